Source: an optimization exercise on an open RTL-to-GDS flow (aim: small area). Production flows keep margins and buffers that such runs may drop. RTL that was checked went through simulation tests only; none was proved equivalent to the original. Order is by start time. A run may have started before the one above it ended, and the first run may already hold edits. Not every run is shown, and edits may drop behaviour that the tests do not exercise. Function not checked in runs 2 and 3: the RTL went through the layout flow alone. Power figures rest on the tool's default switching activity, not on a simulated workload.

### flow/config.mk
export PLATFORM = sky130hd
export DESIGN_NAME = riscv
export DESIGN_NICKNAME = riscv
export VERILOG_FILES = /design/flow/design.v
export SDC_FILE = /design/flow/constraint.sdc
export NUM_CORES = 4
export LEC_CHECK = 0
export CAP_MARGIN = 20
export CORE_MARGIN = 2
export CORE_UTILIZATION = 40
export SETUP_SLACK_MARGIN = 0.2
export SLEW_MARGIN = 20
### flow/constraint.sdc
create_clock -name core_clock -period 10.0 [get_ports {clk}]
set_input_delay 2.0000 -clock core_clock [delete_from_list [all_inputs] [get_ports {clk}]]
set_output_delay 2.0000 -clock core_clock [all_outputs]
set_load 0.01 [all_outputs]
### flow/design.v
module mux(data1,data2,sel,dout
    );
	input [31:0]data1;
	input [31:0]data2;
	input sel;
	output [31:0]dout;
	assign dout = sel ? data1 : data2 ;
endmodule
module cla_4(
    input wire [3:0] p,
    input wire [3:0] g,
    input wire c_in,
    output [4:1] c,
    output gx,
    output px
);
    assign c[1] = p[0] & c_in | g[0];
    assign c[2] = p[1] & p[0] & c_in | p[1] & g[0] | g[1];
    assign c[3] = p[2] & p[1] & p[0] & c_in | p[2] & p[1] & g[0] | p[2] & g[1] | g[2];
    assign c[4] = gx | px & c_in;
    assign px = p[3] & p[2] & p[1] & p[0];
    assign gx = g[3] | p[3] & g[2] | p[3] & p[2] & g[1] | p[3] & p[2] & p[1] & g[0];
endmodule
module cla_adder32(
    input wire [31:0] A,
    input wire [31:0] B,
    input wire cin,
    output wire [31:0] result,
    output wire cout
);
    wire [31:0] TAG = A & B;
    wire [31:0] TAP = A | B;
    wire [32:1] TAC;
    wire [15:0] TAG_0;
    wire [15:0] TAP_0;
    wire [3:0] TAG_1;
    wire [3:0] TAP_1;
    wire [8:1] TAC_1;
    wire [4:1] TAC_2;
    assign result = A ^ B ^ {TAC[31:1], cin};  
    cla_4 cla_0_0(.p(TAP[3:0]), .g(TAG[3:0]), .c_in(cin), .c(TAC[4:1]), .gx(TAG_0[0]), .px(TAP_0[0]));
    cla_4 cla_0_1(.p(TAP[7:4]), .g(TAG[7:4]), .c_in(TAC_1[1]), .c(TAC[8:5]), .gx(TAG_0[1]), .px(TAP_0[1]));
    cla_4 cla_0_2(.p(TAP[11:8]), .g(TAG[11:8]), .c_in(TAC_1[2]), .c(TAC[12:9]), .gx(TAG_0[2]), .px(TAP_0[2]));
    cla_4 cla_0_3(.p(TAP[15:12]), .g(TAG[15:12]), .c_in(TAC_1[3]), .c(TAC[16:13]), .gx(TAG_0[3]), .px(TAP_0[3]));
    cla_4 cla_0_4(.p(TAP[19:16]), .g(TAG[19:16]), .c_in(TAC_1[4]), .c(TAC[20:17]), .gx(TAG_0[4]), .px(TAP_0[4]));
    cla_4 cla_0_5(.p(TAP[23:20]), .g(TAG[23:20]), .c_in(TAC_1[5]), .c(TAC[24:21]), .gx(TAG_0[5]), .px(TAP_0[5]));
    cla_4 cla_0_6(.p(TAP[27:24]), .g(TAG[27:24]), .c_in(TAC_1[6]), .c(TAC[28:25]), .gx(TAG_0[6]), .px(TAP_0[6]));
    cla_4 cla_0_7(.p(TAP[31:28]), .g(TAG[31:28]), .c_in(TAC_1[7]), .c(TAC[32:29]), .gx(TAG_0[7]), .px(TAP_0[7]));
    cla_4 cla_1_0(.p(TAP_0[3:0]), .g(TAG_0[3:0]), .c_in(cin), .c(TAC_1[4:1]), .gx(TAG_1[0]), .px(TAP_1[0]));
    cla_4 cla_1_1(.p(TAP_0[7:4]), .g(TAG_0[7:4]), .c_in(TAC_2[1]), .c(TAC_1[8:5]), .gx(TAG_1[1]), .px(TAP_1[1]));
    cla_4 cla_1_2(.p(TAP_0[11:8]), .g(TAG_0[11:8]), .c_in(TAC_2[2]), .c(), .gx(TAG_1[2]), .px(TAP_1[2]));
    cla_4 cla_1_3(.p(TAP_0[15:12]), .g(TAG_0[15:12]), .c_in(TAC_2[3]), .c(), .gx(TAG_1[3]), .px(TAP_1[3]));
    cla_4 cla_2_0(.p(TAP_1[3:0]), .g(TAG_1[3:0]), .c_in(cin), .c(TAC_2[4:1]), .gx(), .px());
    assign cout = TAC[32];
endmodule
module Adder(
    input wire [31:0] A,
    input wire [31:0] B,
    input wire Cin,
    input wire [3:0] ALU_CTL,
    output wire ADD_carry,
    output wire ADD_OverFlow,
    output wire ADD_zero,
    output wire [31:0] ADD_result
);
    cla_adder32 cla_adder32_inst1(
        .A(A),
        .B(B),
        .cin(Cin),
        .cout(ADD_carry),
        .result(ADD_result)
    );  
    assign ADD_zero = ~(|ADD_result);  
    assign ADD_OverFlow = 
                            ((ALU_CTL == 4'b0001) & ~A[31] & ~B[31] & ADD_result[31])   
                            | ((ALU_CTL == 4'b0001) & A[31] & B[31] & ~ADD_result[31])  
                            | ((ALU_CTL == 4'b0011) & A[31] & ~B[31] & ~ADD_result[31])  
                            | ((ALU_CTL == 4'b0011) & ~A[31] & B[31] & ADD_result[31]);  
endmodule
module logic_unit(
    input wire [31:0] ALU_DA,
    input wire [31:0] ALU_DB,
    input wire [1:0] Logicctr,
    output reg [31:0] logic_result
);
    always @(*) begin
        case(Logicctr)
            2'b00: logic_result = ALU_DA & ALU_DB;   
            2'b01: logic_result = ALU_DA | ALU_DB;   
            2'b10: logic_result = ALU_DA ^ ALU_DB;   
            2'b11: logic_result = ~(ALU_DA | ALU_DB);  
        endcase
    end
endmodule
module Shifter(
    input wire [31:0] ALU_DA,
    input wire [4:0] ALU_SHIFT,
    input wire [1:0] Shiftctr,
    output reg [31:0] shift_result
);
    wire [5:0] shift_n = 6'd32 - ALU_SHIFT;
    always @(*) begin
        case(Shiftctr)
            2'b00: shift_result = ALU_DA << ALU_SHIFT;  
            2'b01: shift_result = ALU_DA >> ALU_SHIFT;  
            2'b10: shift_result = ({32{ALU_DA[31]}} << shift_n) | (ALU_DA >> ALU_SHIFT);  
            default: shift_result = ALU_DA;
        endcase
    end
endmodule
module alu(
    input wire [31:0] ALU_DA,
    input wire [31:0] ALU_DB,
    input wire [3:0] ALU_CTL,
    output wire ALU_ZERO,
    output wire ALU_OverFlow,
    output wire [31:0] ALU_DC
);
    wire SUBctr = (~ALU_CTL[3] & ~ALU_CTL[2] & ALU_CTL[1]) | (ALU_CTL[3] & ~ALU_CTL[2]);
    wire [1:0] Opctr = ALU_CTL[3:2];
    wire Ovctr = ALU_CTL[0] & ~ALU_CTL[3] & ~ALU_CTL[2];
    wire SIGctr = ALU_CTL[0];
    wire [1:0] Logicctr = ALU_CTL[1:0];
    wire [1:0] Shiftctr = ALU_CTL[1:0];
    wire [31:0] logic_result;
    wire [31:0] shift_result;
    wire ADD_carry, ADD_OverFlow;
    wire [31:0] ADD_result;
    logic_unit logic_u (
        .ALU_DA(ALU_DA),
        .ALU_DB(ALU_DB),
        .Logicctr(Logicctr),
        .logic_result(logic_result)
    );
    Shifter shifter (
        .ALU_DA(ALU_DA),
        .ALU_SHIFT(ALU_DB[4:0]),
        .Shiftctr(Shiftctr),
        .shift_result(shift_result)
    );
    Adder adder (
        .A(ALU_DA),
        .B(SUBctr ? ~ALU_DB : ALU_DB),
        .Cin(SUBctr),
        .ALU_CTL(ALU_CTL),
        .ADD_carry(ADD_carry),
        .ADD_OverFlow(ADD_OverFlow),
        .ADD_zero(ALU_ZERO),
        .ADD_result(ADD_result)
    );
    assign ALU_OverFlow = ADD_OverFlow & Ovctr;
    wire LESS_M1 = ADD_carry ^ SUBctr;
    wire LESS_M2 = (ALU_DA[31] ^ ALU_DB[31]) ? ALU_DA[31] : ADD_result[31];
    wire LESS_S = (SIGctr == 1'b0) ? LESS_M1 : LESS_M2;
    wire [31:0] SLT_result = (LESS_S) ? 32'h00000001 : 32'h00000000;
    reg [31:0] ALU_DC_internal;
    always @(*) begin
        case(Opctr)
            2'b00: ALU_DC_internal = ADD_result;
            2'b01: ALU_DC_internal = logic_result;
            2'b10: ALU_DC_internal = SLT_result;
            2'b11: ALU_DC_internal = shift_result; 
        endcase
    end
    assign ALU_DC = ALU_DC_internal;
endmodule
module branch_judge(
  input 	wire	beq,
  input 	wire	bne,
  input 	wire	blt,
  input 	wire	bge,
  input 	wire	bltu,
  input 	wire	bgeu,
  input 	wire	jal,
  input 	wire	jalr,
  input 	wire	zero,
  input 	wire	ALU_result_sig,
  output jump_flag
);
  assign jump_flag = 	jal | jalr |
						(beq && zero)|
						(bne && (!zero))|
						(blt && ALU_result_sig)|
						(bge && (!ALU_result_sig))|
						(bltu && ALU_result_sig)|
						(bgeu && (!ALU_result_sig));
endmodule
module instr_decode(
	input [31:0]instr,
	output [6:0]opcode,
	output [2:0]func3,
	output func7,
	output [4:0]Rs1,
	output [4:0]Rs2,
	output [4:0]Rd,
	output [31:0]imme
	 );
	wire I_type;
	wire U_type;
	wire J_type;
	wire B_type;
	wire S_type;
	wire [31:0]I_imme;
	wire [31:0]U_imme;
	wire [31:0]J_imme;
	wire [31:0]B_imme;
	wire [31:0]S_imme;
	assign opcode=instr[6:0];
	assign func3=instr[14:12];
	assign func7=instr[30];
	assign Rs1=instr[19:15];
	assign Rs2=instr[24:20];
	assign Rd =instr[11:7];
	assign I_type=(instr[6:0]==7'b1100111) | (instr[6:0]==7'b0000011) | (instr[6:0]==7'b0010011);
	assign U_type=(instr[6:0]==7'b0110111) | (instr[6:0]==7'b0010111);
	assign J_type=(instr[6:0]==7'b1101111);
	assign B_type=(instr[6:0]==7'b1100011);
	assign S_type=(instr[6:0]==7'b0100011);
	assign I_imme={{20{instr[31]}},instr[31:20]}; 
	assign U_imme={instr[31:12],{12{1'b0}}};
	assign J_imme={{12{instr[31]}},instr[19:12],instr[20],instr[30:21],1'b0};   
	assign B_imme={{20{instr[31]}},instr[7],instr[30:25],instr[11:8],1'b0};
	assign S_imme={{20{instr[31]}},instr[31:25],instr[11:7]}; 
	assign imme= I_type?I_imme :
				 U_type?U_imme :
				 J_type?J_imme :
				 B_type?B_imme :
				 S_type?S_imme : 32'd0;
endmodule
module registers(
	clk,
	rst_n,
	W_en,
	Rs1,
	Rs2,
	Rd,
	Wr_data,
	Rd_data1,
	Rd_data2
    );
	input clk;
	input rst_n;
	input W_en;
	input [4:0]Rs1;
	input [4:0]Rs2;
	input [4:0]Rd;
	input [31:0]Wr_data;
	output [31:0]Rd_data1;
	output [31:0]Rd_data2;
	reg [31:0] regs [31:0];
	always@(posedge clk )
		begin
			if(!rst_n)
				begin
					regs[0]<=32'd0;
					regs[1]<=32'd0;
					regs[2]<=32'd0;
					regs[3]<=32'd0;
					regs[4]<=32'd0;
					regs[5]<=32'd0;
					regs[6]<=32'd0;
					regs[7]<=32'd0;
					regs[8]<=32'd0;
					regs[9]<=32'd0;
					regs[10]<=32'd0;
					regs[11]<=32'd0;
					regs[12]<=32'd0;
					regs[13]<=32'd0;
					regs[14]<=32'd0;
					regs[15]<=32'd0;
					regs[16]<=32'd0;
					regs[17]<=32'd0;
					regs[18]<=32'd0;
					regs[19]<=32'd0;
					regs[20]<=32'd0;
					regs[21]<=32'd0;
					regs[22]<=32'd0;
					regs[23]<=32'd0;
					regs[24]<=32'd0;
					regs[25]<=32'd0;
					regs[26]<=32'd0;
					regs[27]<=32'd0;
					regs[28]<=32'd0;
					regs[29]<=32'd0;
					regs[30]<=32'd0;
					regs[31]<=32'd0;
				end
			else if(W_en & (Rd!=0))
					regs[Rd]<=Wr_data;	
		end
	assign Rd_data1=(Rs1==5'd0)?32'd0: regs[Rs1];
	assign Rd_data2=(Rs2==5'd0)?32'd0: regs[Rs2];
endmodule
module pc_reg(
	clk,
	rst_n,
	pc_new,
	pc_out
    );
	input clk;
	input rst_n;
	input [31:0]pc_new;
	output reg [31:0]pc_out;
	always@(posedge clk or negedge rst_n)
	begin
		if(!rst_n)
			pc_out<=32'd0;
		else
			pc_out<=pc_new;
	end	
endmodule
module control(
	input 	 wire	[6:0]	opcode,
	input 	 wire	[2:0]	func3,
	input 	 wire	func7,
	output   wire	MemRead,
	output   wire	MemtoReg,
	output   wire	MemWrite,
	output   wire	ALUSrc,
	output   wire	RegWrite,
	output   wire	lui,
	output   wire	U_type,
	output   wire	jal,
	output   wire	jalr,
	output   wire	beq,
	output   wire	bne,
	output   wire	blt,
	output   wire	bge,
	output   wire	bltu,
	output   wire	bgeu,
	output   wire	[2:0]	RW_type,
	output   wire	[3:0]	ALUctl
);
	wire [1:0]ALUop;
	main_control main_control_inst(
	.opcode(opcode),
	.func3(func3),
	.MemRead(MemRead),
	.MemtoReg(MemtoReg),
	.ALUop(ALUop),
	.MemWrite(MemWrite),
	.ALUSrc(ALUSrc),
	.RegWrite(RegWrite),
	.lui(lui),
	.U_type(U_type),
	.jal(jal),
	.jalr(jalr),
	.beq(beq),
	.bne(bne),
	.blt(blt),
	.bge(bge),
	.bltu(bltu),
	.bgeu(bgeu),
	.RW_type(RW_type)
    );
	alu_control alu_control_inst(
	.ALUop(ALUop),
	.func3(func3),
	.func7(func7),
	.ALUctl(ALUctl)
    );
endmodule
module main_control(
	input 	wire	[6:0]	opcode,
	input 	wire	[2:0]	func3,
	output  wire	 		MemRead,
	output  wire 			MemtoReg,
	output  wire 	[1:0]	ALUop,
	output  wire 			MemWrite,
	output  wire 			ALUSrc,
	output  wire 			RegWrite,
	output  wire 			lui,
	output  wire 			U_type,
	output  wire			jal,
	output  wire 			jalr,
	output  wire 			beq,
	output  wire 			bne,
	output  wire 			blt,
	output  wire 			bge,
	output  wire 			bltu,
	output  wire 			bgeu,
	output  wire 	[2:0]	RW_type
);
	wire branch;
	wire R_type;
	wire I_type;
	wire load;
	wire store;
	wire auipc;
	assign branch=(opcode==7'b1100011)?1'b1:1'b0;
	assign R_type=(opcode==7'b0110011)?1'b1:1'b0;
	assign I_type=(opcode==7'b0010011)?1'b1:1'b0;
	assign U_type=(lui | auipc)? 1'b1:1'b0;
	assign load=(opcode==7'b0000011)?1'b1:1'b0;
	assign store=(opcode==7'b0100011)?1'b1:1'b0;
	assign jal=(opcode==7'b1101111)?1'b1:1'b0;
	assign jalr=(opcode==7'b1100111)?1'b1:1'b0;
	assign lui=(opcode==7'b0110111)?1'b1:1'b0;
	assign auipc=(opcode==7'b0010111)?1'b1:1'b0;
	assign beq= branch & (func3==3'b000);
	assign bne= branch & (func3==3'b001);
	assign blt= branch & (func3==3'b100);
	assign bge= branch & (func3==3'b101);
	assign bltu= branch & (func3==3'b110);
	assign bgeu= branch & (func3==3'b111);
	assign RW_type=func3;
	assign MemRead= load;
	assign MemWrite= store;
	assign RegWrite= jal| jalr | load | I_type |R_type | U_type;
	assign ALUSrc=load | store |I_type | jalr;
	assign MemtoReg= load;
	assign ALUop[1]= R_type|branch;
	assign ALUop[0]= I_type|branch;
endmodule
module alu_control(
	input 	wire	[1:0]	ALUop,
	input 	wire	[2:0]	func3,
	input 	wire			func7,
	output 	wire	[3:0]	ALUctl
    );
	wire [3:0]branchop;
	reg  [3:0]RIop;
	assign branchop=(func3[2] & func3[1])? 4'b1000 : (func3[2] ^ func3[1])? 4'b1001 : 4'b0011;
	always@(*)
	begin
		case(func3)
			3'b000: if(ALUop[1] & func7)
					RIop=4'b0011;
					else              
					RIop=4'b0001;
			3'b001: RIop=4'b1100;
			3'b010: RIop=4'b1001;
			3'b011: RIop=4'b1000;
			3'b100: RIop=4'b0110;
			3'b101: if(func7)
					RIop=4'b1110;
					else
					RIop=4'b1101;
			3'b110: RIop=4'b0101;
			3'b111: RIop=4'b0100;
			default:RIop=4'b0001;
		endcase
	end
	assign ALUctl=(ALUop[1]^ALUop[0])? RIop:(ALUop[1]&ALUop[0])?branchop:4'b0001;
endmodule
module datapath(
	input 	clk,
	input   rst_n,
	input   [31:0]instr,
	input   MemtoReg,
	input   ALUSrc,
	input   RegWrite,
	input   lui,
	input   U_type,
	input   jal,
	input   jalr,
	input   beq,
	input   bne,
	input   blt,
	input   bge,
	input   bltu,
	input   bgeu,
	input   [3:0]ALUctl,
	input [31:0]Rd_mem_data,
	output  [7:0]rom_addr,
	output [31:0]Wr_mem_data,
	output [31:0]ALU_result,
	output [6:0]opcode,
	output [2:0]func3,
	output func7
    );
	wire [4:0]Rs1;
	wire [4:0]Rs2;
	wire [4:0]Rd;
	wire [31:0]imme;
	wire [31:0] Wr_reg_data;
	wire [31:0] Rd_data1;
	wire [31:0] Rd_data2;
	wire zero;
	wire [31:0]pc_order;
	wire [31:0]pc_jump;
	wire   [31:0]pc_new;
	wire [31:0]pc_out;
	wire jump_flag;
	wire [31:0]ALU_DB;
	wire [31:0]WB_data;
	wire reg_sel;
	wire [31:0]Wr_reg_data1;
	wire [31:0]Wr_reg_data2;
	wire [31:0]pc_jump_order;
	wire [31:0]pc_jalr;
	wire ALU_result_sig;
	assign reg_sel=jal | jalr ;
	assign Wr_mem_data=Rd_data2;
	assign rom_addr=pc_out[9:2];
	assign pc_jalr={ALU_result[31:1],1'b0};
	assign ALU_result_sig=ALU_result[0];
	pc_reg pc_reg_inst (
    .clk(clk), 
    .rst_n(rst_n), 
    .pc_new(pc_new), 
    .pc_out(pc_out)
    );
	instr_decode instr_decode_inst (
    .instr(instr), 
    .opcode(opcode), 
    .func3(func3), 
    .func7(func7), 
    .Rs1(Rs1), 
    .Rs2(Rs2), 
    .Rd(Rd), 
    .imme(imme)
    );
    registers registers_inst (
    .clk(clk), 
	.rst_n(rst_n), 
    .W_en(RegWrite), 
    .Rs1(Rs1), 
    .Rs2(Rs2), 
    .Rd(Rd), 
    .Wr_data(Wr_reg_data), 
    .Rd_data1(Rd_data1), 
    .Rd_data2(Rd_data2)
    );
	alu alu_inst (
    .ALU_DA(Rd_data1), 
    .ALU_DB(ALU_DB), 
    .ALU_CTL(ALUctl), 
    .ALU_ZERO(zero), 
    .ALU_OverFlow(), 
    .ALU_DC(ALU_result)
    );
	branch_judge branch_judge_inst (
    .beq(beq), 
    .bne(bne), 
    .blt(blt), 
    .bge(bge), 
    .bltu(bltu), 
    .bgeu(bgeu), 
    .jal(jal), 
    .jalr(jalr), 
    .zero(zero), 
    .ALU_result_sig(ALU_result_sig), 
    .jump_flag(jump_flag)
    );
	cla_adder32 pc_adder_4 (
    .A(pc_out), 
    .B(32'd4), 
    .cin(1'd0), 
    .result(pc_order), 
    .cout()
    );
	cla_adder32 pc_adder_imme (
    .A(pc_out), 
    .B(imme), 
    .cin(1'd0), 
    .result(pc_jump), 
    .cout()
    );
	mux pc_mux (
    .data1(pc_jump), 
    .data2(pc_order), 
    .sel(jump_flag), 
    .dout(pc_jump_order)
    );
	mux pc_jalr_mux (
    .data1(pc_jalr), 
    .data2(pc_jump_order), 
    .sel(jalr), 
    .dout(pc_new)
    );
	mux ALU_data_mux (
    .data1(imme), 
    .data2(Rd_data2), 
    .sel(ALUSrc), 
    .dout(ALU_DB)
    );
	mux WB_data_mux (
    .data1(Rd_mem_data), 
    .data2(ALU_result), 
    .sel(MemtoReg), 
    .dout(WB_data)
    );
	mux jalr_mux (
    .data1(pc_order), 
    .data2(WB_data), 
    .sel(reg_sel), 
    .dout(Wr_reg_data2)
    );
	mux lui_mux (
    .data1(imme), 
    .data2(pc_jump), 
    .sel(lui), 
    .dout(Wr_reg_data1)
    );
	mux Wr_reg_mux (
    .data1(Wr_reg_data1), 
    .data2(Wr_reg_data2), 
    .sel(U_type), 
    .dout(Wr_reg_data)
    );
endmodule
module riscv(
	input clk,
	input rst_n,
	input [31:0]instr,
	input [31:0]Rd_mem_data,
	output [7:0]rom_addr,
	output [31:0]Wr_mem_data,
	output W_en,
	output R_en,
	output [31:0]ram_addr,
	output [2:0]RW_type
    );
	wire [6:0]opcode;
	wire [2:0]func3;
	wire func7;
	wire MemtoReg;
	wire ALUSrc;
	wire RegWrite;
	wire lui;
	wire U_type;
	wire jal;
	wire jalr;
	wire beq;
	wire bne;
	wire blt;
	wire bge;
	wire bltu;
	wire bgeu;
	wire [3:0]ALUctl;
	control control_inst (
    .opcode(opcode), 
    .func3(func3), 
    .func7(func7), 
    .MemRead(R_en), 
    .MemtoReg(MemtoReg), 
    .MemWrite(W_en), 
    .ALUSrc(ALUSrc), 
    .RegWrite(RegWrite), 
	.lui(lui),
	.U_type(U_type),
    .jal(jal), 
    .jalr(jalr), 
    .beq(beq), 
    .bne(bne), 
    .blt(blt), 
    .bge(bge), 
    .bltu(bltu), 
    .bgeu(bgeu), 
    .RW_type(RW_type), 
    .ALUctl(ALUctl)
    );
	datapath datapath_inst (
    .clk(clk), 
    .rst_n(rst_n), 
    .instr(instr), 
    .MemtoReg(MemtoReg), 
    .ALUSrc(ALUSrc), 
    .RegWrite(RegWrite), 
	.lui(lui),
	.U_type(U_type),
    .jal(jal), 
    .jalr(jalr), 
    .beq(beq), 
    .bne(bne), 
    .blt(blt), 
    .bge(bge), 
    .bltu(bltu), 
    .bgeu(bgeu), 
    .ALUctl(ALUctl), 
    .Rd_mem_data(Rd_mem_data), 
    .rom_addr(rom_addr), 
    .Wr_mem_data(Wr_mem_data),
	.ALU_result(ram_addr),
	.opcode(opcode),
	.func3(func3),
	.func7(func7)
    );
endmodule
### flow/run.sh
#!/bin/bash
# synth_recipe.tcl (not shown) runs the flow's synth.tcl, then flattens the netlist and writes it again
# the make line also repeats each setting of config.mk as NAME=value (left out here)
make -C /OpenROAD-flow-scripts/flow DESIGN_CONFIG=/design/flow/config.mk WORK_HOME=/design/flow/orfs CLKGATE_MAP_FILE= SYNTH_SCRIPT=/design/flow/synth_recipe.tcl finish
==> results of run 1 <==
-- cell usage in the layout, fill, tap and decap left out, types with 47 or more instances in the layout --
master / n
sky130_fd_sc_hd__a21oi_1: 215
sky130_fd_sc_hd__a211oi_1: 47
sky130_fd_sc_hd__clkbuf_16: 117
sky130_fd_sc_hd__inv_1: 197
sky130_fd_sc_hd__o22ai_1: 65
sky130_fd_sc_hd__nor2_1: 1086
sky130_fd_sc_hd__clkdlybuf4s50_1: 124
sky130_fd_sc_hd__nor3_1: 183
sky130_fd_sc_hd__o21ai_0: 172
sky130_fd_sc_hd__xnor2_1: 81
sky130_fd_sc_hd__buf_12: 51
sky130_fd_sc_hd__nand2_1: 288
sky130_fd_sc_hd__mux4_2: 431
sky130_fd_sc_hd__mux2_2: 97
sky130_fd_sc_hd__a221oi_1: 50
sky130_fd_sc_hd__nand2_2: 51
sky130_fd_sc_hd__mux2i_1: 278
sky130_fd_sc_hd__ha_1: 195
sky130_fd_sc_hd__buf_4: 713
sky130_fd_sc_hd__edfxtp_1: 1024
sky130_fd_sc_hd__nand3_1: 57
sky130_fd_sc_hd__o221ai_1: 52
-- repair_timing --
action / CTS / global route
endpoints found under the setup margin: 62 / 56
cloned: 2 / 5
pin swaps: 12 / 22
setup buffers: 5 / 10
gates resized for setup: 41 / 67
-- stage by stage --
| step | std cells | hold slack [ns] |
|---|---|---|
| after CTS | 8710 | 0.567 |
| after floorplan | 5954 | 0.513 |
| after global placement | 8493 | 0.541 |
| after detailed placement | 8493 | 0.552 |
| final | 8731 | 0.559 |
| after global routing | 8726 | 0.627 |
-- worst paths after layout --
path	startpoint	slack (ns)	endpoint
worst max-delay path	instr[15]	0.23	ram_addr[24]
min in group asynchronous	rst_n	2.10	datapath_inst.pc_reg_inst.pc_out[3]
worst max register to register	datapath_inst.registers_inst.regs[31][11]	1.56	datapath_inst.pc_reg_inst.pc_out[29]
max in group asynchronous	rst_n	7.45	datapath_inst.pc_reg_inst.pc_out[27]
worst min-delay path	datapath_inst.pc_reg_inst.pc_out[0]	0.56	datapath_inst.pc_reg_inst.pc_out[0]
worst min register to register	datapath_inst.pc_reg_inst.pc_out[0]	0.56	datapath_inst.pc_reg_inst.pc_out[0]
-- sequential cells by signal, indices dropped and copies added (netlist names) --
| signal | cells |
|---|---|
| datapath_inst.pc_reg_inst.pc_out | 32 |
| datapath_inst.registers_inst.regs | 1024 |
-- area by class of cell --
| type | instances | area, um^2 | area share, % |
|---|---|---|---|
| sequential | 1056 | 31600 | 39.2 |
| timing repair buffer | 919 | 8110 | 10.1 |
| clock inverter | 69 | 579 | 0.721 |
| clock buffer | 141 | 2910 | 3.62 |
| multi-input combinational | 4129 | 33700 | 41.9 |
| antenna | 6 | 15.0 | 0.0187 |
| tap | 2204 | 2760 | 3.43 |
| inverter | 207 | 779 | 0.970 |
-- layer usage --
layer  vias up  track usage [%]
met4         6             23.7
met3      1200             9.49
met1     28700             44.4
li1      23200                -
met5         -                0
met2      4566             54.9
-- logic make-up after synthesis --
kind of cell	count (synthesis)
simple gates	1968
flops	1056
compound gates	999
mux	810
buf+inv	769
fa+ha+maj	202
xor+xnor	118
other cells	1
-- power by group through the flow --
stage	sequential, mW	clock (mW)	combinational (mW)
after floorplan	5.24	0	2.54
after global placement	5.28	0	4.91
after detailed placement	5.30	0	4.92
after CTS	5.21	4.09	4.98
after global routing	5.23	4.24	5.30
final	5.21	4.08	5.15
-- worst register-to-register path, delay by kind of cell (launching register included) --
kind / cells / cell delay, ns
DFF: 1 / 0.39
xor gates and xnor gates: 1 / 0.15
adders and majority gates: 2 / 0.66
buffers and inverters: 8 / 1.16
AOI/OAI and AO/OA: 8 / 1.54
muxes: 4 / 1.45
and+or+nand+nor: 11 / 2.99
==> reports/metrics.cfg, run 1 <==
[status]
run_status = no timing/DRC/antenna violations

[min_path]
min_path_cells = 2
hold_class = flop to flop

[sta]
hold_violations = 0
setup_viol = 0
timing.final.crit_share_pct = 97.7
tightestPinTransition_ns = 1.21
achievable_frequency_ghz = 0.102
timing.slew.headroom_pct = 19.4
final.setup.worst_slack_ns = 0.228
setup_repair_after_global_routing_missed_its_margin = true
timing_max_transition_violations_final = 0
fin_worst_skew_ns = 0.0597
fin_crit_ns = 9.77
final_tns_setup_ns = 0

[yosys]
synth_enable_flop_cells = 1024
most_instantiated_cells_after_synthesis = 1,096 x sky130_fd_sc_hd__nor2_1, 1,024 x sky130_fd_sc_hd__edfxtp_1, 431 x sky130_fd_sc_hd__mux4_2, 354 x sky130_fd_sc_hd__nand2_1, 346 x sky130_fd_sc_hd__clkbuf_1
post_synth_xor_area_fraction_pct = 1.53
synth_seq_cells = 1056
post_synth_fa_ha_maj_area_fraction_pct = 3.80
synth_simple_gate_area_share_pct = 12.6
ys.flop_type = sky130_fd_sc_hd__edfxtp_1
largest_family_of_logic_cells_by_synthesized_area = multiplexers
synth_top_area_share_pct = 45.5
synth.largest_area_cell = sky130_fd_sc_hd__edfxtp_1
mappedNetlistArea_um2 = 67600
fraction_of_registers_with_async_set_reset_pct = 3.03
post_synth.cell_area_avg_um2 = 11.4
post_synth_mux_area_share_pct = 20.2
synth-seq-area-share_pct = 46.6
synthDistinctLibCells = 115
syn-instance-count = 5923
yosys_warnings = 6
yosys-top-cells-area = sky130_fd_sc_hd__edfxtp_1 45%, sky130_fd_sc_hd__mux4_2 14%, sky130_fd_sc_hd__nor2_1 6.1%
synthMostInstantiatedCell = sky130_fd_sc_hd__nor2_1
synth-compound-area-share_pct = 10.2

[cells_and_area]
finalCoreUtilization_pct = 48.0
finalNetCount = 6693
drive_gt1_share_pct = 26.1
layout.cell_area.non_filler_um2 = 80400
area_growth_pct = 18.8
nFillCells = 15100

[placed_design]
detailedPlace.worstSlack_ns = -1.30
dp_hpwl_um = 210000
place_congestion = 1.01
placed_area_um2 = 76100
io_buffers = 142

[power]
irDropWorstVdd_v = 0.000153
internal_power_mw = 9.14
comb_power_share_pct = 35.6
switching_power_mw = 5.30
p_total_mw = 14.4
p_leak_nw = 30.7
sequentialPowerShare_pct = 36.1
swShare_pct = 36.7
p_per_area_nw_per_um2 = 180
power.share.clock_pct = 28.3

[routing]
topmost_layer_with_routed_signal_wires = met5
met2WireLength_um = 140000
initialDrtViolationCount = 8776
post_drt_via_cell_ratio = 6.61
drt-met1-wl_um = 111000
final_antenna_net_count = 0
route.vias.total = 57700
drcViolationCount = 0
routed-wl-met3_um = 39700
routed_wl_um = 316000
number_of_detailed_route_iterations_in_the_first_pass = 8
drt-wirelength-per-cell_um = 36.2

[clocking]
cts_inserted_buffers = 112
htree_num_levels = 3
cts_hold_repair.buffers = 0
clk_latency_worst_skew_pair_ns = 0.79
clk_path_buf_depth = 3
cts_sinks = 1056
cts_root_buf = sky130_fd_sc_hd__clkbuf_16
clk_pin_slew_worst_paths_ns = 0.07
cts_tree = yes

[critical_path]
critPathBufInv = 6
crit_chain = buf_8 > buf_12 > buf_12 > buf_4 > mux4_2 > mux2_2 > nor4_1 > a311oi_1 > nand3_1 > nand3_1 > o21ai_2 > mux2i_1 > nor2b_1 > a2111oi_2 > buf_4 > a21oi_1 > or3_1 > clkdlybuf4s50_1
critical_path_depth = 18
max_fo_critical_path = 29
reg2reg_depth = 34
setup.worst_path.class = primary input to output pin
timing.critical_path.arrival_ns = 7.77
critical_path_required_ns = 8.00
critPathMaxStageDelay_ns = 0.70
setup.worst_path.start_class = primary input
cpLargestDelayFamily = buffers and inverters
type_of_element_capturing_the_critical_path = output pin
worst_path_max_delay_cell = sky130_fd_sc_hd__nor4_1

[grt]
largest_net_degree_at_the_start_of_global_routing = 69
gr-total-overflow = 0
grt_util_all_layers_pct = 35.8
grt_first_pass_wirelength_um = 436000
grt_pass1_vias = 56200
grt_antenna_before_repair = 8

[job]
max-cap-violations = 0

[floorplan]
core_area_um2 = 168000
i_o_pin_count = 143
chipWidth_um = 415
dieArea_um2 = 172000
initial_utilization_pct = 40.4
floorplan.rows = 150
y_dimension_of_the_die_um = 415

==> run 2: changes to the inputs <==
==> flow/design.v (replaced) <==
module riscv(
	input clk,
	input rst_n,
	input [31:0]instr,
	input [31:0]Rd_mem_data,
	output [7:0]rom_addr,
	output [31:0]Wr_mem_data,
	output W_en,
	output R_en,
	output [31:0]ram_addr,
	output [2:0]RW_type
    );
	reg [31:1] pc;
	reg [31:0] r [1:31];
	wire [31:0] s1n, s2n;
	wire [31:1] wr, hold;
	wire [31:0] wdg;
	wire [31:1] pc_next;
	wire [31:0] rs1v, rs2v;
	genvar gb, gr;
	generate for (gb = 0; gb < 32; gb = gb + 1) begin : g_rd
		wire [31:0] col;
		assign col[0] = 1'b0;
		for (gr = 1; gr < 32; gr = gr + 1) begin : g_c
			assign col[gr] = r[gr][gb];
		end
		rf_rdslice u_rd1 (.d(col), .sn(s1n), .o(rs1v[gb]));
		rf_rdslice u_rd2 (.d(col), .sn(s2n), .o(rs2v[gb]));
	end endgenerate
	riscv_core u_core (
		.rst_n(rst_n), .instr(instr), .Rd_mem_data(Rd_mem_data), .pc(pc), .rs1v(rs1v), .rs2v(rs2v),
		.s1n(s1n), .s2n(s2n), .wr(wr), .hold(hold), .wdg(wdg), .pc_next(pc_next),
		.Wr_mem_data(Wr_mem_data), .W_en(W_en), .R_en(R_en), .ram_addr(ram_addr), .RW_type(RW_type));
	assign rom_addr = pc[9:2];
	always @(posedge clk or negedge rst_n)
		if (!rst_n) pc <= 31'd0;
		else pc <= pc_next;
	generate for (gr = 1; gr < 32; gr = gr + 1) begin : g_wr
		wire [31:0] dnext;
		rf_wcell u_w (.q(r[gr]), .hold(hold[gr]), .wr(wr[gr]), .wd(wdg), .d(dnext));
		always @(posedge clk) r[gr] <= dnext;
	end endgenerate
endmodule
module riscv_core(
	input rst_n,
	input [31:0] instr,
	input [31:0] Rd_mem_data,
	input [31:1] pc,
	input [31:0] rs1v,
	input [31:0] rs2v,
	output reg [31:0] s1n,
	output reg [31:0] s2n,
	output reg [31:1] wr,
	output reg [31:1] hold,
	output [31:0] wdg,
	output [31:1] pc_next,
	output [31:0] Wr_mem_data,
	output W_en,
	output R_en,
	output [31:0] ram_addr,
	output [2:0] RW_type
    );
	wire b6 = instr[6], b5 = instr[5], b4 = instr[4], b3 = instr[3], b2 = instr[2];
	wire [2:0] f3 = instr[14:12];
	wire i30 = instr[30];
	wire i31 = instr[31];
	wire is_load  = ~b6 & ~b5 & ~b4;
	wire is_store = ~b6 &  b5 & ~b4;
	wire is_br    =  b6 & ~b2;
	wire is_jal   =  b3;
	wire is_jump  =  b6 & b2;           
	wire is_lui   = ~b6 & b5 & b2;
	wire is_auipc = ~b6 & ~b5 & b2;
	wire is_alu   = ~b6 & b4 & ~b2;     
	wire is_op    = is_alu & b5;
	wire reg_wr   = ~is_br & ~is_store;
	wire use_pc   = is_auipc | is_jal;
	wire use_rs1  = ~(b2 & (~b6 | b3));  
	wire use_imm  = ~(is_op | is_br);
	wire [4:0] rs1 = instr[19:15];
	wire [4:0] rs2 = instr[24:20];
	wire [4:0] rd  = instr[11:7];
	integer k;
	always @(*) begin
		for (k = 0; k < 32; k = k + 1) begin
			s1n[k] = ~(use_rs1 & (rs1 == k));
			s2n[k] = ~(rs2 == k);
		end
		s1n[0] = use_rs1 & (rs1 != 5'd0);   
	end
	genvar gi;
	wire isS = is_store;
	wire isU = ~b6 & b2;
	wire isJ = is_jal;
	wire [31:0] imm_a;
	assign imm_a[0]     = isU | isJ ? 1'b0 : (isS ? instr[7] : instr[20]);
	assign imm_a[4:1]   = isU ? 4'd0 : (isS ? instr[11:8] : instr[24:21]);
	assign imm_a[10:5]  = isU ? 6'd0 : instr[30:25];
	assign imm_a[11]    = isU ? 1'b0 : (isJ ? instr[20] : i31);
	assign imm_a[19:12] = (isU | isJ) ? instr[19:12] : {8{i31}};
	assign imm_a[30:20] = isU ? instr[30:20] : {11{i31}};
	assign imm_a[31]    = i31;
	wire [31:0] immB = {{19{i31}}, i31, instr[7], instr[30:25], instr[11:8], 1'b0};
	wire [31:0] A = rs1v | ({pc, 1'b0} & {32{use_pc}});
	wire [31:0] B = use_imm ? imm_a : rs2v;
	wire sub = is_br | (is_alu & ~f3[2] & f3[1]) | (is_op & ~f3[2] & ~f3[1] & ~f3[0] & i30);
	wire [31:0] Bx = B ^ {32{sub}};
	wire [31:0] p = A ^ Bx;
	wire [31:0] g = A & Bx;
	wire [32:0] s33 = {1'b0, A} + {1'b0, Bx} + {32'd0, sub};
	wire [31:0] sum = s33[31:0];
	wire cout = s33[32];
	wire signed_cmp = is_br ? ~f3[1] : ~f3[0];
	wire lt = signed_cmp ? (p[31] ^ cout) : ~cout;
	wire eq = &p;
	wire taken = is_br & ((f3[2] ? lt : eq) ^ f3[0]);
	wire [31:0] Arev;
	generate for (gi = 0; gi < 32; gi = gi + 1) begin : g_rev
		assign Arev[gi] = A[31-gi];
	end endgenerate
	wire [31:0] shin = f3[2] ? A : Arev;
	wire fill = i30 & A[31] & f3[2];
	wire [4:0] sh = B[4:0];
	wire [31:0] s1 = sh[0] ? {fill, shin[31:1]} : shin;
	wire [31:0] s2 = sh[1] ? {{2{fill}}, s1[31:2]} : s1;
	wire [31:0] s4 = sh[2] ? {{4{fill}}, s2[31:4]} : s2;
	wire [31:0] s8 = sh[3] ? {{8{fill}}, s4[31:8]} : s4;
	wire [31:0] shr = sh[4] ? {{16{fill}}, s8[31:16]} : s8;
	wire [31:0] shl;
	generate for (gi = 0; gi < 32; gi = gi + 1) begin : g_rev2
		assign shl[gi] = shr[31-gi];
	end endgenerate
	reg [31:0] res;
	always @(*) begin
		if (is_alu) begin
			case (f3)
				3'b000: res = sum;
				3'b001: res = shl;
				3'b010: res = {31'd0, lt};
				3'b011: res = {31'd0, lt};
				3'b100: res = p;
				3'b101: res = shr;
				3'b110: res = p | g;
				default: res = g;
			endcase
		end else
			res = sum;
	end
	wire [31:1] badd = taken ? immB[31:1] : 31'd2;
	wire [31:1] pcadd = pc + badd;
	assign pc_next = is_jump ? sum[31:1] : pcadd;
	wire [31:0] wd = is_load ? Rd_mem_data : (is_jump ? {pcadd, 1'b0} : res);
	assign wdg = wd & {32{rst_n}};
	wire we = reg_wr & rst_n;
	integer j;
	always @(*)
		for (j = 1; j < 32; j = j + 1) begin
			wr[j]   = ~rst_n | (we & (rd == j));
			hold[j] = ~wr[j];
		end
	assign Wr_mem_data = rs2v;
	assign W_en        = is_store;
	assign R_en        = is_load;
	assign ram_addr    = sum;
	assign RW_type     = f3;
endmodule
module rf_rdslice(input [31:0] d, input [31:0] sn, output o);
	assign o = &(d | sn);
endmodule
module rf_wcell(input [31:0] q, input hold, input wr, input [31:0] wd, output [31:0] d);
	assign d = (q & {32{hold}}) | (wd & {32{wr}});
endmodule
--- a/flow/config.mk
+++ b/flow/config.mk
@@ -10,3 +10,4 @@
 export CORE_UTILIZATION = 40
 export SETUP_SLACK_MARGIN = 0.2
 export SLEW_MARGIN = 20
+export SYNTH_HIERARCHICAL = 1
==> run 2 against run 1 <==
  * Worst setup slack better by 0.067 ns
  * Global-route usage is 3.8 points higher
  * Clock skew is 0.0021 ns lower
  * Critical path depth is 26 higher
  * Register-to-register slack better by 0.97 ns
  * Critical path type is now primary input to flop
  * Largest cell class unchanged
  * Largest power group is now combinational cells
  * Highest routed layer unchanged
==> reports/metrics.cfg, run 2 <==
[sta]
fin_worst_skew_ns = 0.0577  ; -0.00205 ns
timing.final.crit_share_pct = 97.1  ; -0.67 points
finalHoldWorstSlack_ns = 0.511  ; -0.0484 ns
tightestPinTransition_ns = 1.23  ; +0.0237 ns
hold_violations = 0  ; unchanged
timing_max_transition_violations_final = 0  ; unchanged
timing.slew.headroom_pct = 17.8  ; -1.6 points
setup_viol = 0  ; unchanged
final.setup.worst_slack_ns = 0.295  ; +0.0665 ns
setup_repair_after_global_routing_missed_its_margin = false
fin_crit_ns = 9.71  ; -0.0665 ns
achievable_frequency_ghz = 0.103  ; +0.69%

[routing]
final_antenna_net_count = 0  ; unchanged
number_of_detailed_route_iterations_in_the_first_pass = 6  ; -2
route.vias.total = 59100  ; +2.4%
drcViolationCount = 0  ; unchanged
initialDrtViolationCount = 9299  ; +6.0%
routed_wl_um = 284000  ; -10%
drt-wirelength-per-cell_um = 32.9  ; -9.0%
post_drt_via_cell_ratio = 6.85  ; +3.7%

[yosys]
synth_top_area_share_pct = 37.6  ; -7.9 points
synth_enable_flop_cells = 0  ; -100%
mappedNetlistArea_um2 = 52800  ; -22%
syn-instance-count = 5808  ; -1.9%
yosys_warnings = 10  ; +4
fraction_of_registers_with_async_set_reset_pct = 3.03  ; unchanged
post_synth.cell_area_avg_um2 = 9.10  ; -20%
synthDistinctLibCells = 104  ; -9.6%
yosys-top-cells-area = sky130_fd_sc_hd__dfxtp_1 38%, sky130_fd_sc_hd__a22o_1 15%, sky130_fd_sc_hd__o22ai_1 12%
synth.largest_area_cell = sky130_fd_sc_hd__dfxtp_1
ys.flop_type = sky130_fd_sc_hd__dfxtp_1
synthMostInstantiatedCell = sky130_fd_sc_hd__o22ai_1
synth_seq_cells = 1023  ; -3.1%
most_instantiated_cells_after_synthesis = 1,036 x sky130_fd_sc_hd__o22ai_1, 992 x sky130_fd_sc_hd__dfxtp_1, 932 x sky130_fd_sc_hd__a22o_1, 719 x sky130_fd_sc_hd__nor2_1, 256 x sky130_fd_sc_hd__nand2_1
synth-seq-area-share_pct = 39.1  ; -7.6 points

[power]
irDropWorstVdd_v = 0.000162  ; +6.3%
p_leak_nw = 29.1  ; -5.1%
p_per_area_nw_per_um2 = 295  ; +64%

[floorplan]
i_o_pin_count = 143  ; unchanged
dieArea_um2 = 135000  ; -22%
initial_utilization_pct = 40.2  ; -0.12 points
y_dimension_of_the_die_um = 367  ; -12%
floorplan.rows = 133  ; -11%
chipWidth_um = 367  ; -12%
core_area_um2 = 131000  ; -22%

[cells_and_area]
area_used_by_multi_input_combinational_logic_um2 = 30100  ; -11%
nFillCells = 12200  ; -19%
finish.cell_count_without_fillers = 8622  ; -1.2%
area_growth_pct = 29.3
top_register = r
drive_gt1_share_pct = 22.2  ; -4.0 points
layout_commonest_cell = sky130_fd_sc_hd__o22ai_1
most_used_cells_in_the_layout_excluding_fill_and_tap_cells = 1,035 x sky130_fd_sc_hd__o22ai_1, 992 x sky130_fd_sc_hd__dfxtp_1, 932 x sky130_fd_sc_hd__a22o_1, 847 x sky130_fd_sc_hd__buf_4, 693 x sky130_fd_sc_hd__nor2_1
biggest_registers_after_layout = r x992, pc x31
finalNetCount = 6911  ; +3.3%
number_of_flip_flops_in_the_largest_register = 992  ; -3.1%
area.sequential_um2 = 20600  ; -35%

[critical_path]
critical_path_depth = 44  ; +26
critical_path.reg2reg.endpoint = r[14][27]
critical_path_required_ns = 10.67  ; +2.67 ns
setup.worst_path.class = primary input to flop
critPathBufInv = 14  ; +8
regToRegSetupSlack_ns = 2.53  ; +0.97 ns
max_fo_critical_path = 11  ; -62%
reg2reg_depth = 35  ; +2.9%
timing.critical_path.arrival_ns = 10.37  ; +2.60 ns
worst_path_max_delay_cell = sky130_fd_sc_hd__clkdlybuf4s50_1
critPathMaxStageDelay_ns = 0.51  ; -0.19 ns
cpLargestDelayFamily = buffers and inverters
worst_path_most_repeated_cell = sky130_fd_sc_hd__buf_4
type_of_element_capturing_the_critical_path = flop
setup.worst_path.start_class = primary input
crit-reg2reg-launch = r[30][0]

[min_path]
min_path_cells = 1  ; -1
worstHoldStart = r[19][10]
hold_class = flop to flop
timing.hold.worst_endpoint = r[19][10]

[clocking]
clk_latency_worst_skew_pair_ns = 0.77  ; -0.02 ns
cts_sinks = 1023  ; -3.1%
cts_tree = yes
htree_num_levels = 3  ; unchanged
clk_path_buf_depth = 3  ; unchanged
cts_inserted_buffers = 106  ; -5.4%
cts_hold_repair.buffers = 0  ; unchanged
clk_pin_slew_worst_paths_ns = 0.06  ; about the same
cts_root_buf = sky130_fd_sc_hd__clkbuf_16

[status]
run_status = no timing/DRC/antenna violations

[placed_design]
dp_hpwl_um = 198000  ; -5.6%
detailedPlace.worstSlack_ns = -1.03  ; +0.275 ns
dpl.cell_count = 8377  ; -1.4%
place_congestion = 1.06  ; +4.8%
io_buffers = 140  ; -1.4%

[job]
max-cap-violations = 0  ; unchanged

[grt]
gr-total-overflow = 0  ; unchanged
grt_util_all_layers_pct = 39.6  ; +3.8 points
grt_antenna_before_repair = 8  ; unchanged
grt_first_pass_wirelength_um = 393000  ; -9.8%
largest_net_degree_at_the_start_of_global_routing = 66  ; -4.3%
grt_pass1_vias = 54300  ; -3.5%

-- run 2: Yosys stat by module (local to each module, per instance) --
module,times used,flops+latches,cells inside
riscv,1,1023,1032
rf_rdslice,64,0,27
riscv_core,1,0,1870
rf_wcell,31,0,38
-- run 2: stage by stage --
step	instance area (um^2)	setup TNS, ns	total power, mW	util (%)
final	68300	0	20.1	52.0
after global routing	68300	0	20.7	52.0
after CTS	67200	0	19.4	51.2
after detailed placement	63500	-544.30	15.2	48.3
after global placement	63500	-443.35	15.1	48.3
after floorplan	53200	0	10.9	-
-- run 2: area by class of cell --
type / count / area share [%]
Sequential cell: 1023 / 30.2
Timing Repair Buffer: 1165 / 16.4
Inverter: 126 / 0.692
Clock buffer: 149 / 4.52
Multi-Input combinational cell: 4346 / 44.1
Clock inverter: 48 / 0.865
Tap cell: 1755 / 3.21
Antenna cell: 10 / 0.0366
-- run 2: routing by layer --
layer | track usage (%) | up-vias | routed length [um]
li1 | - | 24800 | -
met1 | 51.7 | 28600 | 108000
met2 | 56.5 | 4589 | 114000
met3 | 12.8 | 1044 | 40300
met4 | 23.5 | 4 | 21700
met5 | 0 | - | 14
-- run 2: power by group --
part           leakage, nW  total [mW]  switching (mW)  internal (mW)
sequential            8.62        6.96            1.35           5.61
clock                 1.83        4.26            1.83           2.42
combinational         18.7        8.91            4.86           4.04
-- run 2: worst max-delay path by stage --
stage	slack (ns)	startpoint	end
final	0.29	instr[22]	r[14][27]
after global routing	0.17	instr[22]	r[14][27]
after CTS	0.20	instr[24]	r[5][22]
after detailed placement	-1.03	instr[22]	r[5][23]
after global placement	-0.91	instr[22]	r[16][23]
after floorplan	0.22	instr[21]	r[10][11]
-- run 2: repair_timing --
| item | 4_1_cts | 5_1_grt |
|---|---|---|
| setup endpoints to repair | 604 | 670 |
| resized for setup | 27 | 128 |
| gates cloned | 0 | 10 |
| setup buffers | 2 | 26 |
| pin swaps | 7 | 55 |
-- run 2: cell families (layout without fill, tap and decap cells) --
| logic type | Yosys count | count (layout) | synth area share, % |
|---|---|---|---|
| flip-flops | 1023 | 1023 | 39.1 |
| XOR/XNOR | 93 | 93 | 1.54 |
| other | 1 | 74 | 0.00710 |
| buffers and inverters | 502 | 1488 | 6.71 |
| AO/OA/AOI/OAI | 2658 | 2658 | 36.7 |
| adder cells (fa/ha/maj) | 77 | 77 | 1.85 |
| multiplexers | 118 | 118 | 2.86 |
| AND/OR/NAND/NOR | 1336 | 1336 | 11.2 |
==> run 3: changes to the inputs <==
==> flow/design.v (replaced) <==
module riscv(
	input clk,
	input rst_n,
	input [31:0]instr,
	input [31:0]Rd_mem_data,
	output [7:0]rom_addr,
	output [31:0]Wr_mem_data,
	output W_en,
	output R_en,
	output [31:0]ram_addr,
	output [2:0]RW_type
    );
	reg [31:1] pc;           
	reg [31:0] r [1:31];     
	wire [31:1] s1, s2;      
	wire [31:1] wr, hold;    
	wire use_imm, sub, use_pc, is_jump, is_br, is_load, is_store;
	wire [31:0] imm_a;
	wire [12:1] immB;
	wire [7:0] wsel;         
	wire signed_cmp;
	rv_dec u_dec (
		.instr(instr), .rst_n(rst_n),
		.s1(s1), .s2(s2), .wr(wr), .hold(hold),
		.use_imm(use_imm), .sub(sub), .use_pc(use_pc), .is_jump(is_jump), .is_br(is_br),
		.is_load(is_load), .is_store(is_store), .imm_a(imm_a), .immB(immB), .wsel(wsel),
		.signed_cmp(signed_cmp));
	wire [31:0] rs1v, rs2v;
	genvar gb, gr;
	generate for (gb = 0; gb < 32; gb = gb + 1) begin : g_rd
		wire [31:1] col;
		for (gr = 1; gr < 32; gr = gr + 1) begin : g_c
			assign col[gr] = r[gr][gb];
		end
		rf_rdslice u_rd1 (.d(col), .s(s1), .o(rs1v[gb]));
		rf_rdslice u_rd2 (.d(col), .s(s2), .o(rs2v[gb]));
	end endgenerate
	wire [31:0] A;
	rv_opa u_opa (.rs1v(rs1v), .pc(pc), .use_pc(use_pc), .a(A));
	wire [31:0] Bx;
	rv_opb u_opb (.rs2v(rs2v), .imm(imm_a), .use_imm(use_imm), .sub(sub), .bx(Bx));
	wire [31:0] sum, p, g;
	wire cout;
	rv_add32 u_add (.a(A), .b(Bx), .cin(sub), .s(sum), .cout(cout), .p(p), .g(g));
	wire [31:0] shr, shl;
	rv_shift u_sh (.a(A), .sh(Bx[4:0]), .right(instr[14]), .arith(instr[30]), .shr(shr), .shl(shl));
	wire lt, taken;
	rv_cmp u_cmp (.p(p), .cout(cout), .signed_cmp(signed_cmp), .is_br(is_br), .f3(instr[14:12]), .lt(lt), .taken(taken));
	wire [31:2] inc;         
	rv_inc u_inc (.pc(pc[31:2]), .s(inc));
	wire [31:1] tgt;         
	rv_tgt u_tgt (.pc(pc), .immB(immB), .s(tgt));
	wire [31:1] pc_next;
	rv_pcmux u_pcm (.inc({inc, pc[1]}), .tgt(tgt), .sum(sum[31:1]), .taken(taken), .jump(is_jump), .y(pc_next));
	always @(posedge clk or negedge rst_n)
		if (!rst_n) pc <= 31'd0;
		else pc <= pc_next;
	wire [31:0] wd;
	rv_wb u_wb (.mem(Rd_mem_data), .pc4({inc, pc[1], 1'b0}), .sum(sum), .p(p), .g(g), .shl(shl), .shr(shr), .lt(lt),
		.sel(wsel), .wd(wd));
	generate for (gr = 1; gr < 32; gr = gr + 1) begin : g_wr
		wire [31:0] dnext;
		rf_wcell u_w (.q(r[gr]), .hold(hold[gr]), .wr(wr[gr]), .wd(wd), .d(dnext));
		always @(posedge clk) r[gr] <= dnext;
	end endgenerate
	assign rom_addr    = pc[9:2];
	assign Wr_mem_data = rs2v;
	assign W_en        = is_store;
	assign R_en        = is_load;
	assign ram_addr    = sum;
	assign RW_type     = instr[14:12];
endmodule
module rv_dec(
	input [31:0] instr,
	input rst_n,
	output [31:1] s1,
	output [31:1] s2,
	output [31:1] wr,
	output [31:1] hold,
	output use_imm,
	output sub,
	output use_pc,
	output is_jump,
	output is_br,
	output is_load,
	output is_store,
	output [31:0] imm_a,
	output [12:1] immB,
	output [7:0] wsel,
	output signed_cmp
    );
	wire b6 = instr[6], b5 = instr[5], b4 = instr[4], b3 = instr[3], b2 = instr[2];
	wire [2:0] f3 = instr[14:12];
	wire i30 = instr[30];
	wire i31 = instr[31];
	assign is_load  = ~b6 & ~b5 & ~b4;
	assign is_store = ~b6 &  b5 & ~b4;
	assign is_br    =  b6 & ~b2;
	assign is_jump  =  b6 & b2;            
	wire is_jal     =  b3;
	wire is_alu     = ~b6 & b4 & ~b2;      
	wire is_op      = is_alu & b5;
	wire reg_wr     = ~is_br & ~is_store;
	wire isU        = ~b6 & b2;            
	assign use_pc   = (isU & ~b5) | is_jal;  
	wire use_rs1    = ~(b2 & (~b6 | b3));  
	assign use_imm  = ~(is_op | is_br);
	assign sub = is_br | (is_alu & ~f3[2] & f3[1]) | (is_op & ~f3[2] & ~f3[1] & ~f3[0] & i30);
	assign signed_cmp = is_br ? ~f3[1] : ~f3[0];
	rv_dec5 u_d1 (.a(instr[19:15]), .en(use_rs1), .y(s1));
	rv_dec5 u_d2 (.a(instr[24:20]), .en(1'b1), .y(s2));
	rv_dec5w u_dw (.a(instr[11:7]), .en(reg_wr), .rst_n(rst_n), .wr(wr), .hold(hold));
	wire isS = is_store;
	wire isJ = is_jal;
	assign imm_a[0]     = isU | isJ ? 1'b0 : (isS ? instr[7] : instr[20]);
	assign imm_a[4:1]   = isU ? 4'd0 : (isS ? instr[11:8] : instr[24:21]);
	assign imm_a[10:5]  = isU ? 6'd0 : instr[30:25];
	assign imm_a[11]    = isU ? 1'b0 : (isJ ? instr[20] : i31);
	assign imm_a[19:12] = (isU | isJ) ? instr[19:12] : {8{i31}};
	assign imm_a[30:20] = isU ? instr[30:20] : {11{i31}};
	assign imm_a[31]    = i31;
	assign immB = {i31, instr[7], instr[30:25], instr[11:8]};
	wire ok = rst_n;
	wire alu_add = ~is_alu | (f3 == 3'b000);
	assign wsel[0] = ok & is_load;
	assign wsel[1] = ok & is_jump;
	assign wsel[2] = ok & ~is_load & ~is_jump & alu_add;
	assign wsel[3] = ok & is_alu & f3[2] & ~f3[0];             
	assign wsel[4] = ok & is_alu & f3[2] & f3[1];              
	assign wsel[5] = ok & is_alu & (f3 == 3'b001);
	assign wsel[6] = ok & is_alu & (f3 == 3'b101);
	assign wsel[7] = ok & is_alu & ~f3[2] & f3[1];            
endmodule
module rv_dec5(input [4:0] a, input en, output [31:1] y);
	wire [3:0] hin;
	wire [7:0] lon;
	genvar i;
	generate for (i = 0; i < 4; i = i + 1) begin : g_h
		assign hin[i] = ~(en & (a[4:3] == i));
	end
	for (i = 0; i < 8; i = i + 1) begin : g_l
		assign lon[i] = ~(a[2:0] == i);
	end
	for (i = 1; i < 32; i = i + 1) begin : g_y
		g_nor2 u_n (.a(hin[i/8]), .b(lon[i%8]), .y(y[i]));
	end endgenerate
endmodule
module rv_dec5w(input [4:0] a, input en, input rst_n, output [31:1] wr, output [31:1] hold);
	wire [3:0] hin;
	wire [7:0] lon;
	genvar i;
	generate for (i = 0; i < 4; i = i + 1) begin : g_h
		assign hin[i] = ~(en & (a[4:3] == i));
	end
	for (i = 0; i < 8; i = i + 1) begin : g_l
		assign lon[i] = ~(a[2:0] == i);
	end
	for (i = 1; i < 32; i = i + 1) begin : g_y
		g_o21ai u_w (.a1(hin[i/8]), .a2(lon[i%8]), .b1(rst_n), .y(wr[i]));
		g_inv u_h (.a(wr[i]), .y(hold[i]));
	end endgenerate
endmodule
module rf_rdslice(input [31:1] d, input [31:1] s, output o);
	wire [10:0] n;
	genvar i;
	generate for (i = 0; i < 10; i = i + 1) begin : g_p
		g_a222oi u_p (.a1(d[3*i+1]), .a2(s[3*i+1]), .b1(d[3*i+2]), .b2(s[3*i+2]), .c1(d[3*i+3]), .c2(s[3*i+3]), .y(n[i]));
	end endgenerate
	g_nand2 u_l (.a(d[31]), .b(s[31]), .y(n[10]));
	wire [2:0] m;
	g_nand4 u_m0 (.a(n[0]), .b(n[1]), .c(n[2]), .d(n[3]), .y(m[0]));
	g_nand4 u_m1 (.a(n[4]), .b(n[5]), .c(n[6]), .d(n[7]), .y(m[1]));
	g_nand3 u_m2 (.a(n[8]), .b(n[9]), .c(n[10]), .y(m[2]));
	g_or3 u_o (.a(m[0]), .b(m[1]), .c(m[2]), .y(o));
endmodule
module rf_wcell(input [31:0] q, input hold, input wr, input [31:0] wd, output [31:0] d);
	assign d = (q & {32{hold}}) | (wd & {32{wr}});
endmodule
module rv_opa(input [31:0] rs1v, input [31:1] pc, input use_pc, output [31:0] a);
	assign a = rs1v | ({pc, 1'b0} & {32{use_pc}});
endmodule
module rv_opb(input [31:0] rs2v, input [31:0] imm, input use_imm, input sub, output [31:0] bx);
	assign bx = (use_imm ? imm : rs2v) ^ {32{sub}};
endmodule
module rv_add32(input [31:0] a, input [31:0] b, input cin, output [31:0] s, output cout,
	output [31:0] p, output [31:0] g);
	assign p = a ^ b;
	assign g = a & b;
	wire [32:0] c;
	rv_bk #(.N(32)) u_bk (.g(g), .p(p), .cin(cin), .c(c));
	assign s = p ^ c[31:0];
	assign cout = c[32];
endmodule
module rv_bk #(parameter N = 32) (input [N-1:0] g, input [N-1:0] p, input cin, output [N:0] c);
	localparam D0 = (1 << $clog2(N)) / 4;
	reg [N-1:0] G, P;
	integer d, i;
	always @(*) begin
		G = g;
		P = p;
		G[0] = g[0] | (p[0] & cin);
		for (d = 1; d < N; d = d * 2)
			for (i = 2 * d - 1; i < N; i = i + 2 * d) begin
				G[i] = G[i] | (P[i] & G[i - d]);
				P[i] = P[i] & P[i - d];
			end
		for (d = D0; d >= 1; d = d / 2)
			for (i = 3 * d - 1; i < N; i = i + 2 * d)
				G[i] = G[i] | (P[i] & G[i - d]);
	end
	assign c = {G, cin};
endmodule
module rv_cmp(input [31:0] p, input cout, input signed_cmp, input is_br, input [2:0] f3,
	output lt, output taken);
	assign lt = signed_cmp ? (p[31] ^ cout) : ~cout;
	wire eq = &p;
	assign taken = is_br & ((f3[2] ? lt : eq) ^ f3[0]);
endmodule
module rv_shift(input [31:0] a, input [4:0] sh, input right, input arith, output [31:0] shr, output [31:0] shl);
	wire fill = arith & a[31] & right;
	wire filln = ~fill;
	wire [31:0] x0, x1, x2, x3, x4, x5;
	genvar i;
	generate for (i = 0; i < 32; i = i + 1) begin : g_s
		g_mux2i u0 (.a0(a[31-i]), .a1(a[i]), .s(right), .y(x0[i]));
		g_mux2i u1 (.a0(x0[i]), .a1(i + 1  < 32 ? x0[(i + 1)  % 32] : filln), .s(sh[0]), .y(x1[i]));
		g_mux2i u2 (.a0(x1[i]), .a1(i + 2  < 32 ? x1[(i + 2)  % 32] : fill),  .s(sh[1]), .y(x2[i]));
		g_mux2i u3 (.a0(x2[i]), .a1(i + 4  < 32 ? x2[(i + 4)  % 32] : filln), .s(sh[2]), .y(x3[i]));
		g_mux2i u4 (.a0(x3[i]), .a1(i + 8  < 32 ? x3[(i + 8)  % 32] : fill),  .s(sh[3]), .y(x4[i]));
		g_mux2i u5 (.a0(x4[i]), .a1(i + 16 < 32 ? x4[(i + 16) % 32] : filln), .s(sh[4]), .y(x5[i]));
		assign shr[i] = x5[i];
		assign shl[i] = x5[31-i];
	end endgenerate
endmodule
module rv_inc(input [31:2] pc, output [31:2] s);
	wire [31:3] c;
	assign s[2] = ~pc[2];
	assign c[3] = pc[2];
	genvar i;
	generate for (i = 3; i < 31; i = i + 1) begin : g_i
		g_ha u_h (.a(pc[i]), .b(c[i]), .s(s[i]), .c(c[i+1]));
	end endgenerate
	assign s[31] = pc[31] ^ c[31];
endmodule
module rv_tgt(input [31:1] pc, input [12:1] immB, output [31:1] s);
	wire [13:1] c;
	assign c[1] = 1'b0;
	genvar i;
	generate for (i = 1; i < 13; i = i + 1) begin : g_lo
		g_fa u_f (.a(pc[i]), .b(immB[i]), .ci(c[i]), .s(s[i]), .co(c[i+1]));
	end endgenerate
	wire neg = immB[12];
	wire up = c[13] & ~neg;      
	wire dn = ~c[13] & neg;      
	wire [31:13] ti, td;         
	assign ti[13] = 1'b1;
	assign td[13] = 1'b1;
	generate for (i = 14; i < 32; i = i + 1) begin : g_hi
		assign ti[i] = ti[i-1] & pc[i-1];
		assign td[i] = td[i-1] & ~pc[i-1];
	end endgenerate
	assign s[31:13] = pc[31:13] ^ (({19{up}} & ti) | ({19{dn}} & td));
endmodule
module rv_pcmux(input [31:1] inc, input [31:1] tgt, input [31:1] sum, input taken, input jump, output [31:1] y);
	wire e_s = jump;
	wire e_t = taken & ~jump;
	wire e_i = ~taken & ~jump;
	assign y = (sum & {31{e_s}}) | (tgt & {31{e_t}}) | (inc & {31{e_i}});
endmodule
module rv_wb(input [31:0] mem, input [31:0] pc4, input [31:0] sum, input [31:0] p, input [31:0] g,
	input [31:0] shl, input [31:0] shr, input lt, input [7:0] sel, output [31:0] wd);
	assign wd = (mem & {32{sel[0]}}) | (pc4 & {32{sel[1]}}) | (sum & {32{sel[2]}}) |
	            (p & {32{sel[3]}}) | (g & {32{sel[4]}}) | (shl & {32{sel[5]}}) | (shr & {32{sel[6]}}) |
	            {31'd0, lt & sel[7]};
endmodule
module g_nand2(input a, input b, output y);
	assign y = ~(a & b);
endmodule
module g_o21ai(input a1, input a2, input b1, output y);
	assign y = ~((a1 | a2) & b1);
endmodule
module g_o22ai(input a1, input a2, input b1, input b2, output y);
	assign y = ~((a1 | a2) & (b1 | b2));
endmodule
module g_nor4(input a, input b, input c, input d, output y);
	assign y = ~(a | b | c | d);
endmodule
module g_and4(input a, input b, input c, input d, output y);
	assign y = a & b & c & d;
endmodule
module g_mux2i(input a0, input a1, input s, output y);
	assign y = ~(s ? a1 : a0);
endmodule
module g_nor2(input a, input b, output y);
	assign y = ~(a | b);
endmodule
module g_nand3(input a, input b, input c, output y);
	assign y = ~(a & b & c);
endmodule
module g_nand4(input a, input b, input c, input d, output y);
	assign y = ~(a & b & c & d);
endmodule
module g_or3(input a, input b, input c, output y);
	assign y = a | b | c;
endmodule
module g_inv(input a, output y);
	assign y = ~a;
endmodule
module g_a222oi(input a1, input a2, input b1, input b2, input c1, input c2, output y);
	assign y = ~((a1 & a2) | (b1 & b2) | (c1 & c2));
endmodule
module g_ha(input a, input b, output s, output c);
	assign s = a ^ b;
	assign c = a & b;
endmodule
module g_fa(input a, input b, input ci, output s, output co);
	assign s = a ^ b ^ ci;
	assign co = (a & b) | (ci & (a ^ b));
endmodule
==> run 3 against run 2 <==
  * Still clean
  * Synthesized area shrank 8.0%
  * Sequential cell count is the same
  * Global-route usage shrank 4.6 points
  * Routed wire length shrank 19%
  * First-iteration DRC count shrank 3.4%
  * Sequential power grew 8.0%
==> reports/metrics.cfg, run 3 <==
[cells_and_area]
nFillCells = 11000  ; -10%
finalNetCount = 5064  ; -27%
area.sequential_um2 = 20600  ; unchanged
number_of_flip_flops_in_the_largest_register = 992  ; unchanged
area_used_by_multi_input_combinational_logic_um2 = 25900  ; -14%
top_register = r
layout_commonest_cell = sky130_fd_sc_hd__dfxtp_1
biggest_registers_after_layout = r x992, pc x31
finish.cell_count_without_fillers = 6632  ; -23%
drive_gt1_share_pct = 20.9  ; -1.2 points
area_growth_pct = 22.2
most_used_cells_in_the_layout_excluding_fill_and_tap_cells = 992 x sky130_fd_sc_hd__dfxtp_1, 930 x sky130_fd_sc_hd__a22o_1, 671 x sky130_fd_sc_hd__a222oi_1, 622 x sky130_fd_sc_hd__buf_4, 258 x sky130_fd_sc_hd__mux2i_1

[yosys]
post_synth.cell_area_avg_um2 = 11.3  ; +24%
yosys-top-cells-area = sky130_fd_sc_hd__dfxtp_1 41%, sky130_fd_sc_hd__a22o_1 17%, sky130_fd_sc_hd__a222oi_1 14%
fraction_of_registers_with_async_set_reset_pct = 3.03  ; unchanged
synthDistinctLibCells = 74  ; -29%
mappedNetlistArea_um2 = 48600  ; -8.0%
synth_top_area_share_pct = 40.8  ; +3.3 points
synth-seq-area-share_pct = 42.4  ; +3.4 points
syn-instance-count = 4311  ; -26%
synth_enable_flop_cells = 0  ; unchanged
synth.largest_area_cell = sky130_fd_sc_hd__dfxtp_1
ys.flop_type = sky130_fd_sc_hd__dfxtp_1
synthMostInstantiatedCell = sky130_fd_sc_hd__dfxtp_1
synth_seq_cells = 1023  ; unchanged
most_instantiated_cells_after_synthesis = 992 x sky130_fd_sc_hd__dfxtp_1, 930 x sky130_fd_sc_hd__a22o_1, 671 x sky130_fd_sc_hd__a222oi_1, 259 x sky130_fd_sc_hd__mux2i_1, 198 x sky130_fd_sc_hd__buf_6
yosys_warnings = 10  ; unchanged

[sta]
timing_max_transition_violations_final = 0  ; unchanged
hold_violations = 0  ; unchanged
setup_repair_after_global_routing_missed_its_margin = true
tightestPinTransition_ns = 0.979  ; -0.251 ns
timing.final.crit_share_pct = 98.0  ; +0.96 points
timing.slew.headroom_pct = 34.5  ; +17 points
fin_crit_ns = 9.80  ; +0.0960 ns
achievable_frequency_ghz = 0.102  ; -0.98%
setup_viol = 0  ; unchanged
finalHoldWorstSlack_ns = 0.511  ; -0.000292 ns
fin_worst_skew_ns = 0.0473  ; -0.0104 ns

[critical_path]
reg2reg_depth = 20  ; -43%
type_of_element_capturing_the_critical_path = output pin
worst_path_max_delay_cell = sky130_fd_sc_hd__clkdlybuf4s50_1
crit_chain = clkdlybuf4s50_1 > nand3b_1 > buf_12 > nor2_4 > buf_4 > a222oi_1 > nand4_1 > buf_4 > or3_1 > ha_1 > a21o_4 > a31o_1 > a211o_4 > nand4_4 > a21oi_2 > a221o_1 > a31oi_4 > inv_1 > xor2_1 > buf_4 > clkdlybuf4s50_1
setup.worst_path.start_class = primary input
critPathMaxStageDelay_ns = 0.63  ; +0.12 ns
worst_path_most_repeated_cell = sky130_fd_sc_hd__buf_4
critical_path_required_ns = 8.00  ; -2.67 ns
regToRegSetupSlack_ns = 2.41  ; -0.12 ns
max_fo_critical_path = 13  ; +2
critical_path.reg2reg.endpoint = pc[22]
timing.critical_path.arrival_ns = 7.80  ; -2.57 ns
crit-reg2reg-launch = pc[1]
setup.worst_path.class = primary input to output pin

[routing]
route.vias.total = 47500  ; -20%
final_antenna_net_count = 0  ; unchanged
drcViolationCount = 0  ; unchanged
routed_wl_um = 229000  ; -19%
initialDrtViolationCount = 8981  ; -3.4%
drt-wirelength-per-cell_um = 34.6  ; +5.0%
number_of_detailed_route_iterations_in_the_first_pass = 14  ; +8
post_drt_via_cell_ratio = 7.16  ; +4.4%

[min_path]
timing.hold.worst_endpoint = r[31][31]
worstHoldStart = r[31][31]
hold_class = flop to flop
min_path_cells = 1  ; unchanged

[placed_design]
place_congestion = 1.06  ; +0.22%
io_buffers = 140  ; unchanged
dp_hpwl_um = 159000  ; -20%
dpl.cell_count = 6413  ; -23%

[power]
p_leak_nw = 24.5  ; -16%
sequentialPowerShare_pct = 40.2  ; +5.6 points
internal_power_mw = 11.6  ; -4.0%
p_per_area_nw_per_um2 = 315  ; +6.9%
swShare_pct = 38.1  ; -1.9 points
irDropWorstVdd_v = 0.000218  ; +34%
switching_power_mw = 7.13  ; -11%
power.share.clock_pct = 23.4  ; +2.3 points
comb_power_share_pct = 36.4  ; -7.9 points

[grt]
grt_util_all_layers_pct = 34.9  ; -4.6 points
gr-total-overflow = 0  ; unchanged
grt_pass1_vias = 44500  ; -18%
largest_net_degree_at_the_start_of_global_routing = 64  ; -3.0%
grt_first_pass_wirelength_um = 323000  ; -18%
grt_antenna_before_repair = 4  ; -4

[floorplan]
floorplan.rows = 127  ; -4.5%
dieArea_um2 = 124000  ; -7.9%
i_o_pin_count = 143  ; unchanged
initial_utilization_pct = 40.4  ; +0.18 points
chipWidth_um = 353  ; -4.0%
y_dimension_of_the_die_um = 353  ; -4.0%
core_area_um2 = 120000  ; -8.4%

[status]
run_status = no timing/DRC/antenna violations

[clocking]
clk_path_buf_depth = 3  ; unchanged
clk_pin_slew_worst_paths_ns = 0.06  ; about the same
cts_sinks = 1023  ; unchanged
clk_latency_worst_skew_pair_ns = 0.76  ; about the same
cts_inserted_buffers = 108  ; +1.9%
cts_root_buf = sky130_fd_sc_hd__clkbuf_16
cts_tree = yes
cts_hold_repair.buffers = 0  ; unchanged
htree_num_levels = 3  ; unchanged

[job]
max-cap-violations = 0  ; unchanged

[run 3: power by group through the flow]
stage	Clock (mW)	Sequential (mW)	Combinational, mW
3_3_place_gp	0	7.44	6.54
4_1_cts	4.40	7.45	6.64
3_5_place_dp	0	7.51	6.61
6_report	4.39	7.52	6.81
2_1_floorplan	0	7.05	3.94
5_1_grt	4.57	7.73	7.10
[run 3: timing repair]
action,4_1_cts,5_1_grt
gates cloned,0,0
pin swaps,9,10
endpoints found under the hold margin,0,0
buffers inserted,10,3
setup endpoints to repair,13,12
resized for setup,16,23
[run 3: kinds of logic after synthesis]
logic type | synth area share, %
buf+inv | 6.41
xor+xnor | 1.53
compound gates | 35.5
fa+ha+maj | 2.09
flops | 42.4
other cells | 0.0232
simple gates | 6.71
mux | 5.33
[run 3: layout make-up]
class	instances	area share [%]
flip-flops and latches	1023	34.7
repair buffers	799	11.5
inverters	43	0.272
multi-input cells	2949	43.6
well taps	1612	3.39
clock buffers	165	5.59
clock inverters	37	0.937
diodes	4	0.0168
[run 3: stage by stage]
stage          total power, mW  util (%)  area, um^2  worst slack, ns  TNS, ns
2_1_floorplan             11.0         -       48700            0.242        0
5_1_grt                   19.4      49.4       59400            0.140        0
3_5_place_dp              14.1      45.9       55200           -0.178   -0.243
3_3_place_gp              14.0      45.9       55200           -0.218   -0.358
4_1_cts                   18.5      49.3       59300            0.216        0
6_report                  18.7      49.4       59400            0.199        0
[run 3: worst max-delay path by stage]
| stage | startpoint | to | cells after the start |
|---|---|---|---|
| finish | instr[18] | ram_addr[30] | 21 |
| global route | instr[23] | ram_addr[30] | 25 |
| CTS | instr[24] | ram_addr[29] | 24 |
| detailed placement | instr[6] | ram_addr[31] | 24 |
| global placement | instr[6] | ram_addr[31] | 23 |
| floorplan | instr[23] | ram_addr[31] | 16 |
[run 3: per-layer routing]
| metal | routed length (um) | vias to the layer above | global-route usage, % |
|---|---|---|---|
| li1 | - | 19900 | - |
| met1 | 87700 | 23400 | 44.7 |
| met5 | 17 | - | 0 |
| met4 | 17300 | 2 | 22.8 |
| met3 | 26600 | 618 | 8.45 |
| met2 | 97700 | 3450 | 52.4 |
[run 3: critical path: cells and delay by family]
family / cells / cell delay, ns
AO/OA/AOI/OAI: 7 / 2.05
AND/OR/NAND/NOR: 5 / 1.19
buffers and inverters: 7 / 2.02
adder cells (fa/ha/maj): 1 / 0.37
XOR/XNOR: 1 / 0.14
[run 3: per-module statistics from Yosys (local to each module, per instance), a selection]
module	cells	area, um^2	copies in the design	flops+latches
rv_tgt	79	599	1	0
rv_opa	35	275	1	0
rv_add32	64	681	1	0
g_o21ai	1	5.00	31	0
rv_wb	150	1090	1	0
rv_dec5w	12	88.8	1	0
g_fa	1	20.0	12	0
g_nand4	1	6.26	128	0
riscv	1035	20700	1	1023
==> run 4: changes to the inputs <==
--- a/flow/design.v
+++ b/flow/design.v
@@ -51,10 +51,9 @@
 	wire [31:1] tgt;         
 	rv_tgt u_tgt (.pc(pc), .immB(immB), .s(tgt));
 	wire [31:1] pc_next;
-	rv_pcmux u_pcm (.inc({inc, pc[1]}), .tgt(tgt), .sum(sum[31:1]), .taken(taken), .jump(is_jump), .y(pc_next));
-	always @(posedge clk or negedge rst_n)
-		if (!rst_n) pc <= 31'd0;
-		else pc <= pc_next;
+	rv_pcmux u_pcm (.inc({inc, pc[1]}), .tgt(tgt), .sum(sum[31:1]), .taken(taken), .jump(is_jump), .rst_n(rst_n), .y(pc_next));
+	always @(posedge clk)
+		pc <= pc_next;
 	wire [31:0] wd;
 	rv_wb u_wb (.mem(Rd_mem_data), .pc4({inc, pc[1], 1'b0}), .sum(sum), .p(p), .g(g), .shl(shl), .shr(shr), .lt(lt),
 		.sel(wsel), .wd(wd));
@@ -174,7 +173,10 @@
 	g_or3 u_o (.a(m[0]), .b(m[1]), .c(m[2]), .y(o));
 endmodule
 module rf_wcell(input [31:0] q, input hold, input wr, input [31:0] wd, output [31:0] d);
-	assign d = (q & {32{hold}}) | (wd & {32{wr}});
+	genvar i;
+	generate for (i = 0; i < 32; i = i + 1) begin : g_b
+		g_a22o u_b (.a1(q[i]), .a2(hold), .b1(wd[i]), .b2(wr), .y(d[i]));
+	end endgenerate
 endmodule
 module rv_opa(input [31:0] rs1v, input [31:1] pc, input use_pc, output [31:0] a);
 	assign a = rs1v | ({pc, 1'b0} & {32{use_pc}});
@@ -192,7 +194,7 @@
 	assign cout = c[32];
 endmodule
 module rv_bk #(parameter N = 32) (input [N-1:0] g, input [N-1:0] p, input cin, output [N:0] c);
-	localparam D0 = (1 << $clog2(N)) / 4;
+	localparam D0 = N > 16 ? 8 : (N > 8 ? 4 : (N > 4 ? 2 : 1));   
 	reg [N-1:0] G, P;
 	integer d, i;
 	always @(*) begin
@@ -261,11 +263,17 @@
 	end endgenerate
 	assign s[31:13] = pc[31:13] ^ (({19{up}} & ti) | ({19{dn}} & td));
 endmodule
-module rv_pcmux(input [31:1] inc, input [31:1] tgt, input [31:1] sum, input taken, input jump, output [31:1] y);
-	wire e_s = jump;
-	wire e_t = taken & ~jump;
-	wire e_i = ~taken & ~jump;
-	assign y = (sum & {31{e_s}}) | (tgt & {31{e_t}}) | (inc & {31{e_i}});
+module rv_pcmux(input [31:1] inc, input [31:1] tgt, input [31:1] sum, input taken, input jump, input rst_n,
+	output [31:1] y);
+	wire e_s = rst_n & jump;
+	wire e_t = rst_n & taken & ~jump;
+	wire e_i = rst_n & ~taken & ~jump;
+	wire [31:1] yn;
+	genvar i;
+	generate for (i = 1; i < 32; i = i + 1) begin : g_m
+		g_a222oi u_m (.a1(sum[i]), .a2(e_s), .b1(tgt[i]), .b2(e_t), .c1(inc[i]), .c2(e_i), .y(yn[i]));
+		g_inv u_i (.a(yn[i]), .y(y[i]));
+	end endgenerate
 endmodule
 module rv_wb(input [31:0] mem, input [31:0] pc4, input [31:0] sum, input [31:0] p, input [31:0] g,
 	input [31:0] shl, input [31:0] shr, input lt, input [7:0] sel, output [31:0] wd);
@@ -317,3 +325,6 @@
 	assign s = a ^ b ^ ci;
 	assign co = (a & b) | (ci & (a ^ b));
 endmodule
+module g_a22o(input a1, input a2, input b1, input b2, output y);
+	assign y = (a1 & a2) | (b1 & b2);
+endmodule
==> flow/flow/run.sh (new file) <==
#!/bin/bash
# Own layout flow: the standard flow (standard.sh, all steps, standard synthesis),
# with one change: the input and output ports are buffered with sky130_fd_sc_hd__buf_1
# instead of the default port buffer cell chosen by buffer_ports.
set -euo pipefail
export BUFFER_PORTS_ARGS="-buffer_cell sky130_fd_sc_hd__buf_1"
bash standard.sh > standard_flow.log 2>&1
==> flow/standard.sh (new file) <==
#!/bin/bash
# synth_recipe.tcl (not shown) runs the flow's synth.tcl, then flattens the netlist and writes it again
# the make line also repeats each setting of config.mk as NAME=value (left out here)
make -C /OpenROAD-flow-scripts/flow DESIGN_CONFIG=/design/flow/config.mk WORK_HOME=/design/flow/orfs CLKGATE_MAP_FILE= SYNTH_SCRIPT=/design/flow/synth_recipe.tcl "${@:-finish}"
--- a/flow/config.mk
+++ b/flow/config.mk
@@ -7,7 +7,10 @@
 export LEC_CHECK = 0
 export CAP_MARGIN = 20
 export CORE_MARGIN = 2
-export CORE_UTILIZATION = 40
+export CORE_UTILIZATION = 60
+export CTS_BUF_LIST = sky130_fd_sc_hd__clkbuf_16
+export CTS_CLUSTER_DIAMETER = 100
+export CTS_CLUSTER_SIZE = 30
 export SETUP_SLACK_MARGIN = 0.2
 export SLEW_MARGIN = 20
 export SYNTH_HIERARCHICAL = 1
removed: flow/run.sh
==> run 4 against run 3 <==
  * Sequential power is 13% lower
  * Sequential share of layout area increased by 4.6 points
  * Combinational power shrank 33%
  * Die area is 36% lower
  * Final cell count fell by 16%
  * Clock power is 49% lower
  * Synthesized cell count is 5.2% lower
  * Synthesized area shrank 5.3%
  * Routed wire length is 7.6% lower
  * Largest cell class unchanged
  * Fmax shrank 0.85%
  * Worst setup slack worse by 0.084 ns
==> reports/metrics.cfg, run 4 <==
[power]
sequentialPowerShare_pct = 49.2  ; +9.0 points
p_leak_nw = 21.1  ; -14%
comb_power_share_pct = 34.2  ; -2.2 points
p_per_area_nw_per_um2 = 256  ; -19%
swShare_pct = 38.6  ; +0.54 points
internal_power_mw = 8.18  ; -29%
irDropWorstVdd_v = 0.000229  ; +5.2%
power.share.clock_pct = 16.7  ; -6.7 points
switching_power_mw = 5.15  ; -28%

[sta]
hold_violations = 0  ; unchanged
setup_viol = 0  ; unchanged
achievable_frequency_ghz = 0.101  ; -0.85%
timing.final.crit_share_pct = 98.8  ; +0.84 points
fin_crit_ns = 9.88  ; +0.0836 ns
timing_max_transition_violations_final = 0  ; unchanged
final_tns_setup_ns = 0  ; unchanged
tightestPinTransition_ns = 1.32  ; +0.345 ns
fin_worst_skew_ns = 0.0638  ; +0.0166 ns
timing.slew.headroom_pct = 11.6  ; -23 points
setup_repair_after_global_routing_missed_its_margin = false

[critical_path]
max_fo_critical_path = 24  ; +11
timing.critical_path.arrival_ns = 7.88  ; +0.08 ns
type_of_element_capturing_the_critical_path = output pin
regToRegSetupSlack_ns = 2.19  ; -0.22 ns
setup.worst_path.start_class = primary input
setup.worst_path.class = primary input to output pin
critical_path_required_ns = 8.00  ; about the same

[cells_and_area]
finalNetCount = 4655  ; -8.1%
number_of_flip_flops_in_the_largest_register = 992  ; unchanged
layout_commonest_cell = sky130_fd_sc_hd__dfxtp_1
nFillCells = 5970  ; -46%
biggest_registers_after_layout = r x992, pc x31
drive_gt1_share_pct = 11.7  ; -9.2 points
area_growth_pct = 13.2
top_register = r
most_used_cells_in_the_layout_excluding_fill_and_tap_cells = 1,023 x sky130_fd_sc_hd__dfxtp_1, 992 x sky130_fd_sc_hd__a22o_1, 702 x sky130_fd_sc_hd__a222oi_1, 319 x sky130_fd_sc_hd__buf_4, 228 x sky130_fd_sc_hd__mux2i_1
layout.cell_area.non_filler_um2 = 52100  ; -12%

[yosys]
fraction_of_registers_with_async_set_reset_pct = 0  ; -3.0 points
post_synth_fa_ha_maj_area_fraction_pct = 2.21  ; +0.12 points
synth_top_area_share_pct = 44.5  ; +3.6 points
synth.largest_area_cell = sky130_fd_sc_hd__dfxtp_1
post_synth_mux_area_share_pct = 4.95  ; -0.38 points
synth-seq-area-share_pct = 44.5  ; +2.0 points
ys.flop_type = sky130_fd_sc_hd__dfxtp_1
synth_simple_gate_area_share_pct = 6.89  ; +0.18 points
synth-compound-area-share_pct = 37.6  ; +2.1 points
mappedNetlistArea_um2 = 46100  ; -5.3%
synthMostInstantiatedCell = sky130_fd_sc_hd__dfxtp_1
yosys_warnings = 10  ; unchanged
synthDistinctLibCells = 72  ; -2.7%
post_synth_xor_area_fraction_pct = 1.62  ; +0.085 points
largest_family_of_logic_cells_by_synthesized_area = compound AO/OA/AOI/OAI gates
yosys-top-cells-area = sky130_fd_sc_hd__dfxtp_1 44%, sky130_fd_sc_hd__a22o_1 19%, sky130_fd_sc_hd__a222oi_1 15%
synth_enable_flop_cells = 0  ; unchanged
most_instantiated_cells_after_synthesis = 1,023 x sky130_fd_sc_hd__dfxtp_1, 992 x sky130_fd_sc_hd__a22o_1, 702 x sky130_fd_sc_hd__a222oi_1, 228 x sky130_fd_sc_hd__mux2i_1, 139 x sky130_fd_sc_hd__nand4_1
post_synth.cell_area_avg_um2 = 11.3  ; about the same
syn-instance-count = 4086  ; -5.2%
synth_seq_cells = 1023  ; unchanged

[clocking]
clk_latency_worst_skew_pair_ns = 0.68  ; -0.08 ns
clk_path_buf_depth = 3  ; unchanged
htree_num_levels = 2  ; -1
cts_root_buf = sky130_fd_sc_hd__clkbuf_16
cts_sinks = 1023  ; unchanged
cts_inserted_buffers = 43  ; -60%
clk_pin_slew_worst_paths_ns = 0.11  ; +0.05 ns
cts_tree = yes

[grt]
largest_net_degree_at_the_start_of_global_routing = 43  ; -33%
grt_first_pass_wirelength_um = 296000  ; -8.5%
gr-total-overflow = 0  ; unchanged
grt_antenna_before_repair = 10  ; +6
grt_pass1_vias = 42600  ; -4.3%
grt_util_all_layers_pct = 50.8  ; +16 points

[floorplan]
i_o_pin_count = 143  ; unchanged
initial_utilization_pct = 60.6  ; +20 points
core_area_um2 = 75900  ; -37%
dieArea_um2 = 79000  ; -36%
chipWidth_um = 281  ; -20%
floorplan.rows = 101  ; -20%
y_dimension_of_the_die_um = 281  ; -20%

[routing]
final_antenna_net_count = 0  ; unchanged
drt-wirelength-per-cell_um = 38.1  ; +10%
routed_wl_um = 212000  ; -7.6%
route.vias.total = 47200  ; -0.54%
number_of_detailed_route_iterations_in_the_first_pass = 14  ; unchanged
drcViolationCount = 0  ; unchanged
initialDrtViolationCount = 11700  ; +30%
post_drt_via_cell_ratio = 8.48  ; +19%

[placed_design]
dp_hpwl_um = 139000  ; -13%
io_buffers = 140  ; unchanged
placed_area_um2 = 50800  ; -8.1%
place_congestion = 1.09  ; +3.0%

[status]
run_status = no timing/DRC/antenna violations

[job]
max-cap-violations = 0  ; unchanged

[min_path]
hold_class = flop to flop

[run 4: metal layers]
metal  track usage [%]  up-vias  wire, um  share of wire (%)
met5             0.250        -        25              0.012
met1              64.5    22600     74400                 35
met3              19.7      955     35900                 17
met4              37.8        4     19300                9.1
met2              69.3     4552     82200                 39
li1                  -    19100         -                  -
[run 4: power by group through the flow]
stage                     registers [mW]  clock network, mW  logic, mW
final                               6.56               2.22       4.55
after CTS                           6.49               2.20       4.34
after global placement              6.52                  0       4.25
after global routing                6.70               2.33       4.72
after floorplan                     6.30                  0       2.86
after detailed placement            6.58                  0       4.33
[run 4: stage by stage]
stage | power [mW] | hold slack, ns | cells | util [%] | setup slack, ns
2_1_floorplan | 9.16 | 0.477 | 4089 | - | 0.243
3_5_place_dp | 10.9 | 0.494 | 5495 | 66.9 | 0.187
5_1_grt | 13.8 | 0.533 | 5553 | 68.6 | 0.235
3_3_place_gp | 10.8 | 0.487 | 5495 | 66.9 | 0.197
4_1_cts | 13.0 | 0.523 | 5548 | 68.5 | 0.237
6_report | 13.3 | 0.521 | 5564 | 68.6 | 0.115
[run 4: kinds of logic (layout without fill, tap and decap cells)]
family,Yosys count,in the layout
AOI/OAI and AO/OA,1923,1923
DFF,1023,1023
and+or+nand+nor,574,578
muxes,228,228
buffers and inverters,176,606
xor gates and xnor gates,85,85
adders and majority gates,74,74
other,3,17
[run 4: critical path: stages]
cell and delay, ns:
sky130_fd_sc_hd__buf_1 0.47, sky130_fd_sc_hd__nand3b_1 0.52, sky130_fd_sc_hd__nor2_4 0.34, sky130_fd_sc_hd__buf_4 0.31
sky130_fd_sc_hd__a222oi_1 0.60, sky130_fd_sc_hd__nand4_1 0.36, sky130_fd_sc_hd__or3_1 0.64, sky130_fd_sc_hd__a21o_1 0.27
sky130_fd_sc_hd__ha_1 0.36, sky130_fd_sc_hd__a21oi_1 0.20, sky130_fd_sc_hd__nand2_1 0.07, sky130_fd_sc_hd__a21o_1 0.18
sky130_fd_sc_hd__a21oi_1 0.18, sky130_fd_sc_hd__a21oi_2 0.08, sky130_fd_sc_hd__a221o_1 0.42, sky130_fd_sc_hd__a31oi_4 0.24
sky130_fd_sc_hd__o21bai_1 0.09, sky130_fd_sc_hd__xor2_1 0.34, sky130_fd_sc_hd__buf_1 0.20
[run 4: cell type report]
class / count / area (um^2) / share of cell area (%)
well taps: 1030 / 1290 / 2.47
clock buffers: 43 / 1080 / 2.06
flip-flops and latches: 1023 / 20500 / 39.3
multi-input cells: 2894 / 25500 / 48.9
repair buffers: 479 / 3310 / 6.36
inverters: 74 / 278 / 0.533
diodes: 11 / 27.5 / 0.0528
clock inverters: 10 / 189 / 0.362
[run 4: path summary, 6_finish.rpt]
kind              cells after the start      endpoint       from
setup / recovery                     19  ram_addr[31]  instr[16]
hold / removal                        1      r[31][3]   r[31][3]
setup reg to reg                     20        pc[30]      pc[1]
hold reg to reg                       1      r[31][3]   r[31][3]
[run 4: Yosys stat by module, one instance, submodules excluded, a selection]
module	flip-flops and latches	cell area, um^2	copies in the design	cells inside
g_nand3	0	5.00	64	1
rv_dec	0	661	1	105
g_nand4	0	6.26	128	1
rv_wb	0	1090	1	150
g_mux2i	0	10.0	192	1
rv_inc	0	12.5	1	2
g_fa	0	20.0	12	1
g_nor2	0	3.75	62	1
rv_opb	0	677	1	72
g_ha	0	12.5	28	1
[run 4: timing repair]
| action | in CTS | in global routing |
|---|---|---|
| endpoints found under the setup margin | 2 | 12 |
| pin swaps | 0 | 5 |
| gates cloned | 0 | 4 |
| resized for setup | 1 | 8 |
| hold buffers | 0 | 0 |
| buffers inserted | 0 | 0 |
==> run 5: changes to the inputs <==
--- a/flow/design.v
+++ b/flow/design.v
@@ -43,7 +43,8 @@
 	wire cout;
 	rv_add32 u_add (.a(A), .b(Bx), .cin(sub), .s(sum), .cout(cout), .p(p), .g(g));
 	wire [31:0] shr, shl;
-	rv_shift u_sh (.a(A), .sh(Bx[4:0]), .right(instr[14]), .arith(instr[30]), .shr(shr), .shl(shl));
+	wire [4:0] shamt = use_imm ? instr[24:20] : rs2v[4:0];
+	rv_shift u_sh (.a(A), .sh(shamt), .right(instr[14]), .arith(instr[30]), .shr(shr), .shl(shl));
 	wire lt, taken;
 	rv_cmp u_cmp (.p(p), .cout(cout), .signed_cmp(signed_cmp), .is_br(is_br), .f3(instr[14:12]), .lt(lt), .taken(taken));
 	wire [31:2] inc;         
@@ -107,7 +108,7 @@
 	assign sub = is_br | (is_alu & ~f3[2] & f3[1]) | (is_op & ~f3[2] & ~f3[1] & ~f3[0] & i30);
 	assign signed_cmp = is_br ? ~f3[1] : ~f3[0];
 	rv_dec5 u_d1 (.a(instr[19:15]), .en(use_rs1), .y(s1));
-	rv_dec5 u_d2 (.a(instr[24:20]), .en(1'b1), .y(s2));
+	rv_dec5 u_d2 (.a(instr[24:20]), .en(~b2), .y(s2));       
 	rv_dec5w u_dw (.a(instr[11:7]), .en(reg_wr), .rst_n(rst_n), .wr(wr), .hold(hold));
 	wire isS = is_store;
 	wire isJ = is_jal;
@@ -133,30 +134,33 @@
 module rv_dec5(input [4:0] a, input en, output [31:1] y);
 	wire [3:0] hin;
 	wire [7:0] lon;
+	rv_pre u_p (.a(a), .en(en), .hin(hin), .lon(lon));
 	genvar i;
-	generate for (i = 0; i < 4; i = i + 1) begin : g_h
-		assign hin[i] = ~(en & (a[4:3] == i));
-	end
-	for (i = 0; i < 8; i = i + 1) begin : g_l
-		assign lon[i] = ~(a[2:0] == i);
-	end
-	for (i = 1; i < 32; i = i + 1) begin : g_y
+	generate for (i = 1; i < 32; i = i + 1) begin : g_y
 		g_nor2 u_n (.a(hin[i/8]), .b(lon[i%8]), .y(y[i]));
 	end endgenerate
 endmodule
 module rv_dec5w(input [4:0] a, input en, input rst_n, output [31:1] wr, output [31:1] hold);
 	wire [3:0] hin;
 	wire [7:0] lon;
+	rv_pre u_p (.a(a), .en(en), .hin(hin), .lon(lon));
+	genvar i;
+	generate for (i = 1; i < 32; i = i + 1) begin : g_y
+		g_o21ai u_w (.a1(hin[i/8]), .a2(lon[i%8]), .b1(rst_n), .y(wr[i]));
+		g_inv u_h (.a(wr[i]), .y(hold[i]));
+	end endgenerate
+endmodule
+module rv_pre(input [4:0] a, input en, output [3:0] hin, output [7:0] lon);
+	wire [4:0] an;
 	genvar i;
-	generate for (i = 0; i < 4; i = i + 1) begin : g_h
-		assign hin[i] = ~(en & (a[4:3] == i));
+	generate for (i = 0; i < 5; i = i + 1) begin : g_i
+		g_inv u_i (.a(a[i]), .y(an[i]));
 	end
 	for (i = 0; i < 8; i = i + 1) begin : g_l
-		assign lon[i] = ~(a[2:0] == i);
+		g_nand3 u_l (.a(i % 2 ? a[0] : an[0]), .b((i / 2) % 2 ? a[1] : an[1]), .c(i / 4 ? a[2] : an[2]), .y(lon[i]));
 	end
-	for (i = 1; i < 32; i = i + 1) begin : g_y
-		g_o21ai u_w (.a1(hin[i/8]), .a2(lon[i%8]), .b1(rst_n), .y(wr[i]));
-		g_inv u_h (.a(wr[i]), .y(hold[i]));
+	for (i = 0; i < 4; i = i + 1) begin : g_h
+		g_nand3 u_h (.a(en), .b(i % 2 ? a[3] : an[3]), .c(i / 2 ? a[4] : an[4]), .y(hin[i]));
 	end endgenerate
 endmodule
 module rf_rdslice(input [31:1] d, input [31:1] s, output o);
==> flow/flow/run.sh (replaced) <==
#!/bin/bash
# Own layout flow: the standard flow (standard.sh, all steps, standard synthesis),
# with two changes:
#  - the input and output ports are buffered with sky130_fd_sc_hd__buf_2 instead of the
#    default port buffer cell chosen by buffer_ports;
#  - timing repair does not clone gates (a clone once ended up right at its max-capacitance
#    limit after routing).
set -euo pipefail
export BUFFER_PORTS_ARGS="-buffer_cell sky130_fd_sc_hd__buf_2"
export SKIP_GATE_CLONING=1
bash standard.sh > standard_flow.log 2>&1
--- a/flow/config.mk
+++ b/flow/config.mk
@@ -9,8 +9,8 @@
 export CORE_MARGIN = 2
 export CORE_UTILIZATION = 60
 export CTS_BUF_LIST = sky130_fd_sc_hd__clkbuf_16
-export CTS_CLUSTER_DIAMETER = 100
-export CTS_CLUSTER_SIZE = 30
+export CTS_CLUSTER_DIAMETER = 80
+export CTS_CLUSTER_SIZE = 25
 export SETUP_SLACK_MARGIN = 0.2
 export SLEW_MARGIN = 20
 export SYNTH_HIERARCHICAL = 1
==> run 5 against run 4 <==
  * Fmax about the same
  * Routed wire length about the same
  * Design area shrank 1.5%
  * Synthesized area hardly changed
  * Global-route usage rose by 0.28 points
  * Critical path type unchanged
  * Critical path depth grew 2
  * Power down 0.48%
  * Clock power rose by 8%
  * Worst hold slack lost 0.0028 ns
  * Clock-buffer cell count increased by 8
  * Die area barely moved
  * Worst setup slack improved by 0.0025 ns
==> reports/metrics.cfg, run 5 <==
[status]
run_status = no timing/DRC/antenna violations

[yosys]
synth_top_area_share_pct = 44.5  ; about the same
mappedNetlistArea_um2 = 46100  ; about the same
synthMostInstantiatedCell = sky130_fd_sc_hd__dfxtp_1
ys.flop_type = sky130_fd_sc_hd__dfxtp_1
yosys-top-cells-area = sky130_fd_sc_hd__dfxtp_1 44%, sky130_fd_sc_hd__a22o_1 19%, sky130_fd_sc_hd__a222oi_1 15%
syn-instance-count = 4106  ; +0.49%
synth.largest_area_cell = sky130_fd_sc_hd__dfxtp_1
synthDistinctLibCells = 70  ; -2.8%
yosys_warnings = 10  ; unchanged
synth_enable_flop_cells = 0  ; unchanged
post_synth.cell_area_avg_um2 = 11.2  ; -0.47%
synth-seq-area-share_pct = 44.5  ; about the same
fraction_of_registers_with_async_set_reset_pct = 0  ; unchanged
synth_seq_cells = 1023  ; unchanged
most_instantiated_cells_after_synthesis = 1,023 x sky130_fd_sc_hd__dfxtp_1, 992 x sky130_fd_sc_hd__a22o_1, 702 x sky130_fd_sc_hd__a222oi_1, 228 x sky130_fd_sc_hd__mux2i_1, 141 x sky130_fd_sc_hd__nand3_1

[routing]
drt-wirelength-per-cell_um = 38.6  ; +1.5%
post_drt_via_cell_ratio = 8.55  ; +0.76%
initialDrtViolationCount = 11100  ; -5.1%
routed_wl_um = 212000  ; about the same
drcViolationCount = 0  ; unchanged
route.vias.total = 46800  ; -0.78%
number_of_detailed_route_iterations_in_the_first_pass = 14  ; unchanged
final_antenna_net_count = 0  ; unchanged

[grt]
grt_first_pass_wirelength_um = 298000  ; +0.82%
grt_util_all_layers_pct = 51.1  ; +0.28 points
grt_antenna_before_repair = 28  ; +18
grt_pass1_vias = 42700  ; +0.36%
gr-total-overflow = 0  ; unchanged
largest_net_degree_at_the_start_of_global_routing = 42  ; -2.3%

[sta]
setup_repair_after_global_routing_missed_its_margin = true
timing.slew.headroom_pct = 19.6  ; +8.0 points
final_tns_setup_ns = 0  ; unchanged
achievable_frequency_ghz = 0.101  ; about the same
timing_max_transition_violations_final = 0  ; unchanged
fin_worst_skew_ns = 0.0336  ; -0.0302 ns
fin_crit_ns = 9.88  ; -0.00246 ns
tightestPinTransition_ns = 1.20  ; -0.122 ns
timing.final.crit_share_pct = 98.8  ; about the same
hold_violations = 0  ; unchanged
setup_viol = 0  ; unchanged

[placed_design]
place_congestion = 1.11  ; +2.0%
io_buffers = 140  ; unchanged
dp_hpwl_um = 139000  ; about the same
placed_area_um2 = 49800  ; -1.9%
dpl.cell_count = 5394  ; -1.8%

[critical_path]
crit_chain = buf_2 > inv_1 > nand3_1 > buf_4 > nor2_2 > buf_4 > a222oi_1 > nand3_1 > or3_1 > mux2i_1 > xnor2_1 > ha_1 > nand4_1 > o21ai_0 > a211oi_1 > a21oi_2 > a221o_1 > a31oi_4 > o21bai_1 > xor2_2 > buf_2
max_fo_critical_path = 17  ; -29%
critical_path.reg2reg.endpoint = pc[27]
critical_path_required_ns = 8.00  ; about the same
crit-reg2reg-launch = pc[1]
type_of_element_capturing_the_critical_path = output pin
regToRegSetupSlack_ns = 1.99  ; -0.20 ns
critPathMaxStageDelay_ns = 0.52  ; -0.12 ns
setup.worst_path.start_class = primary input
timing.critical_path.arrival_ns = 7.88  ; about the same
worst_path_max_delay_cell = sky130_fd_sc_hd__nor2_2
setup.worst_path.class = primary input to output pin
reg2reg_depth = 20  ; unchanged

[clocking]
cts_hold_repair.buffers = 0  ; unchanged
cts_sinks = 1023  ; unchanged
clk_latency_worst_skew_pair_ns = 0.68  ; about the same
htree_num_levels = 2  ; unchanged
cts_tree = yes
cts_inserted_buffers = 50  ; +16%
clk_path_buf_depth = 3  ; unchanged
clk_pin_slew_worst_paths_ns = 0.09  ; -0.02 ns
cts_root_buf = sky130_fd_sc_hd__clkbuf_16

[cells_and_area]
finish.cell_count_without_fillers = 5479  ; -1.5%
layout.cell_area.non_filler_um2 = 51400  ; -1.5%
most_used_cells_in_the_layout_excluding_fill_and_tap_cells = 1,023 x sky130_fd_sc_hd__dfxtp_1, 992 x sky130_fd_sc_hd__a22o_1, 702 x sky130_fd_sc_hd__a222oi_1, 228 x sky130_fd_sc_hd__mux2i_1, 212 x sky130_fd_sc_hd__buf_4
top_register = r
drive_gt1_share_pct = 12.4  ; +0.72 points
number_of_flip_flops_in_the_largest_register = 992  ; unchanged
biggest_registers_after_layout = r x992, pc x31
layout_commonest_cell = sky130_fd_sc_hd__dfxtp_1
finalNetCount = 4557  ; -2.1%
area_growth_pct = 11.5

[floorplan]
core_area_um2 = 75900  ; unchanged
y_dimension_of_the_die_um = 281  ; about the same
dieArea_um2 = 79000  ; about the same
floorplan.rows = 101  ; unchanged
i_o_pin_count = 143  ; unchanged
initial_utilization_pct = 60.7  ; about the same
chipWidth_um = 281  ; about the same

[power]
p_leak_nw = 21.0  ; -0.43%
irDropWorstVdd_v = 0.000189  ; -18%
p_per_area_nw_per_um2 = 258  ; +1.0%

[min_path]
worstHoldStart = r[20][23]
min_path_cells = 1  ; unchanged
timing.hold.worst_endpoint = r[20][23]
hold_class = flop to flop

[job]
max-cap-violations = 0  ; unchanged

## run 5: changes by cell type after synthesis, moves of 2 or more
cell / change
sky130_fd_sc_hd__inv_1: +16
sky130_fd_sc_hd__nand3b_1: -15
sky130_fd_sc_hd__or3b_1: -12
sky130_fd_sc_hd__nand3_1: +30
sky130_fd_sc_hd__mux2_2: +5
sky130_fd_sc_hd__or3_1: -3
sky130_fd_sc_hd__buf_4: -2
sky130_fd_sc_hd__nand2_1: +3
## run 5: logic make-up after synthesis
kind of cell               count (synthesis)  share of synthesized area, %
buffers and inverters                    191                          2.35
and+or+nand+nor                          576                          6.69
xor gates and xnor gates                  85                          1.62
adders and majority gates                 74                          2.21
DFF                                     1023                          44.5
other                                      2                        0.0163
AOI/OAI and AO/OA                       1922                          37.6
muxes                                    233                          5.08
## run 5: layout make-up
type | instances | area (um^2)
inverter | 90 | 338
multi-input combinational | 2892 | 25300
tap | 1030 | 1290
sequential | 1023 | 20500
clock buffer | 51 | 1280
clock inverter | 14 | 185
fill | 6026 | 24600
antenna | 19 | 47.5
timing repair buffer | 360 | 2440
## run 5: worst max path at each step
stage,start,endpoint,slack [ns],cells past startpoint
6_report,instr[2],ram_addr[31],0.12,21
5_1_grt,instr[2],ram_addr[31],0.18,21
4_1_cts,instr[6],ram_addr[31],0.41,21
3_3_place_gp,instr[8],pc[27],0.42,21
2_1_floorplan,instr[8],pc[27],1.33,22
3_5_place_dp,instr[8],pc[27],0.37,21
## run 5: power by group
part	leakage, nW	switching, mW	internal (mW)
logic	11.9	2.55	1.77
registers	8.45	1.14	5.43
clock network	0.715	1.41	0.973
## run 5: what timing repair did
item                                    CTS  global route
setup buffers                             0             1
resized for setup                         0             6
endpoints found under the setup margin    0             6
## run 5: stage by stage
stage	setup slack (ns)	util [%]	total power [mW]	hold slack [ns]
floorplan	1.33	-	9.08	0.477
global placement	0.421	65.6	10.5	0.487
detailed placement	0.368	65.6	10.7	0.493
CTS	0.412	67.5	13.0	0.518
global route	0.184	67.6	13.7	0.532
finish	0.117	67.6	13.3	0.518
## run 5: critical path: cells and delay by family
| family | cells | cell delay (ns) |
|---|---|---|
| compound gates | 7 | 1.72 |
| xor+xnor | 2 | 0.42 |
| fa+ha+maj | 1 | 0.33 |
| buf+inv | 5 | 1.38 |
| mux | 1 | 0.15 |
| simple gates | 5 | 1.86 |
## run 5: routing by layer
metal  part of all wire [%]  track usage (%)
met1                     35             64.0
met2                     40             72.7
met3                     16             17.5
met4                    8.8             37.2
met5                  0.077            0.125
## run 5: modules after synthesis (local to each module, per instance), excerpt
module / area, um^2 / copies in the design
rv_tgt: 599 / 1
g_inv: 3.75 / 77
rv_pcmux: 28.8 / 1
g_a22o: 8.76 / 992
g_nand3: 5.00 / 100
rv_opb: 677 / 1
g_nand4: 6.26 / 128
g_nand2: 3.75 / 64
==> run 6: changes to the inputs <==
--- a/flow/design.v
+++ b/flow/design.v
@@ -14,7 +14,7 @@
 	reg [31:0] r [1:31];     
 	wire [31:1] s1, s2;      
 	wire [31:1] wr, hold;    
-	wire use_imm, sub, use_pc, is_jump, is_br, is_load, is_store;
+	wire use_imm, sub, use_pc, use_rs1, is_jump, is_br, is_load, is_store;
 	wire [31:0] imm_a;
 	wire [12:1] immB;
 	wire [7:0] wsel;         
@@ -22,7 +22,7 @@
 	rv_dec u_dec (
 		.instr(instr), .rst_n(rst_n),
 		.s1(s1), .s2(s2), .wr(wr), .hold(hold),
-		.use_imm(use_imm), .sub(sub), .use_pc(use_pc), .is_jump(is_jump), .is_br(is_br),
+		.use_imm(use_imm), .sub(sub), .use_pc(use_pc), .use_rs1(use_rs1), .is_jump(is_jump), .is_br(is_br),
 		.is_load(is_load), .is_store(is_store), .imm_a(imm_a), .immB(immB), .wsel(wsel),
 		.signed_cmp(signed_cmp));
 	wire [31:0] rs1v, rs2v;
@@ -36,7 +36,7 @@
 		rf_rdslice u_rd2 (.d(col), .s(s2), .o(rs2v[gb]));
 	end endgenerate
 	wire [31:0] A;
-	rv_opa u_opa (.rs1v(rs1v), .pc(pc), .use_pc(use_pc), .a(A));
+	rv_opa u_opa (.rs1v(rs1v), .pc(pc), .use_rs1(use_rs1), .use_pc(use_pc), .a(A));
 	wire [31:0] Bx;
 	rv_opb u_opb (.rs2v(rs2v), .imm(imm_a), .use_imm(use_imm), .sub(sub), .bx(Bx));
 	wire [31:0] sum, p, g;
@@ -80,6 +80,7 @@
 	output use_imm,
 	output sub,
 	output use_pc,
+	output use_rs1,
 	output is_jump,
 	output is_br,
 	output is_load,
@@ -103,12 +104,12 @@
 	wire reg_wr     = ~is_br & ~is_store;
 	wire isU        = ~b6 & b2;            
 	assign use_pc   = (isU & ~b5) | is_jal;  
-	wire use_rs1    = ~(b2 & (~b6 | b3));  
+	assign use_rs1  = ~(b2 & (~b6 | b3));  
 	assign use_imm  = ~(is_op | is_br);
 	assign sub = is_br | (is_alu & ~f3[2] & f3[1]) | (is_op & ~f3[2] & ~f3[1] & ~f3[0] & i30);
 	assign signed_cmp = is_br ? ~f3[1] : ~f3[0];
-	rv_dec5 u_d1 (.a(instr[19:15]), .en(use_rs1), .y(s1));
-	rv_dec5 u_d2 (.a(instr[24:20]), .en(~b2), .y(s2));       
+	rv_dec5 u_d1 (.a(instr[19:15]), .y(s1));
+	rv_dec5 u_d2 (.a(instr[24:20]), .y(s2));
 	rv_dec5w u_dw (.a(instr[11:7]), .en(reg_wr), .rst_n(rst_n), .wr(wr), .hold(hold));
 	wire isS = is_store;
 	wire isJ = is_jal;
@@ -131,10 +132,10 @@
 	assign wsel[6] = ok & is_alu & (f3 == 3'b101);
 	assign wsel[7] = ok & is_alu & ~f3[2] & f3[1];            
 endmodule
-module rv_dec5(input [4:0] a, input en, output [31:1] y);
+module rv_dec5(input [4:0] a, output [31:1] y);
 	wire [3:0] hin;
 	wire [7:0] lon;
-	rv_pre u_p (.a(a), .en(en), .hin(hin), .lon(lon));
+	rv_pre2 u_p (.a(a), .hin(hin), .lon(lon));
 	genvar i;
 	generate for (i = 1; i < 32; i = i + 1) begin : g_y
 		g_nor2 u_n (.a(hin[i/8]), .b(lon[i%8]), .y(y[i]));
@@ -163,6 +164,19 @@
 		g_nand3 u_h (.a(en), .b(i % 2 ? a[3] : an[3]), .c(i / 2 ? a[4] : an[4]), .y(hin[i]));
 	end endgenerate
 endmodule
+module rv_pre2(input [4:0] a, output [3:0] hin, output [7:0] lon);
+	wire [4:0] an;
+	genvar i;
+	generate for (i = 0; i < 5; i = i + 1) begin : g_i
+		g_inv u_i (.a(a[i]), .y(an[i]));
+	end
+	for (i = 0; i < 8; i = i + 1) begin : g_l
+		g_nand3 u_l (.a(i % 2 ? a[0] : an[0]), .b((i / 2) % 2 ? a[1] : an[1]), .c(i / 4 ? a[2] : an[2]), .y(lon[i]));
+	end
+	for (i = 0; i < 4; i = i + 1) begin : g_h
+		g_nand2 u_h (.a(i % 2 ? a[3] : an[3]), .b(i / 2 ? a[4] : an[4]), .y(hin[i]));
+	end endgenerate
+endmodule
 module rf_rdslice(input [31:1] d, input [31:1] s, output o);
 	wire [10:0] n;
 	genvar i;
@@ -182,8 +196,8 @@
 		g_a22o u_b (.a1(q[i]), .a2(hold), .b1(wd[i]), .b2(wr), .y(d[i]));
 	end endgenerate
 endmodule
-module rv_opa(input [31:0] rs1v, input [31:1] pc, input use_pc, output [31:0] a);
-	assign a = rs1v | ({pc, 1'b0} & {32{use_pc}});
+module rv_opa(input [31:0] rs1v, input [31:1] pc, input use_rs1, input use_pc, output [31:0] a);
+	assign a = (rs1v & {32{use_rs1}}) | ({pc, 1'b0} & {32{use_pc}});
 endmodule
 module rv_opb(input [31:0] rs2v, input [31:0] imm, input use_imm, input sub, output [31:0] bx);
 	assign bx = (use_imm ? imm : rs2v) ^ {32{sub}};
--- a/flow/config.mk
+++ b/flow/config.mk
@@ -11,6 +11,6 @@
 export CTS_BUF_LIST = sky130_fd_sc_hd__clkbuf_16
 export CTS_CLUSTER_DIAMETER = 80
 export CTS_CLUSTER_SIZE = 25
-export SETUP_SLACK_MARGIN = 0.2
+export SETUP_SLACK_MARGIN = 0.45
 export SLEW_MARGIN = 20
 export SYNTH_HIERARCHICAL = 1
==> run 6 against run 5 <==
  * Power up 9.0%
  * Clock power about the same
  * Design area up 1.2%
  * Critical path depth down 2
  * Critical path type unchanged
  * First-iteration DRC count up 6.2%
  * Global-route usage up 3.1 points
==> reports/metrics.cfg, run 6 <==
[status]
run_status = no timing/DRC/antenna violations

[power]
swShare_pct = 40.7  ; +2.2 points
p_per_area_nw_per_um2 = 278  ; +7.7%
power.share.clock_pct = 16.7  ; -1.3 points
sequentialPowerShare_pct = 47.1  ; -2.4 points
p_total_mw = 14.5  ; +9.0%
p_leak_nw = 21.1  ; +0.35%
switching_power_mw = 5.88  ; +15%
comb_power_share_pct = 36.2  ; +3.7 points
internal_power_mw = 8.58  ; +5.0%
irDropWorstVdd_v = 0.000226  ; +20%

[grt]
largest_net_degree_at_the_start_of_global_routing = 43  ; +2.4%
grt_first_pass_wirelength_um = 313000  ; +4.8%
grt_antenna_before_repair = 43  ; +54%
gr-total-overflow = 0  ; unchanged
grt_util_all_layers_pct = 54.2  ; +3.1 points
grt_pass1_vias = 43900  ; +2.7%

[yosys]
synth_seq_cells = 1023  ; unchanged
ys.flop_type = sky130_fd_sc_hd__dfxtp_1
post_synth.cell_area_avg_um2 = 11.2  ; about the same
synth_top_area_share_pct = 44.4  ; -0.054 points
synthDistinctLibCells = 70  ; unchanged
mappedNetlistArea_um2 = 46100  ; +0.12%
most_instantiated_cells_after_synthesis = 1,023 x sky130_fd_sc_hd__a22o_1, 1,023 x sky130_fd_sc_hd__dfxtp_1, 702 x sky130_fd_sc_hd__a222oi_1, 228 x sky130_fd_sc_hd__mux2i_1, 139 x sky130_fd_sc_hd__nand4_1
yosys-top-cells-area = sky130_fd_sc_hd__dfxtp_1 44%, sky130_fd_sc_hd__a22o_1 19%, sky130_fd_sc_hd__a222oi_1 15%
syn-instance-count = 4108  ; +0.049%
synth_enable_flop_cells = 0  ; unchanged
yosys_warnings = 10  ; unchanged
synth.largest_area_cell = sky130_fd_sc_hd__dfxtp_1
synth-seq-area-share_pct = 44.4  ; -0.054 points
fraction_of_registers_with_async_set_reset_pct = 0  ; unchanged

[critical_path]
setup.worst_path.class = primary input to output pin
critical_path_required_ns = 8.00  ; about the same
type_of_element_capturing_the_critical_path = output pin
critPathBufInv = 3  ; -2
critPathMaxStageDelay_ns = 1.06  ; +0.54 ns
cpLargestDelayFamily = simple AND/OR/NAND/NOR gates
worst_path_max_delay_cell = sky130_fd_sc_hd__nor2_4
worst_path_most_repeated_cell = sky130_fd_sc_hd__a21o_1
setup.worst_path.start_class = primary input
timing.critical_path.arrival_ns = 7.67  ; -0.21 ns
max_fo_critical_path = 26  ; +9
crit_chain = buf_2 > inv_1 > nand3_1 > nor2_4 > a222oi_1 > nand4_1 > or3_1 > and2_1 > ha_1 > a21o_1 > a31o_1 > a211o_2 > a31oi_4 > o21ai_1 > a21o_1 > a21o_1 > a21o_1 > xor2_1 > buf_2

[clocking]
clk_pin_slew_worst_paths_ns = 0.10  ; about the same
clk_latency_worst_skew_pair_ns = 0.69  ; about the same
htree_num_levels = 2  ; unchanged
cts_root_buf = sky130_fd_sc_hd__clkbuf_16
cts_sinks = 1023  ; unchanged
cts_tree = yes
cts_inserted_buffers = 50  ; unchanged
clk_path_buf_depth = 3  ; unchanged

[cells_and_area]
area_growth_pct = 12.7
most_used_cells_in_the_layout_excluding_fill_and_tap_cells = 1,023 x sky130_fd_sc_hd__a22o_1, 1,023 x sky130_fd_sc_hd__dfxtp_1, 702 x sky130_fd_sc_hd__a222oi_1, 234 x sky130_fd_sc_hd__buf_4, 223 x sky130_fd_sc_hd__mux2i_1
finalNetCount = 4587  ; +0.66%
nFillCells = 6024  ; -0.033%
number_of_flip_flops_in_the_largest_register = 992  ; unchanged
drive_gt1_share_pct = 13.6  ; +1.2 points
top_register = r
biggest_registers_after_layout = r x992, pc x31

[floorplan]
initial_utilization_pct = 60.6  ; about the same
dieArea_um2 = 79100  ; +0.12%
y_dimension_of_the_die_um = 281  ; about the same
chipWidth_um = 281  ; about the same
i_o_pin_count = 143  ; unchanged
core_area_um2 = 76100  ; +0.17%
floorplan.rows = 101  ; unchanged

[sta]
setup_viol = 0  ; unchanged
hold_violations = 0  ; unchanged
fin_worst_skew_ns = 0.0401  ; +0.00646 ns
timing.final.crit_share_pct = 96.7  ; -2.1 points
timing_max_transition_violations_final = 0  ; unchanged
finalHoldWorstSlack_ns = 0.519  ; +0.000895 ns
final.setup.worst_slack_ns = 0.327  ; +0.209 ns
timing.slew.headroom_pct = 19.7  ; +0.039 points
achievable_frequency_ghz = 0.103  ; +2.2%
final_tns_setup_ns = 0  ; unchanged
setup_repair_after_global_routing_missed_its_margin = false
tightestPinTransition_ns = 1.20  ; -0.000589 ns
fin_crit_ns = 9.67  ; -0.209 ns

[placed_design]
detailedPlace.worstSlack_ns = 0.402  ; +0.0337 ns
dp_hpwl_um = 146000  ; +5.4%
place_congestion = 1.09  ; -2.3%
io_buffers = 140  ; unchanged

[routing]
number_of_detailed_route_iterations_in_the_first_pass = 15  ; +1
initialDrtViolationCount = 11800  ; +6.2%
route.vias.total = 48200  ; +2.8%
routed_wl_um = 225000  ; +6.2%
routed-wl-met3_um = 40300  ; +22%
final_antenna_net_count = 0  ; unchanged
drcViolationCount = 0  ; unchanged
post_drt_via_cell_ratio = 8.73  ; +2.2%
drt-met1-wl_um = 75100  ; +0.95%
met2WireLength_um = 87300  ; +2.1%
drt-wirelength-per-cell_um = 40.8  ; +5.5%
topmost_layer_with_routed_signal_wires = met5

[min_path]
hold_class = flop to flop

[job]
max-cap-violations = 0  ; unchanged

-- run 6: cell count changes after synthesis, moves of 2 or more --
cell	previous run	this run
sky130_fd_sc_hd__a22o_1	992	1023
sky130_fd_sc_hd__a21o_1	66	36
sky130_fd_sc_hd__nand3_1	141	133
sky130_fd_sc_hd__nand2_1	94	99
sky130_fd_sc_hd__and2_1	10	12
sky130_fd_sc_hd__buf_2	25	27
-- run 6: metrics by stage --
stage / util, % / std cells / area [um^2]
global route: 68.3 / 5497 / 51900
CTS: 67.9 / 5490 / 51700
finish: 68.3 / 5513 / 52000
floorplan: - / 4108 / 46100
detailed placement: 66.0 / 5421 / 50200
global placement: 66.0 / 5421 / 50200
-- run 6: layer usage --
layer | track usage [%] | vias up
met3 | 24.6 | 1260
li1 | - | 19000
met5 | 1.13 | -
met2 | 74.2 | 4897
met1 | 65.8 | 23000
met4 | 41.3 | 48
-- run 6: cell type report --
type	count	area [um^2]	area share, %
diodes	19	47.5	0.0915
clock buffers	51	1280	2.46
clock inverters	18	206	0.397
multi-input cells	2892	25500	49.0
well taps	1030	1290	2.48
flip-flops and latches	1023	20500	39.4
inverters	89	334	0.643
repair buffers	391	2850	5.48
-- run 6: cells by family after synthesis --
family,count (synthesis),synth area share [%]
compound gates,1923,37.6
xor+xnor,85,1.61
fa+ha+maj,74,2.20
buf+inv,193,2.38
flops,1023,44.4
mux,233,5.07
other cells,2,0.0163
simple gates,575,6.69
-- run 6: timing repair --
action / CTS / global route
buffers inserted: 0 / 2
gates resized for setup: 1 / 30
pin swaps: 0 / 14
hold buffers: 0 / 0
setup endpoints to repair: 1 / 13
-- run 6: power by group through the flow --
stage | Combinational, mW | Sequential, mW | Clock (mW)
after global routing | 5.34 | 6.97 | 2.51
after global placement | 4.76 | 6.76 | 0
after CTS | 4.87 | 6.74 | 2.37
after detailed placement | 4.85 | 6.82 | 0
final | 5.24 | 6.81 | 2.41
after floorplan | 3.17 | 6.50 | 0
-- run 6: final timing paths --
path                  start      endpoint  slack, ns  cells past startpoint
hold / removal     r[31][4]      r[31][4]       0.52                      1
hold reg to reg    r[31][4]      r[31][4]       0.52                      1
setup reg to reg      pc[1]        pc[27]       2.10                     20
setup / recovery  instr[16]  ram_addr[19]       0.33                     19
-- run 6: Yosys stat by module (local to each module, per instance), a selection --
| module | times used | flip-flops and latches | cells | area, um^2 |
|---|---|---|---|---|
| g_nand3 | 92 | 0 | 1 | 5.00 |
| g_inv | 77 | 0 | 1 | 3.75 |
| rv_cmp | 1 | 0 | 19 | 113 |
| rv_wb | 1 | 0 | 150 | 1090 |
| g_nand2 | 72 | 0 | 1 | 3.75 |
| rv_tgt | 1 | 0 | 79 | 599 |
| g_o21ai | 31 | 0 | 1 | 5.00 |
| g_a222oi | 671 | 0 | 1 | 10.0 |
| rv_add32 | 1 | 0 | 64 | 681 |
| rv_shift | 1 | 0 | 34 | 251 |
| g_nand4 | 128 | 0 | 1 | 6.26 |
| riscv | 1 | 1023 | 1040 | 20600 |
| rv_opa | 1 | 0 | 38 | 327 |
==> run 7: changes to the inputs <==
--- a/flow/design.v
+++ b/flow/design.v
@@ -295,9 +295,18 @@
 endmodule
 module rv_wb(input [31:0] mem, input [31:0] pc4, input [31:0] sum, input [31:0] p, input [31:0] g,
 	input [31:0] shl, input [31:0] shr, input lt, input [7:0] sel, output [31:0] wd);
-	assign wd = (mem & {32{sel[0]}}) | (pc4 & {32{sel[1]}}) | (sum & {32{sel[2]}}) |
-	            (p & {32{sel[3]}}) | (g & {32{sel[4]}}) | (shl & {32{sel[5]}}) | (shr & {32{sel[6]}}) |
-	            {31'd0, lt & sel[7]};
+	genvar i;
+	generate for (i = 0; i < 32; i = i + 1) begin : g_w
+		wire n0, n1, n2;
+		g_a222oi u_0 (.a1(mem[i]), .a2(sel[0]), .b1(pc4[i]), .b2(sel[1]), .c1(sum[i]), .c2(sel[2]), .y(n0));
+		g_a222oi u_1 (.a1(p[i]), .a2(sel[3]), .b1(g[i]), .b2(sel[4]), .c1(shl[i]), .c2(sel[5]), .y(n1));
+		if (i == 0) begin : g_0
+			g_a22oi u_2 (.a1(shr[i]), .a2(sel[6]), .b1(lt), .b2(sel[7]), .y(n2));
+		end else begin : g_n
+			g_nand2 u_2 (.a(shr[i]), .b(sel[6]), .y(n2));
+		end
+		g_nand3 u_o (.a(n0), .b(n1), .c(n2), .y(wd[i]));
+	end endgenerate
 endmodule
 module g_nand2(input a, input b, output y);
 	assign y = ~(a & b);
@@ -346,3 +355,6 @@
 module g_a22o(input a1, input a2, input b1, input b2, output y);
 	assign y = (a1 & a2) | (b1 & b2);
 endmodule
+module g_a22oi(input a1, input a2, input b1, input b2, output y);
+	assign y = ~((a1 & a2) | (b1 & b2));
+endmodule
--- a/flow/config.mk
+++ b/flow/config.mk
@@ -11,6 +11,6 @@
 export CTS_BUF_LIST = sky130_fd_sc_hd__clkbuf_16
 export CTS_CLUSTER_DIAMETER = 80
 export CTS_CLUSTER_SIZE = 25
-export SETUP_SLACK_MARGIN = 0.45
+export SETUP_SLACK_MARGIN = 0.4
 export SLEW_MARGIN = 20
 export SYNTH_HIERARCHICAL = 1
==> run 7 against run 6 <==
  * Utilization fell by 0.097 points
  * Clock power barely moved
  * Critical path depth rose by 1
  * Sequential cell count did not move
  * Synthesized area fell by 0.35%
  * Routed wire length fell by 4.0%
  * Still clean on timing, DRC and antenna
  * Sequential share of layout area rose by 0.12 points
  * Clock-buffer cell count did not move
  * Critical endpoint is now ram_addr[30]
  * Final cell count fell by 0.44%
  * Fmax barely moved
==> reports/metrics.cfg, run 7 <==
[clocking]
clk_latency_worst_skew_pair_ns = 0.68  ; about the same
htree_num_levels = 2  ; unchanged
cts_sinks = 1023  ; unchanged
cts_root_buf = sky130_fd_sc_hd__clkbuf_16
clk_pin_slew_worst_paths_ns = 0.10  ; about the same
clk_path_buf_depth = 3  ; unchanged
cts_inserted_buffers = 51  ; +2.0%
cts_tree = yes

[job]
max-cap-violations = 0  ; unchanged

[grt]
globalRoute.busiestLayer = met2
globalRouteMet2Util_pct = 73.6  ; -0.63 points
routing_usage_on_met1_pct = 64.4  ; -1.4 points
grt_first_pass_wirelength_um = 300000  ; -4.1%
largest_net_degree_at_the_start_of_global_routing = 43  ; unchanged
grt_pass1_vias = 42700  ; -2.8%
gr-total-overflow = 0  ; unchanged
grt_util_all_layers_pct = 51.6  ; -2.6 points
use_met3_pct = 18.7  ; -5.9 points
grt_antenna_before_repair = 13  ; -70%

[power]
irDropWorstVdd_v = 0.000214  ; -5.5%
p_per_area_nw_per_um2 = 277  ; -0.55%
p_total_mw = 14.3  ; -0.86%
p_leak_nw = 21.1  ; -0.15%

[cells_and_area]
finish.cell_count_without_fillers = 5489  ; -0.44%
area_growth_pct = 12.7  ; about the same
top_register = r
biggest_registers_after_layout = r x992, pc x31
finalCoreUtilization_pct = 68.2  ; -0.097 points
number_of_flip_flops_in_the_largest_register = 992  ; unchanged
most_used_cells_in_the_layout_excluding_fill_and_tap_cells = 1,023 x sky130_fd_sc_hd__a22o_1, 1,023 x sky130_fd_sc_hd__dfxtp_1, 735 x sky130_fd_sc_hd__a222oi_1, 228 x sky130_fd_sc_hd__mux2i_1, 224 x sky130_fd_sc_hd__buf_4
drive_gt1_share_pct = 13.4  ; -0.22 points
nFillCells = 6059  ; +0.58%
finalNetCount = 4583  ; -0.087%

[yosys]
synth_top_area_share_pct = 44.6  ; +0.16 points
fraction_of_registers_with_async_set_reset_pct = 0  ; unchanged
post_synth.cell_area_avg_um2 = 11.2  ; +0.19%
synth.largest_area_cell = sky130_fd_sc_hd__dfxtp_1
syn-instance-count = 4086  ; -0.54%
mappedNetlistArea_um2 = 46000  ; -0.35%
ys.flop_type = sky130_fd_sc_hd__dfxtp_1
yosys_warnings = 10  ; unchanged
synth-seq-area-share_pct = 44.6  ; +0.16 points
synth_enable_flop_cells = 0  ; unchanged
yosys-top-cells-area = sky130_fd_sc_hd__dfxtp_1 45%, sky130_fd_sc_hd__a22o_1 19%, sky130_fd_sc_hd__a222oi_1 16%
most_instantiated_cells_after_synthesis = 1,023 x sky130_fd_sc_hd__a22o_1, 1,023 x sky130_fd_sc_hd__dfxtp_1, 735 x sky130_fd_sc_hd__a222oi_1, 228 x sky130_fd_sc_hd__mux2i_1, 138 x sky130_fd_sc_hd__nand4_1
synth_seq_cells = 1023  ; unchanged
synthDistinctLibCells = 71  ; +1.4%

[floorplan]
dieArea_um2 = 78800  ; -0.34%
core_area_um2 = 75900  ; -0.17%
chipWidth_um = 281  ; -0.17%
i_o_pin_count = 143  ; unchanged
initial_utilization_pct = 60.5  ; -0.11 points
floorplan.rows = 101  ; unchanged
y_dimension_of_the_die_um = 281  ; -0.17%

[critical_path]
reg2reg_depth = 20  ; unchanged
setup.worst_path.start_class = primary input
crit_chain = buf_2 > inv_1 > nand3_1 > nor2_4 > a222oi_1 > nand4_1 > or3_4 > a22o_1 > ha_1 > a21oi_1 > o21a_1 > o21ai_0 > buf_4 > a211oi_1 > a21oi_2 > a221o_1 > a31oi_4 > inv_1 > xor2_1 > buf_2
critPathMaxStageDelay_ns = 0.61  ; -0.45 ns
type_of_element_capturing_the_critical_path = output pin
cpLargestDelayFamily = compound AO/OA/AOI/OAI gates
critical_path_launch_point = instr[16]
worst_path_max_delay_cell = sky130_fd_sc_hd__or3_4
setup.worst_path.class = primary input to output pin
critical_path.reg2reg.endpoint = pc[27]
crit-reg2reg-launch = pc[1]
timing.critical_path.arrival_ns = 7.68  ; about the same
critPathBufInv = 5  ; +2
critical_path_required_ns = 8.00  ; about the same
regToRegSetupSlack_ns = 1.86  ; -0.24 ns
max_fo_critical_path = 24  ; -7.7%

[min_path]
timing.hold.worst_endpoint = r[31][15]
min_path_cells = 1  ; unchanged
worstHoldStart = r[31][15]
hold_class = flop to flop

[sta]
setup_viol = 0  ; unchanged
setup_repair_after_global_routing_missed_its_margin = false
fin_worst_skew_ns = 0.0340  ; -0.00603 ns
hold_violations = 0  ; unchanged
final_tns_setup_ns = 0  ; unchanged
tightestPinTransition_ns = 1.25  ; +0.0500 ns
achievable_frequency_ghz = 0.103  ; about the same
timing.final.crit_share_pct = 96.8  ; about the same
timing.slew.headroom_pct = 16.3  ; -3.3 points
fin_crit_ns = 9.68  ; +0.00324 ns
timing_max_transition_violations_final = 0  ; unchanged

[routing]
initialDrtViolationCount = 11800  ; +0.54%
route.vias.total = 47300  ; -1.8%
drt-wirelength-per-cell_um = 39.3  ; -3.6%
drcViolationCount = 0  ; unchanged
final_antenna_net_count = 0  ; unchanged
number_of_detailed_route_iterations_in_the_first_pass = 14  ; -1
routed_wl_um = 216000  ; -4.0%
post_drt_via_cell_ratio = 8.61  ; -1.4%

[status]
run_status = no timing/DRC/antenna violations

[placed_design]
place_congestion = 1.07  ; -1.7%
dp_hpwl_um = 141000  ; -3.6%
dpl.cell_count = 5414  ; -0.13%
io_buffers = 140  ; unchanged

-- run 7: worst max path at each step --
stage / end / depth (start not counted)
4_1_cts: ram_addr[30] / 20
6_report: ram_addr[30] / 20
3_5_place_dp: pc[27] / 21
5_1_grt: ram_addr[30] / 20
2_1_floorplan: pc[27] / 22
3_3_place_gp: pc[27] / 21
-- run 7: timing repair --
item / 4_1_cts / 5_1_grt
resized for setup: 0 / 20
endpoints found under the hold margin: 0 / 0
setup endpoints to repair: 0 / 6
hold buffers: 0 / 0
buffers inserted: 0 / 6
-- run 7: cells by family after synthesis --
kind of cell | Yosys count | share of synthesized area, %
xor gates and xnor gates | 85 | 1.62
and+or+nand+nor | 606 | 6.96
muxes | 233 | 5.09
other | 2 | 0.0163
adders and majority gates | 74 | 2.21
DFF | 1023 | 44.6
buffers and inverters | 172 | 2.12
AOI/OAI and AO/OA | 1891 | 37.4
-- run 7: per-stage QoR --
step | area [um^2] | hold slack [ns] | setup slack, ns
floorplan | 46000 | 0.477 | 1.33
global route | 51800 | 0.530 | 0.396
detailed placement | 50100 | 0.492 | 0.279
finish | 51800 | 0.517 | 0.324
CTS | 51600 | 0.518 | 0.455
global placement | 50100 | 0.487 | 0.427
-- run 7: area by class of cell --
class / count / area, um^2 / area share (%)
Antenna cell: 5 / 12.5 / 0.0242
Sequential cell: 1023 / 20500 / 39.5
Multi-Input combinational cell: 2891 / 25400 / 49.0
Clock inverter: 13 / 216 / 0.418
Clock buffer: 51 / 1280 / 2.46
Tap cell: 1030 / 1290 / 2.49
Timing Repair Buffer: 387 / 2820 / 5.45
Inverter: 89 / 334 / 0.645
-- run 7: layer usage --
layer / vias to the layer above / wire [um]
met5: - / 159
met4: 16 / 20100
met3: 1115 / 36100
met2: 4534 / 85800
met1: 22700 / 73600
li1: 18900 / -
-- run 7: power breakdown --
part	internal (mW)	switching, mW	total [mW]
combinational	2.05	3.06	5.11
sequential	5.56	1.25	6.82
clock	0.981	1.43	2.42
-- run 7: Yosys stat by module (local to each module, per instance), a selection --
module    flip-flops and latches  cells  times used  cell area, um^2
rv_add32                       0     64           1              681
rv_shift                       0     34           1              251
rv_opb                         0     72           1              677
g_inv                          0      1          77             3.75
g_mux2i                        0      1         192             10.0
g_ha                           0      1          28             12.5
g_or3                          0      1          64             6.26
g_a22o                         0      1         992             8.76
g_nor2                         0      1          62             3.75
rv_inc                         0      2           1             12.5
g_a22oi                        0      1           1             12.5
g_nand2                        0      1         103             3.75
rv_opa                         0     38           1              327

separate check: timing with driven ports:
Ports are ideal in the flow. The routed layouts listed here were re-timed in OpenROAD.
Step 1 sets driving cells, clkbuf_16 on the clock port and buf_2 on the other inputs (assumed; they add their load-dependent delay and slew).
Step 2 also shifts input and output timing later by t, the mid clock arrival at the registers, as if the neighbouring blocks saw the same clock.
a / b / c = no drivers / after step 1 / after step 2; a / b = the first two.
| run | t, ns | setup slack, ns | hold slack, ns | clock arrival spread, ns |
|---|---|---|---|---|
| run 1 | 0.851 | 0.228 / 0.088 / -0.589 | 0.559 / 0.559 / 0.559 | 0.060 / 0.060 |
| run 2 | 0.826 | 0.295 / 0.282 / -0.472 | 0.511 / 0.511 / 0.511 | 0.058 / 0.057 |
| run 3 | 0.812 | 0.199 / 0.171 / 0.171 | 0.511 / 0.511 / 0.511 | 0.048 / 0.047 |
| run 4 | 0.720 | 0.115 / 0.089 / 0.089 | 0.521 / 0.521 / 0.521 | 0.064 / 0.064 |
| run 5 | 0.737 | 0.117 / 0.098 / 0.098 | 0.518 / 0.518 / 0.518 | 0.033 / 0.034 |
| run 6 | 0.745 | 0.327 / 0.265 / 0.241 | 0.519 / 0.519 / 0.519 | 0.040 / 0.040 |
| run 7 | 0.743 | 0.324 / 0.302 / 0.056 | 0.517 / 0.517 / 0.517 | 0.034 / 0.034 |
Met with ideal ports but missed after step 2: setup timing in run 1 and run 2. For run 1, which loses most, drivers alone change the setup slack by -0.140 ns; drivers and shift together by -0.817 ns.
